Background: an optimization exercise with open tools, aiming at a short achievable clock period and few clock cycles. Do not read the settings as production practice. RTL that was checked went through simulation tests only; none was proved equivalent to the original. Order is by start time. A run may have started before the one above it ended, and the first run may already hold edits. Not every run is shown, and edits may drop behaviour that the tests do not exercise. Function not checked in run 2: the RTL went through the layout flow alone. Power and IR drop assume default switching activity.

File: design/flow/constraint.sdc
create_clock -name core_clock -period 25.0 [get_ports {Clk}]
set_input_delay 5.0000 -clock core_clock [delete_from_list [all_inputs] [get_ports {Clk}]]
set_output_delay 5.0000 -clock core_clock [all_outputs]
set_load 0.01 [all_outputs]
File: design/flow/run.sh
#!/bin/bash
# synth_recipe.tcl (not shown) runs the flow's synth.tcl, then flattens the netlist and writes it again
# the make line also repeats each setting of config.mk as NAME=value (left out here)
make -C /OpenROAD-flow-scripts/flow DESIGN_CONFIG=/design/flow/config.mk WORK_HOME=/design/flow/orfs CLKGATE_MAP_FILE= SYNTH_SCRIPT=/design/flow/synth_recipe.tcl finish
File: design/flow/config.mk
export PLATFORM = sky130hd
export DESIGN_NAME = ARM_Processor
export DESIGN_NICKNAME = ARM_Processor
export VERILOG_FILES = /design/flow/design.v
export SDC_FILE = /design/flow/constraint.sdc
export NUM_CORES = 4
export LEC_CHECK = 0
export CAP_MARGIN = 20
export CORE_MARGIN = 2
export CORE_UTILIZATION = 40
export SLEW_MARGIN = 20
File: design/flow/design.v
module Adder_N
          #(parameter N = 3)
          (input logic [N-1:0] A, B,
          input logic Ci,
          output logic [N-1:0] S,
          output logic Co, V, Z, Neg);
  assign {Co, S}= A + B + Ci;
  assign Neg = S[N-1] ? 1'b1 : 1'b0;
  assign Z = (S == 0) ? 1'b1 : 1'b0;
  assign V = (~A[N-1] & ~B[N-1] & S[N-1]) | (A[N-1] & B[N-1] & ~S[N-1] );
endmodule
module MUX_2_To_1
						#(parameter N = 8)
						(input logic S,
						input logic [N-1:0] D0, D1,
						output logic [N-1:0] Y);
	always_comb
		begin
			case(S)
				1'b0: Y = D0;
				1'b1: Y = D1;
				default : Y = 0;
			endcase
		end
endmodule
module Plus4(input logic [31:0] PC,
					output logic [31:0] PCP);
	always_comb
		PCP = PC + 4;
endmodule
module PC_Register(input logic clk,reset,
						 input logic [31:0] PCP,
						 output logic [31:0] PC);
	always_ff @(posedge clk)
		begin
			if(reset)
				PC <= 0;
			else
				PC <= PCP;
		end
endmodule
module Extend(input logic [1:0] ImmSrc,
				  input logic [23:0] Instr,
				  output logic [31:0] ExtImm);
	always_comb
		case(ImmSrc)
			2'b00 : ExtImm = {24'b0, Instr[7:0]};
			2'b01 : ExtImm = {20'b0, Instr[11:0]};
			2'b10 : ExtImm = {{6{Instr[23]}}, Instr[23:0], 2'b00};
			default : ExtImm = 32'b0;
		endcase
endmodule
module Register_Bank(input logic Clk, WE3,
							input logic [3:0] A1, A2, A3,
							input logic [31:0] WD3, R15,
							output logic [31:0] RD1, RD2);
	logic [31:0] rf[14:0];
	always_ff @(negedge Clk)
		if(WE3) rf[A3] <= WD3;
	assign RD1 = (A1 == 4'b1111) ? R15 : rf[A1];
	assign RD2 = (A2 == 4'b1111) ? R15 : rf[A2];
endmodule
module ALU(input logic [1:0] ALUControl,
			  input logic [31:0] SrcA, SrcB,
			  output logic [31:0] ALUResult,
			  output logic [3:0] ALUFlags);
	logic [31:0] AddS, SubS;
	logic AddC, AddV, AddZ, AddN, SubC, SubV, SubZ, SubN;
	Adder_N #(32) Add(SrcA, SrcB, 1'b0, AddS, AddC, AddV, AddZ, AddN);
	Adder_N #(32) Sub(SrcA, ~SrcB, 1'b1, SubS, SubC, SubV, SubZ, SubN);
	always_comb
		begin
			case(ALUControl)
				2'b00 : begin
							ALUResult = AddS;
							ALUFlags = {AddN, AddZ, AddC, AddV};
						  end
				2'b01 : begin
							ALUResult = SubS;
							ALUFlags = {SubN, SubZ, SubC, SubV};
						  end
				2'b10 : begin
							ALUResult = SrcA & SrcB;
							ALUFlags = {ALUResult[31], (ALUResult == 32'b0), 2'b00};
						  end
				2'b11 : begin
							ALUResult = SrcA | SrcB;
							ALUFlags = {ALUResult[31], (ALUResult == 32'b0), 2'b00};
						  end
				default : begin
								ALUResult = 32'b0;
								ALUFlags = 4'b0;
							 end
			endcase
		end
endmodule
module ALU_Decoder(input logic ALUOp,
						 input logic [4:0] Funct,
						 output logic NoWrite,
						 output logic [1:0] FlagW, ALUControl);
	logic [3:0] Cmd;
	assign Cmd = Funct[4:1];
	logic S;
	assign S = Funct[0];
	always_comb
		begin
			if(~ALUOp)
				begin
					ALUControl = 2'b00;
					FlagW = 2'b00;
					NoWrite = 1'b0;
				end
			else
				begin
					case(Cmd)
						4'b0100 : begin
										NoWrite = 1'b0;
										ALUControl = 2'b00;
										if(~S) FlagW = 2'b00;
										else FlagW = 2'b11;
									 end
						4'b0010 : begin
										NoWrite = 1'b0;
										ALUControl = 2'b01;
										if(~S) FlagW = 2'b00;
										else FlagW = 2'b11;
									 end
						4'b0000 : begin
										NoWrite = 1'b0;
										ALUControl = 2'b10;
										if(~S) FlagW = 2'b00;
										else FlagW = 2'b10;
									 end
						4'b1100 : begin
										NoWrite = 1'b0;
										ALUControl = 2'b11;
										if(~S) FlagW = 2'b00;
										else FlagW = 2'b10;
									 end
						4'b1010 : begin
										NoWrite = 1'b1;
										ALUControl = 2'b01;
										if(S) FlagW = 2'b11;
										else FlagW = 2'bXX;
									 end
						default : begin
										NoWrite = 1'bx;
										ALUControl = 2'bXX;
										FlagW = 2'bXX;
									 end
					endcase
				end
		end
endmodule		
module Decoder(input logic [1:0] Op,
				   input logic [5:0] Funct,
					input logic [3:0] Rd,
					output logic PCS, RegW, MemW, MemToReg, ALUSrc, NoWrite,
					output logic [1:0] ImmSrc, RegSrc, ALUControl, FlagW);
	logic ALUOp;
	assign MemToReg = ~Op[1] & Op[0] & Funct[0];
	assign MemW = ~Op[1] & Op[0] & ~Funct[0];
	assign ALUSrc = ~(~Op[0] & ~Op[1] & ~Funct[5]);
	assign RegW = ~((~Op[1] & Op[0] & ~Funct[0]) | (Op[1] & ~Op[0]));
	assign ALUOp = ~Op[0] & ~Op[1];
	assign PCS = (((Rd == 15) & RegW) | (Op[1] & ~Op[0]));
	always_comb
		begin
			case(Op)
				2'b00 : if(~Funct[5])
								begin
									ImmSrc = 2'bXX;
									RegSrc = 2'b00;
								end
						  else
								begin
									ImmSrc = 2'b00;
									RegSrc = 2'bX0;
								end
				2'b01 : begin 
							  ImmSrc = 2'b01;
							  if(~Funct[0]) RegSrc = 2'b10;
							  else RegSrc = 2'bX0;
						  end
				2'b10 : begin
								ImmSrc = 2'b10;
								RegSrc = 2'bX1;
						  end
				default:
						begin
							ImmSrc = 2'bXX;
							RegSrc = 2'bXX;
						end
			endcase
		end
	ALU_Decoder ALUDeco(ALUOp, Funct[4:0], NoWrite, FlagW, ALUControl);
endmodule
module Conditional_Logic(input logic [3:0] Cond, ALUFlags,
								 input logic [1:0] FlagW,
								 input logic Clk, Reset, PCS, RegW, MemW, NoWrite,
								 output logic PCSrc, RegWrite, MemWrite);
	logic [3:0] Flags;
	logic [1:0] FlagWrite;
	logic CondEx;
	assign PCSrc = PCS & CondEx;
	assign RegWrite = (RegW) & (CondEx) & (~NoWrite);
	assign MemWrite = MemW & CondEx;
	assign FlagWrite = FlagW & {2{CondEx}};
	logic N, Z, C, V;
	assign {N, Z, C, V} = Flags;
	always_comb
		begin
			case(Cond)
				4'b0000 : CondEx = Z;
				4'b0001 : CondEx = ~Z;
				4'b0010 : CondEx = C;
				4'b0011 : CondEx = ~C;
				4'b0100 : CondEx = N;
				4'b0101 : CondEx = ~N;
				4'b0110 : CondEx = V;
				4'b0111 : CondEx = ~V;
				4'b1000 : CondEx = ~Z & C;
				4'b1001 : CondEx = Z | ~C;
				4'b1010 : CondEx = ~(N ^ V);
				4'b1011 : CondEx = (N ^ V);
				4'b1100 : CondEx = ~Z & (~(N ^ V));
				4'b1101 : CondEx = Z | (N ^ V);
				4'b1110 : CondEx = 1'b1;
				default : CondEx = 1'bX;
			endcase
		end
	always_ff @(negedge Clk)
		begin
			if(!Reset)
				begin
					if(FlagWrite[0]) Flags[1:0] <= ALUFlags[1:0];
					if(FlagWrite[1]) Flags[3:2] <= ALUFlags[3:2];
				end
			else Flags <= 4'b0;	
		end
endmodule
module Control_Unit(input logic [3:0] Cond, ALUFlags, Rd,
						  input logic [5:0] Funct,
						  input logic [1:0] Op,
						  input logic Clk, Reset,
						  output logic [1:0] ImmSrc, RegSrc, ALUControl,
						  output logic PCSrc, RegWrite, MemWrite, MemToReg, ALUSrc);
	logic PCS, RegW, MemW, NoWrite;
	logic [1:0] FlagW;
	Decoder Main_Decoder(Op, Funct, Rd, PCS, RegW, MemW, MemToReg, ALUSrc, NoWrite, ImmSrc, RegSrc, ALUControl, FlagW);
	Conditional_Logic Cond_Logic(Cond, ALUFlags, FlagW, Clk, Reset, PCS, RegW, MemW, NoWrite, PCSrc, RegWrite, MemWrite);
endmodule
module Datapath(input logic Clk, Reset, RegWrite, ALUSrc, MemToReg, PCSrc,
					 input logic [1:0] RegSrc, ImmSrc, ALUControl,
					 input logic [31:0] Instr, ReadData,
					 output logic [3:0] ALUFlags,
					 output logic [31:0] PC, ALUResult, WriteData);
	logic [31:0] PCP, PCP4, PCP8, Result, ExtImm, SrcB, SrcA;
	logic [3:0] RA1, RA2, RD1, RD2;
	Plus4 PCPlus4(PC, PCP4);
	Plus4 PCPlus8(PCP4, PCP8);
	MUX_2_To_1 #(32) PCMux(PCSrc, PCP4, Result, PCP);
	PC_Register PCReg(Clk, Reset, PCP, PC);
	MUX_2_To_1 #(4) RA1Mux(RegSrc[0], Instr[19:16], 4'b1111, RA1);
	MUX_2_To_1 #(4) RA2Mux(RegSrc[1], Instr[3:0], Instr[15:12], RA2);
	Extend Ext(ImmSrc, Instr[23:0], ExtImm);
	MUX_2_To_1 #(32) SrcBMux(ALUSrc, WriteData, ExtImm, SrcB);
	ALU alu(ALUControl, SrcA, SrcB, ALUResult, ALUFlags);
	MUX_2_To_1 #(32) ResultMux(MemToReg, ALUResult, ReadData, Result);
	Register_Bank RegBank(Clk, RegWrite, RA1, RA2, Instr[15:12], Result, PCP8, SrcA, WriteData);
endmodule
module ARM_Processor(input logic Clk, Reset,
							input logic [31:0] Instr, ReadData,
							output logic [31:0] PC, WriteData, ALUResult,
							output logic MemWrite);
	logic RegWrite, ALUSrc, MemToReg, PCSrc;
	logic [1:0] RegSrc, ImmSrc, ALUControl;
	logic [3:0] ALUFlags;
	Datapath Path(Clk, Reset, RegWrite, ALUSrc, MemToReg, PCSrc, RegSrc, ImmSrc, ALUControl, Instr, ReadData, ALUFlags, PC, ALUResult, WriteData);
	Control_Unit Control(Instr[31:28], ALUFlags, Instr[15:12], Instr[25:20], Instr[27:26], Clk, Reset, ImmSrc, RegSrc, ALUControl, PCSrc, RegWrite, MemWrite, MemToReg, ALUSrc);
endmodule
==> summary.md, run 1 <==
* 0 — final hold violations
* 0% — proportion of synthesized flip-flops having asynchronous set or reset
* built — CTS tree
* 101 — number of unique standard cell types used by synthesis
* 0 — aggregate global routing overflow
* 12.19 ns — arrival time of data at the critical path endpoint
* 31,371 — via count of the first global-routing pass
* 0.00342 W — total power of the final layout
* 32,191 — number of vias after detailed routing
* 0 — final slew viol count
* sky130_fd_sc_hd__edfxtp_1 — dominant cell by count in the synthesized netlist
* sky130_fd_sc_hd__edfxtp_1 — Yosys top cell by area
* 516 — Yosys reg bits
* Path.RegBank.rf[5][28]$_DFFE_NP_ — worst setup path end
* 0 — number of hold buffers added after CTS
* 10.3 um^2 — Synth Area per Inst
* 0 — remaining routing DRC violations
* 4,177 — Nets
* 0.577 ns — minimum hold slack
* sky130_fd_sc_hd__edfxtp_1 — top flip-flop cell by instance count after synthesis
* 0.03 ns — clock slew at the register clock pins of the worst setup and hold paths
* 0.0773 ns — worst clock skew
* 0 — Max Cap Violations
* timing/DRC/antenna clean — result of the run
* 5 — antenna violations before repair
* Control.Cond_Logic.Flags[2]$_SDFFE_NP0P_ — endpoint of the worst-slack reg-to-reg timing path
* 35.2% — GRT Overall Usage
* 45.4% — share of synthesized area occupied by flip-flops and latches
* input pin — Critical Path Start Type
* input pin to flip-flop — kind of critical path
* 0 — Post-CTS Setup Repair Bufs
* 0 ns — aggregate negative setup slack
* 3 — Max clock buf depth
* false — setup repair after global routing missed its margin
* 154 mm — Routed WL
* 0.70 ns — source-to-sink clock delay at the later pin of the worst-skew pair
* 2 — number of stages on the worst hold path
* 1.18 ns — transition time of the tightest slew-check pin
* 163 — I/O pin total
* 21 — Critical Path Fanout Max
* 4,533 — cell count after placement
* 293 um — die width
* 10 — Ys Warns
* sky130_fd_sc_hd__edfxtp_1, sky130_fd_sc_hd__mux4_2, sky130_fd_sc_hd__nand2_1 — Area contributors post-synth
* flip-flop — category of the worst setup path capture point
* 293 um — Die Y
* 480 — number of enable flip-flop cells after synthesis
* 12.81 ns — Required @ worst endpoint
* 4.65 ns — flop2flop setup slack
* sky130_fd_sc_hd__clkbuf_16 — CTS Root Cell
* 162 — number of buffers added on ports
* 3,400 — Synth Net Count
* 0 — antenna-violating nets left
* 5,126 — non-filler cells, final
* 21.1% — Worst slew margin
* flip-flop to flip-flop — Worst Hold Class
* 85,600 um^2 — area of the die
* 0 — final setup fails
* 109 mm — hpwl dp
* 6.28 — detail-routed via count per cell
* 81.7 nW/um^2 — Pwr Density
* 16.4% — fraction of final layout cells sized beyond drive strength 1
* 1.12 — placer's final routability congestion estimate
* 82,200 um^2 — total core area
* 105 — number of placement rows
* 43.3% — top cell type's share of synthesized area
* 217 mm — wire length of the first global-routing pass
* 3,229 — gate count of the mapped netlist
* Path.PCReg.PC[2]$_SDFF_PP0_ — startpoint of the lowest-slack register-to-register path
* 63 — largest net degree at the start of global routing
* Instr[27] — critical path startpoint
* 33,300 um^2 — cell area after synthesis
* 0.0723 mV — peak supply drop
* 24 — r2r worst-path depth
* 4,299 — Detailed Route Iter0 Violations
* 2 — H-tree levels
* 7 — detailed-routing iteration count for the pre-antenna-repair pass
* sky130_fd_sc_hd__edfxtp_1, sky130_fd_sc_hd__nand2_1, sky130_fd_sc_hd__nor2_1, sky130_fd_sc_hd__o21ai_0, sky130_fd_sc_hd__a21oi_1 — most numerous cell types in the synthesized netlist
* 40.5% — effective utilization at floorplan
* 16.9 nW — Static Leak
* 0 — post-CTS sizing
* 58 — TritonCTS buffer count
* 30.1 um — DR WL/cell
* 25.8% — growth of design area from synthesis to finish
* 516 — total number of clock tree sinks
==> per-layer routing <==
layer  track usage (%)  vias up  wire length [um]
li1                  -    13858                 -
met5                 0        -                26
met3              8.53      467             16700
met1              43.3    15678             56800
met4              24.6        4             11300
met2              54.4     2184             69600
==> sequential cells by signal, summed over array words and instances, names as in the netlist <==
name,count
Path.RegBank.rf,480
Path.PCReg.PC,32
Control.Cond_Logic.Flags,4
==> through the flow <==
step	area (um^2)	setup WS, ns	util, %
after floorplan	33300	1.81	-
after global placement	38000	0.223	46.3
after detailed placement	38000	0.0854	46.3
after CTS	41900	0.792	50.9
after global routing	41900	0.280	50.9
final	41900	0.615	50.9
==> worst min path at each step <==
stage,endpoint,slack [ns],startpoint
4_1_cts,Control.Cond_Logic.Flags[1]$_SDFFE_NP0P_,0.59,Control.Cond_Logic.Flags[1]$_SDFFE_NP0P_
3_5_place_dp,Control.Cond_Logic.Flags[1]$_SDFFE_NP0P_,0.57,Control.Cond_Logic.Flags[1]$_SDFFE_NP0P_
3_3_place_gp,Control.Cond_Logic.Flags[3]$_SDFFE_NP0P_,0.56,Control.Cond_Logic.Flags[3]$_SDFFE_NP0P_
2_1_floorplan,Path.PCReg.PC[1]$_SDFFE_PP0P_,0.50,Path.PCReg.PC[1]$_SDFFE_PP0P_
5_1_grt,Control.Cond_Logic.Flags[3]$_SDFFE_NP0P_,0.64,Control.Cond_Logic.Flags[3]$_SDFFE_NP0P_
6_report,Control.Cond_Logic.Flags[3]$_SDFFE_NP0P_,0.58,Control.Cond_Logic.Flags[3]$_SDFFE_NP0P_
==> kinds of logic (layout without fill, tap and decap cells) <==
kind of cell	count (synthesis)	after routing	synth area share, %
and+or+nand+nor	990	990	14.1
xor gates and xnor gates	90	90	2.41
buffers and inverters	349	1173	4.08
adders and majority gates	105	105	3.99
other	0	3	0
DFF	516	516	45.4
muxes	272	272	12.3
AOI/OAI and AO/OA	907	907	17.7
==> cell usage in the layout (no fill, tap or decap), types with 27 or more instances in the layout <==
cell type	n
sky130_fd_sc_hd__ha_1	103
sky130_fd_sc_hd__mux4_2	101
sky130_fd_sc_hd__xor2_1	27
sky130_fd_sc_hd__clkdlybuf4s50_1	158
sky130_fd_sc_hd__o22ai_1	36
sky130_fd_sc_hd__o21a_1	35
sky130_fd_sc_hd__a211oi_1	75
sky130_fd_sc_hd__dfxtp_1	36
sky130_fd_sc_hd__nand4_1	28
sky130_fd_sc_hd__a21oi_1	189
sky130_fd_sc_hd__mux2_2	82
sky130_fd_sc_hd__nor2b_1	48
sky130_fd_sc_hd__nand3_1	57
sky130_fd_sc_hd__xnor2_1	61
sky130_fd_sc_hd__clkbuf_16	60
sky130_fd_sc_hd__or3_1	29
sky130_fd_sc_hd__nor2_1	207
sky130_fd_sc_hd__inv_1	614
sky130_fd_sc_hd__nor3_1	52
sky130_fd_sc_hd__buf_4	287
sky130_fd_sc_hd__a31oi_1	91
sky130_fd_sc_hd__nand2_1	387
sky130_fd_sc_hd__o21ai_0	220
sky130_fd_sc_hd__mux2i_1	84
sky130_fd_sc_hd__edfxtp_1	480
sky130_fd_sc_hd__nor4_1	35
==> final cells by class <==
type,instances,area (um^2)
Antenna cell,3,7.51
Timing Repair Buffer,464,4060
Clock inverter,531,2350
Multi-Input combinational cell,2364,17100
Sequential cell,516,15100
Inverter,118,443
Fill cell,7561,40300
Tap cell,1070,1340
Clock buffer,60,1500
==> critical path: stages <==
cell and delay (ns):
sky130_fd_sc_hd__clkdlybuf4s50_1 0.45, sky130_fd_sc_hd__inv_1 0.10, sky130_fd_sc_hd__ha_1 0.45, sky130_fd_sc_hd__buf_4 0.30, sky130_fd_sc_hd__mux2i_4 0.63, sky130_fd_sc_hd__buf_4 0.34, sky130_fd_sc_hd__nor2_1 0.08, sky130_fd_sc_hd__nand3_1 0.09
sky130_fd_sc_hd__buf_4 0.22, sky130_fd_sc_hd__buf_4 0.28, sky130_fd_sc_hd__o21ai_0 0.23, sky130_fd_sc_hd__a222oi_1 0.51, sky130_fd_sc_hd__buf_4 0.23, sky130_fd_sc_hd__ha_1 0.33, sky130_fd_sc_hd__nor4_1 0.56, sky130_fd_sc_hd__o21ai_0 0.26
sky130_fd_sc_hd__nand3_1 0.30, sky130_fd_sc_hd__o21bai_1 0.16, sky130_fd_sc_hd__a21oi_1 0.15, sky130_fd_sc_hd__a21oi_1 0.09, sky130_fd_sc_hd__xnor2_1 0.22, sky130_fd_sc_hd__a221o_1 0.22, sky130_fd_sc_hd__nor2_1 0.07, sky130_fd_sc_hd__nor2_1 0.88
==> report_power, final <==
part	leakage [nW]	internal, W	switching, W
sequential	4.62	0.00106	0.0000209
combinational	8.72	0.000404	0.000735
clock	3.59	0.000627	0.000581
Testbench counts, summed over its fixed seeds: cycles 92,970.
==> run 2, diff against run 1 <==
==> design/flow/design.v (replaced) <==
module ARM_Processor(input logic Clk, Reset,
                     input logic [31:0] Instr, ReadData,
                     output logic [31:0] PC, WriteData, ALUResult,
                     output logic MemWrite);
	function automatic logic cond_pass(input logic [3:0] c, input logic [3:0] f);
		logic n, z, cc, v;
		{n, z, cc, v} = f;
		case (c)
			4'b0000: cond_pass = z;
			4'b0001: cond_pass = ~z;
			4'b0010: cond_pass = cc;
			4'b0011: cond_pass = ~cc;
			4'b0100: cond_pass = n;
			4'b0101: cond_pass = ~n;
			4'b0110: cond_pass = v;
			4'b0111: cond_pass = ~v;
			4'b1000: cond_pass = ~z & cc;
			4'b1001: cond_pass = z | ~cc;
			4'b1010: cond_pass = ~(n ^ v);
			4'b1011: cond_pass = n ^ v;
			4'b1100: cond_pass = ~z & ~(n ^ v);
			4'b1101: cond_pass = z | (n ^ v);
			default: cond_pass = 1'b1;
		endcase
	endfunction
	localparam int NB = 4;    
	logic [31:0] PC_F;
	logic [31:0] IR, PC_D;
	logic        V_D, PT_D;
	logic        V_E;
	logic [3:0]  cond_E, rd_E;
	logic        dp_E, ld_E, st_E, wr_E, s_E, arith_E, sub_E, and_E, orr_E;
	logic [31:0] a_E, b_E, sd_E;
	logic [31:0] alu_M;
	logic [3:0]  rd_M;
	logic        wr_M, ld_M;
	logic [31:0] alu_W, ld_W;
	logic [3:0]  rd_W;
	logic        wr_W, ld_W_sel;
	logic [3:0]  flags;
	logic [31:0] rf [0:14];
	logic        bv [0:NB-1];
	logic [29:0] btag [0:NB-1];
	logic [29:0] btgt [0:NB-1];
	logic [1:0]  bptr;
	logic        bhit;
	logic [29:0] bhit_tgt;
	always_comb begin
		bhit = 1'b0;
		bhit_tgt = 30'b0;
		for (int i = 0; i < NB; i++)
			if (bv[i] && btag[i] == PC_F[31:2]) begin
				bhit = 1'b1;
				bhit_tgt = bhit_tgt | btgt[i];
			end
	end
	logic [3:0]  cond_D, rn_D, rd_D, rm_D, cmd_D;
	logic [1:0]  op_D;
	logic        i_D, s_D, l_D;
	assign cond_D = IR[31:28];
	assign op_D   = IR[27:26];
	assign i_D    = IR[25];
	assign cmd_D  = IR[24:21];
	assign s_D    = IR[20];
	assign l_D    = IR[20];
	assign rn_D   = IR[19:16];
	assign rd_D   = IR[15:12];
	assign rm_D   = IR[3:0];
	logic dp_D, mem_D, ld_D, st_D, b_D;
	assign dp_D  = (op_D == 2'b00);
	assign mem_D = (op_D == 2'b01);
	assign ld_D  = mem_D & l_D;
	assign st_D  = mem_D & ~l_D;
	assign b_D   = (op_D == 2'b10);
	logic use_a_D, use_b_D, use_s_D;
	assign use_a_D = V_D & (dp_D | mem_D);
	assign use_b_D = V_D & dp_D & ~i_D;
	assign use_s_D = V_D & st_D;
	logic [31:0] alu_E;
	logic [3:0]  flags_E;    
	logic        cx_E;       
	logic stall;
	assign stall = V_E & ld_E & cx_E &
	               ((use_a_D & rn_D == rd_E) | (use_b_D & rm_D == rd_E) | (use_s_D & rd_D == rd_E));
	logic [31:0] pc8_D;
	assign pc8_D = PC_D + 32'd8;
	function automatic logic [31:0] fwd(input logic [3:0] r);
		if (V_E & wr_E & cx_E & rd_E == r)
			fwd = alu_E;
		else if (wr_M & rd_M == r)
			fwd = ld_M ? ReadData : alu_M;
		else if (wr_W & rd_W == r)
			fwd = ld_W_sel ? ld_W : alu_W;
		else
			fwd = rf[r];
	endfunction
	logic [31:0] ra_D, rb_D, rs_D;
	assign ra_D = (rn_D == 4'd15) ? pc8_D : fwd(rn_D);
	assign rb_D = i_D ? {24'b0, IR[7:0]} : ((rm_D == 4'd15) ? pc8_D : fwd(rm_D));
	assign rs_D = (rd_D == 4'd15) ? pc8_D : fwd(rd_D);
	logic [31:0] tgt_D, pc4_D;
	assign tgt_D = pc8_D + {{6{IR[23]}}, IR[23:0], 2'b00};
	assign pc4_D = PC_D + 32'd4;
	logic taken_D, mispred;
	assign taken_D = V_D & b_D & cond_pass(cond_D, flags_E);
	assign mispred = V_D & ~stall &
	                 (taken_D ? ~(PT_D & (PC_F == tgt_D)) : PT_D);
	logic [32:0] sum_E;
	logic [31:0] bop_E;
	assign bop_E = sub_E ? ~b_E : b_E;
	assign sum_E = {1'b0, a_E} + {1'b0, bop_E} + {32'b0, sub_E};
	always_comb begin
		if (and_E)      alu_E = a_E & b_E;
		else if (orr_E) alu_E = a_E | b_E;
		else            alu_E = sum_E[31:0];
	end
	assign cx_E = cond_pass(cond_E, flags);
	logic vflag_E;
	assign vflag_E = (a_E[31] & bop_E[31] & ~sum_E[31]) | (~a_E[31] & ~bop_E[31] & sum_E[31]);
	always_comb begin
		flags_E = flags;
		if (V_E & dp_E & s_E & cx_E) begin
			flags_E[3] = alu_E[31];
			flags_E[2] = (alu_E == 32'b0);
			if (arith_E) begin
				flags_E[1] = sum_E[32];
				flags_E[0] = vflag_E;
			end
		end
	end
	always_ff @(posedge Clk) begin
		if (Reset) begin
			PC_F <= 32'b0;
			V_D  <= 1'b0;
		end else if (mispred) begin
			PC_F <= taken_D ? tgt_D : pc4_D;
			V_D  <= 1'b0;
		end else if (!stall) begin
			PC_F <= bhit ? {bhit_tgt, 2'b00} : PC_F + 32'd4;
			V_D  <= 1'b1;
		end
		if (!stall) begin
			IR   <= Instr;
			PC_D <= PC_F;
			PT_D <= bhit;
		end
		if (Reset) begin
			for (int i = 0; i < NB; i++) bv[i] <= 1'b0;
			bptr <= 2'd0;
		end else if (mispred & taken_D) begin
			bv[bptr]   <= 1'b1;
			btag[bptr] <= PC_D[31:2];
			btgt[bptr] <= tgt_D[31:2];
			bptr <= bptr + 2'd1;
		end
		V_E     <= ~Reset & V_D & ~stall & (dp_D | mem_D);
		cond_E  <= cond_D;
		rd_E    <= rd_D;
		dp_E    <= dp_D;
		ld_E    <= ld_D;
		st_E    <= st_D;
		wr_E    <= (dp_D & cmd_D != 4'b1010) | ld_D;
		s_E     <= s_D;
		arith_E <= dp_D & (cmd_D == 4'b0100 | cmd_D == 4'b0010 | cmd_D == 4'b1010);
		sub_E   <= dp_D & (cmd_D == 4'b0010 | cmd_D == 4'b1010);
		and_E   <= dp_D & (cmd_D == 4'b0000);
		orr_E   <= dp_D & (cmd_D == 4'b1100);
		a_E     <= ra_D;
		b_E     <= mem_D ? {20'b0, IR[11:0]} : rb_D;
		sd_E    <= rs_D;
		if (Reset) flags <= 4'b0;
		else       flags <= flags_E;
		alu_M <= alu_E;
		rd_M  <= rd_E;
		wr_M  <= ~Reset & V_E & wr_E & cx_E;
		ld_M  <= ld_E;
		if (V_E & (ld_E | st_E)) ALUResult <= alu_E;
		if (V_E & st_E) WriteData <= sd_E;
		MemWrite <= ~Reset & V_E & st_E & cx_E;
		alu_W    <= alu_M;
		ld_W     <= ReadData;
		rd_W     <= rd_M;
		wr_W     <= ~Reset & wr_M;
		ld_W_sel <= ld_M;
		if (wr_W) rf[rd_W] <= ld_W_sel ? ld_W : alu_W;
	end
	assign PC = PC_F;
endmodule
==> run 2 against run 1 <==
Net effect: largest cell class is now sequential cells; sequential power up 110%; synthesized cell count rose by 40%; worst hold slack worse by 0.26 ns; die area grew 77%; sequential cell count increased by 611; still clean on timing, DRC and antenna; critical endpoint is now btgt[3][10]$_DFFE_PP_; utilization is 5.5 points lower; synthesized area is 78% higher; cell area increased by 60%; register-to-register slack gained 12 ns; combinational power is about 30% lower; largest power group is now sequential cells.
==> summary.md, run 2 <==
* timing/DRC/antenna clean — result of the run
* 13.1 um^2 — Synth Area per Inst
* 0 — number of stages on the worst hold path
* 39,719 — via count of the first global-routing pass
* 43.2% — top cell type's share of synthesized area
* 1.10 ns — transition time of the tightest slew-check pin
* 118 — TritonCTS buffer count
* 5 — antenna violations before repair
* 1,127 — Yosys reg bits
* 4,517 — gate count of the mapped netlist
* simple AND/OR/NAND/NOR gates — kind of cell adding the most delay to the critical path
* 141 — number of placement rows
* 8.16 ns — min cycle time layout
* 13.2% — growth of design area from synthesis to finish
* 31.8 um — DR WL/cell
* 210 mm — Routed WL
* 72.7 nW/um^2 — Pwr Density
* ha_1, and2_1, nor2b_1, nand4_1, xor2_1, inv_1, ha_1, nand2_1, o21bai_1, o21ai_1, and4b_1, nor4_1, o2111ai_1, nor4_1, nand4_1, nor4_1, and4_1, nor2_1, nand2_2, nor2_1, and2_2, buf_4 — Cell Chain, Critical Path
* 389 um — Die Y
* 6 — detailed-routing iteration count for the pre-antenna-repair pass
* 59,300 um^2 — cell area after synthesis
* 5,635 — Detailed Route Iter0 Violations
* 0 — Post-CTS Setup Repair Bufs
* 0 — antenna-violating nets left
* 6.30 — detail-routed via count per cell
* 0 ns — aggregate negative setup slack
* 0 — number of hold buffers added after CTS
* rf — most flop-heavy register
* flip-flop to flip-flop — kind of critical path
* 151,000 um^2 — area of the die
* 4,703 — Nets
* 40.2% — effective utilization at floorplan
* 296 mm — wire length of the first global-routing pass
* 26.5% — Worst slew margin
* 25.32 ns — Required @ worst endpoint
* 0.70 ns — longest individual stage delay on the worst path
* sky130_fd_sc_hd__nor4_1 — library cell appearing most often on the critical path
* sky130_fd_sc_hd__edfxtp_1 — top flip-flop cell by instance count after synthesis
* 123 MHz — upper clock frequency limit
* 389 um — die width
* flip-flop — category of the worst setup path capture point
* 0.0948 ns — worst clock skew
* 1.00 — placer's final routability congestion estimate
* 853 — number of enable flip-flop cells after synthesis
* flip-flop — Critical Path Start Type
* flip-flop to flip-flop — Worst Hold Class
* built — CTS tree
* false — setup repair after global routing missed its margin
* 0.07 ns — clock slew at the register clock pins of the worst setup and hold paths
* 32.6% — Final period util
* 27.2% — GRT Overall Usage
* 162 — number of buffers added on ports
* 0% — proportion of synthesized flip-flops having asynchronous set or reset
* 41,631 — number of vias after detailed routing
* 1 — Ys Warns
* sky130_fd_sc_hd__clkbuf_16 — CTS Root Cell
* sky130_fd_sc_hd__edfxtp_1, sky130_fd_sc_hd__mux4_2, sky130_fd_sc_hd__nand2_1 — commonest cells after routing, fill and taps aside
* 0 — Max Cap Violations
* sky130_fd_sc_hd__edfxtp_1, sky130_fd_sc_hd__mux4_2, sky130_fd_sc_hd__dfxtp_1 — Area contributors post-synth
* 0 — post-CTS sizing
* 16.99 ns — minimum setup slack after placement
* 18.2% — fraction of final layout cells sized beyond drive strength 1
* 144 mm — hpwl dp
* 107 — number of unique standard cell types used by synthesis
* 16.84 ns — crit path setup slack, layout
* sky130_fd_sc_hd__edfxtp_1, sky130_fd_sc_hd__mux4_2, sky130_fd_sc_hd__nand2_1, sky130_fd_sc_hd__dfxtp_1, sky130_fd_sc_hd__clkbuf_1 — most numerous cell types in the synthesized netlist
* 0.0656 mV — peak supply drop
* sky130_fd_sc_hd__edfxtp_1 — cell with the largest stage delay on the worst path
* 0 — remaining routing DRC violations
* 0.80 ns — source-to-sink clock delay at the later pin of the worst-skew pair
* sky130_fd_sc_hd__edfxtp_1 — dominant cell by count in the synthesized netlist
* 97 — largest net degree at the start of global routing
* 23.9 nW — Static Leak
* 4,655 — Synth Net Count
* 0 — final slew viol count
* 0 — aggregate global routing overflow
* 480 — max FFs per register
* 22 — r2r worst-path depth
* 3 — Max clock buf depth
* 147,000 um^2 — total core area
* 3 — H-tree levels
* rf x480, btag x120, btgt x120 — largest registers
* sky130_fd_sc_hd__edfxtp_1 — most frequent standard cell in the layout excluding fill and tap cells
* 2 — number of buffers and inverters on the critical path
* 163 — I/O pin total
* 22 — number of logic stages on the critical path including buffering
* 52.5% — share of synthesized area occupied by flip-flops and latches
* 1,127 — total number of clock tree sinks
* 60 — Critical Path Fanout Max
* 8.48 ns — arrival time of data at the critical path endpoint
* sky130_fd_sc_hd__edfxtp_1 — Yosys top cell by area
* 0 — final hold violations
* 0 — final setup fails
-- run 2: cell types whose count changed in the layout (fill, tap and decap cells not counted), moves of 77 or more --
cell / previous run / this run
sky130_fd_sc_hd__buf_4: 287 / 114
sky130_fd_sc_hd__mux2i_1: 84 / 232
sky130_fd_sc_hd__xor2_1: 27 / 202
sky130_fd_sc_hd__mux4_2: 101 / 382
sky130_fd_sc_hd__edfxtp_1: 480 / 853
sky130_fd_sc_hd__dfxtp_1: 36 / 259
sky130_fd_sc_hd__nand2_1: 387 / 310
sky130_fd_sc_hd__inv_1: 614 / 55
-- run 2: layout make-up --
type                            count  area [um^2]
Antenna cell                        3         7.51
Inverter                           55          206
Multi-Input combinational cell   2983        26800
Sequential cell                  1127        31100
Timing Repair Buffer              280         2540
Clock buffer                      152         3180
Tap cell                         1930         2410
Fill cell                       13133        80400
Clock inverter                     74          846
-- run 2: cell families (layout without fill, tap and decap cells) --
kind of cell,Yosys count,after routing,share of synthesized area [%]
other,0,3,0
AO/OA/AOI/OAI,933,933,10.5
buffers and inverters,407,561,2.71
AND/OR/NAND/NOR,961,961,7.93
adder cells (fa/ha/maj),72,72,1.55
flip-flops,1127,1127,52.5
XOR/XNOR,341,341,5.21
multiplexers,676,676,19.6
-- run 2: path summary, 6_finish.rpt --
kind                                         from               endpoint  slack [ns]
worst max-delay path            PC_D[3]$_DFFE_PN_  btgt[3][10]$_DFFE_PP_       16.84
worst min-delay path             alu_M[8]$_DFF_P_       alu_W[8]$_DFF_P_        0.32
worst max register to register  PC_D[3]$_DFFE_PN_  btgt[3][10]$_DFFE_PP_       16.84
worst min register to register   alu_M[8]$_DFF_P_       alu_W[8]$_DFF_P_        0.32
-- run 2: stage by stage --
step | total power [W] | util (%) | area [um^2] | hold WS [ns] | instances
2_1_floorplan | 0.00274 | - | 59300 | 0.329 | 4517
4_1_cts | 0.00488 | 45.5 | 67100 | 0.305 | 6600
6_report | 0.00488 | 45.5 | 67100 | 0.318 | 6604
5_1_grt | 0.00502 | 45.5 | 67100 | 0.316 | 6601
3_5_place_dp | 0.00307 | 42.7 | 63000 | 0.336 | 6374
3_3_place_gp | 0.00307 | 42.7 | 63000 | 0.333 | 6374
-- run 2: routing by layer --
metal / share of wire [%] / routed length [um] / vias up / track usage (%)
met1: 41 / 87200 / 21194 / 38.5
met2: 44 / 92900 / 2366 / 40.8
met4: 4.2 / 8880 / 0 / 10.6
met5: 0 / 0 / - / 0
met3: 10 / 21100 / 359 / 6.06
li1: - / - / 17712 / -
-- run 2: where the power goes --
part           switching [W]  internal (W)
logic               0.000532      0.000266
registers          0.0000743       0.00218
clock network       0.000793       0.00103
total                0.00140       0.00348
==> run 3, diff against run 2 <==
==> design/flow/design.v (replaced) <==
module ARM_Processor(input logic Clk, Reset,
                     input logic [31:0] Instr, ReadData,
                     output logic [31:0] PC, WriteData, ALUResult,
                     output logic MemWrite);
	function automatic logic cond_pass(input logic [3:0] c, input logic [3:0] f);
		logic n, z, cc, v;
		{n, z, cc, v} = f;
		case (c)
			4'b0000: cond_pass = z;
			4'b0001: cond_pass = ~z;
			4'b0010: cond_pass = cc;
			4'b0011: cond_pass = ~cc;
			4'b0100: cond_pass = n;
			4'b0101: cond_pass = ~n;
			4'b0110: cond_pass = v;
			4'b0111: cond_pass = ~v;
			4'b1000: cond_pass = ~z & cc;
			4'b1001: cond_pass = z | ~cc;
			4'b1010: cond_pass = ~(n ^ v);
			4'b1011: cond_pass = n ^ v;
			4'b1100: cond_pass = ~z & ~(n ^ v);
			4'b1101: cond_pass = z | (n ^ v);
			default: cond_pass = 1'b1;
		endcase
	endfunction
	localparam int NB = 2;    
	logic [31:0] PC_F, NPC_F;         
	logic        FV_F;                
	logic [3:0]  FC_F;                
	logic [31:0] FPC_F, FPC4_F;       
	logic [31:0] IR, PC4_D, PC8_D, PC12_D;
	logic        V_D, FV_D;
	logic [3:0]  FC_D;
	logic [31:0] FPC_D, FPC4_D;
	logic        V_E;                 
	logic [3:0]  rd_E;
	logic        ld_E, wr_E, s_E, arith_E, sub_E, and_E, orr_E;
	logic [31:0] a_E, b_E;
	logic [31:0] alu_M, ldd_M;
	logic [3:0]  rd_M;
	logic        wr_M, ld_M;
	logic [3:0]  flags;
	logic [31:0] rf [0:14];
	logic        bv [0:NB-1];
	logic [29:0] btag [0:NB-1];       
	logic [3:0]  bcond [0:NB-1];
	logic [31:0] btgt [0:NB-1];
	logic [31:0] btgt4 [0:NB-1];
	logic        bptr;              
	logic        bhit;
	logic [3:0]  bhit_cond;
	logic [31:0] bhit_tgt, bhit_tgt4;
	always_comb begin
		bhit = 1'b0;
		bhit_cond = 4'b0;
		bhit_tgt = 32'b0;
		bhit_tgt4 = 32'b0;
		for (int i = 0; i < NB; i++)
			if (bv[i] && btag[i] == NPC_F[31:2]) begin
				bhit = 1'b1;
				bhit_cond = bhit_cond | bcond[i];
				bhit_tgt = bhit_tgt | btgt[i];
				bhit_tgt4 = bhit_tgt4 | btgt4[i];
			end
	end
	logic [3:0]  cond_D, rn_D, rd_D, rm_D, cmd_D;
	logic [1:0]  op_D;
	logic        i_D, s_D, l_D;
	assign cond_D = IR[31:28];
	assign op_D   = IR[27:26];
	assign i_D    = IR[25];
	assign cmd_D  = IR[24:21];
	assign s_D    = IR[20];
	assign l_D    = IR[20];
	assign rn_D   = IR[19:16];
	assign rd_D   = IR[15:12];
	assign rm_D   = IR[3:0];
	logic dp_D, mem_D, ld_D, st_D, b_D;
	assign dp_D  = (op_D == 2'b00);
	assign mem_D = (op_D == 2'b01);
	assign ld_D  = mem_D & l_D;
	assign st_D  = mem_D & ~l_D;
	assign b_D   = (op_D == 2'b10);
	logic [31:0] alu_E;
	logic [3:0]  flags_E;    
	logic stall;
	assign stall = V_D & mem_D & V_E & ld_E & wr_E & (rn_D == rd_E);
	function automatic logic [31:0] fwd(input logic [3:0] r);
		if (V_E & wr_E & rd_E == r)
			fwd = ld_E ? ReadData : alu_E;
		else if (wr_M & rd_M == r)
			fwd = ld_M ? ldd_M : alu_M;
		else
			fwd = rf[r];
	endfunction
	function automatic logic [31:0] fwd_a(input logic [3:0] r);
		if (V_E & wr_E & rd_E == r)
			fwd_a = alu_E;
		else if (wr_M & rd_M == r)
			fwd_a = ld_M ? ldd_M : alu_M;
		else
			fwd_a = rf[r];
	endfunction
	logic [31:0] ra_D, rb_D, rs_D, base_D, addr_D;
	assign ra_D   = (rn_D == 4'd15) ? PC8_D : fwd(rn_D);
	assign rb_D   = i_D ? {24'b0, IR[7:0]} : ((rm_D == 4'd15) ? PC8_D : fwd(rm_D));
	assign rs_D   = (rd_D == 4'd15) ? PC8_D : fwd(rd_D);
	assign base_D = (rn_D == 4'd15) ? PC8_D : fwd_a(rn_D);
	assign addr_D = base_D + {20'b0, IR[11:0]};
	logic cx_D;
	assign cx_D = cond_pass(cond_D, flags_E);
	logic [31:0] off_D, tgt_D, tgt4_D;
	assign off_D  = {{6{IR[23]}}, IR[23:0], 2'b00};
	assign tgt_D  = PC8_D + off_D;
	assign tgt4_D = PC12_D + off_D;
	logic kill, taken, redirect, go_D;
	assign kill     = V_D & FV_D & ~cond_pass(FC_D, flags_E);
	assign taken    = V_D & b_D & cx_D;
	assign redirect = kill | taken;
	assign go_D     = V_D & ~stall & ~kill;
	logic [31:0] rtgt, rtgt4;
	assign rtgt  = kill ? FPC_D : tgt_D;
	assign rtgt4 = kill ? FPC4_D : tgt4_D;
	logic [29:0] bpc_D;
	assign bpc_D = PC4_D[31:2] - 30'd1;
	logic [32:0] sum_E;
	logic [31:0] bop_E;
	assign bop_E = sub_E ? ~b_E : b_E;
	assign sum_E = {1'b0, a_E} + {1'b0, bop_E} + {32'b0, sub_E};
	always_comb begin
		if (and_E)      alu_E = a_E & b_E;
		else if (orr_E) alu_E = a_E | b_E;
		else            alu_E = sum_E[31:0];
	end
	logic vflag_E, zflag_E;
	assign vflag_E = (a_E[31] & bop_E[31] & ~sum_E[31]) | (~a_E[31] & ~bop_E[31] & sum_E[31]);
	always_comb begin
		if (and_E)      zflag_E = ~|(a_E & b_E);
		else if (orr_E) zflag_E = ~|(a_E | b_E);
		else            zflag_E = &((a_E ^ bop_E) ~^ {a_E[30:0] | bop_E[30:0], sub_E});
	end
	always_comb begin
		flags_E = flags;
		if (V_E & s_E) begin
			flags_E[3] = alu_E[31];
			flags_E[2] = zflag_E;
			if (arith_E) begin
				flags_E[1] = sum_E[32];
				flags_E[0] = vflag_E;
			end
		end
	end
	always_ff @(posedge Clk) begin
		if (Reset) begin
			PC_F  <= 32'd0;
			NPC_F <= 32'd4;
			FV_F  <= 1'b0;
		end else if (redirect) begin
			PC_F  <= rtgt;
			NPC_F <= rtgt4;
			FV_F  <= 1'b0;
		end else if (!stall) begin
			if (bhit) begin
				PC_F  <= bhit_tgt;
				NPC_F <= bhit_tgt4;
			end else begin
				PC_F  <= NPC_F;
				NPC_F <= NPC_F + 32'd4;
			end
			FV_F   <= bhit;
			FC_F   <= bhit_cond;
			FPC_F  <= NPC_F + 32'd4;
			FPC4_F <= NPC_F + 32'd8;
		end
		if (Reset | redirect)
			V_D <= 1'b0;
		else if (!stall)
			V_D <= 1'b1;
		if (!stall) begin
			IR     <= Instr;
			PC4_D  <= NPC_F;
			PC8_D  <= NPC_F + 32'd4;
			PC12_D <= NPC_F + 32'd8;
			FV_D   <= FV_F;
			FC_D   <= FC_F;
			FPC_D  <= FPC_F;
			FPC4_D <= FPC4_F;
		end
		if (Reset) begin
			for (int i = 0; i < NB; i++) bv[i] <= 1'b0;
			bptr <= 1'b0;
		end else if (taken & ~kill) begin
			bv[bptr]    <= 1'b1;
			btag[bptr]  <= bpc_D;
			bcond[bptr] <= cond_D;
			btgt[bptr]  <= tgt_D;
			btgt4[bptr] <= tgt4_D;
			bptr <= bptr + 1'b1;
		end
		V_E     <= ~Reset & go_D & cx_D & (dp_D | ld_D);
		rd_E    <= rd_D;
		ld_E    <= ld_D;
		wr_E    <= (dp_D & cmd_D != 4'b1010) | ld_D;
		s_E     <= dp_D & s_D;
		arith_E <= cmd_D == 4'b0100 | cmd_D == 4'b0010 | cmd_D == 4'b1010;
		sub_E   <= cmd_D == 4'b0010 | cmd_D == 4'b1010;
		and_E   <= cmd_D == 4'b0000;
		orr_E   <= cmd_D == 4'b1100;
		a_E     <= ra_D;
		b_E     <= rb_D;
		ALUResult <= addr_D;
		WriteData <= rs_D;
		MemWrite <= ~Reset & go_D & st_D & cx_D;
		if (Reset) flags <= 4'b0;
		else       flags <= flags_E;
		alu_M <= alu_E;
		ldd_M <= ReadData;
		rd_M  <= rd_E;
		wr_M  <= ~Reset & V_E & wr_E;
		ld_M  <= ld_E;
		if (wr_M) rf[rd_M] <= ld_M ? ldd_M : alu_M;
	end
	assign PC = PC_F;
endmodule
==> design/flow/flow/run.sh (new file) <==
#!/bin/bash
# The standard ORFS layout (standard.sh, with its unchanged synthesis), with
# timing repair aiming well below the 25 ns clock so that the achieved period
# shrinks, cell sizing not held to each cell's footprint, and ports buffered
# with buf_4. The SDC, clock period and I/O delays are the standard flow's, unchanged.
set -euo pipefail
bash standard.sh \
  SETUP_SLACK_MARGIN=19 \
  MATCH_CELL_FOOTPRINT=0 \
  "BUFFER_PORTS_ARGS=-buffer_cell sky130_fd_sc_hd__buf_4" \
  finish > flow_make.log 2>&1
==> design/flow/standard.sh (new file) <==
#!/bin/bash
# synth_recipe.tcl (not shown) runs the flow's synth.tcl, then flattens the netlist and writes it again
# the make line also repeats each setting of config.mk as NAME=value (left out here)
make -C /OpenROAD-flow-scripts/flow DESIGN_CONFIG=/design/flow/config.mk WORK_HOME=/design/flow/orfs CLKGATE_MAP_FILE= SYNTH_SCRIPT=/design/flow/synth_recipe.tcl "${@:-finish}"
--- a/design/flow/config.mk
+++ b/design/flow/config.mk
@@ -5,7 +5,8 @@
 export SDC_FILE = /design/flow/constraint.sdc
 export NUM_CORES = 4
 export LEC_CHECK = 0
+export ABC_CLOCK_PERIOD_IN_PS = 5000
 export CAP_MARGIN = 20
 export CORE_MARGIN = 2
-export CORE_UTILIZATION = 40
+export CORE_UTILIZATION = 65
 export SLEW_MARGIN = 20
removed: design/flow/run.sh
==> run 3 against run 2 <==
Net effect: count of clock-buffer cells in the layout increased by 12; clock power about the same; synthesized area increased by 5.8%; critical path depth decreased by 21; register-to-register slack improved by 2.3 ns; global-route usage increased by 13 points; non-clock buffer count increased by 4; still clean; setup slack improved by 1.9 ns; utilization increased by 28 points; highest routed layer is now met5; sequential cell count increased by 97; final cell count decreased by 4.5%.
==> summary.md, run 3 <==
* timing/DRC/antenna clean — result of the run
* 73.7% — post-layout util
* 55.1% — met2 Resource Use GR
* buf_6 — Cell Chain, Critical Path
* met1 — grt peak-use layer
* 113 — number of placement rows
* 161 MHz — upper clock frequency limit
* 6.22 ns — min cycle time layout
* flip-flop to primary output — kind of critical path
* 0 — final setup fails
* 2.84% — Post-Synth Adder-Cell Area
* flip-flops — kind of cell adding the most delay to the critical path
* 7.06 — detail-routed via count per cell
* 44.4% — top cell type's share of synthesized area
* 24.9% — Final period util
* 31.5 um — DR WL/cell
* 0.36 ns — longest individual stage delay on the worst path
* sky130_fd_sc_hd__clkbuf_16 — CTS Root Cell
* sky130_fd_sc_hd__edfxtp_1, sky130_fd_sc_hd__nand2_1, sky130_fd_sc_hd__mux4_2, sky130_fd_sc_hd__dfxtp_1, sky130_fd_sc_hd__o21ai_0 — most numerous cell types in the synthesized netlist
* 25.4 nW — Static Leak
* 95,300 um^2 — total core area
* 928 — number of enable flip-flop cells after synthesis
* flip-flop to flip-flop — Worst Hold Class
* 480 — max FFs per register
* 199 mm — Routed WL
* 90 — number of unique standard cell types used by synthesis
* 315 um — die width
* 0 — number of hold buffers added after CTS
* primary output — category of the worst setup path capture point
* 21.8% — fraction of final layout cells sized beyond drive strength 1
* 12.0% — growth of design area from synthesis to finish
* 163 — I/O pin total
* sky130_fd_sc_hd__edfxtp_1 — most frequent standard cell in the layout excluding fill and tap cells
* 315 um — Die Y
* 9.97% — synthesized-area fraction occupied by ao, oa, aoi and oai cells
* 3 — Max clock buf depth
* true — setup repair after global routing missed its margin
* 0.122 mV — peak supply drop
* flip-flop — Critical Path Start Type
* 111 — largest net degree at the start of global routing
* 1,224 — Yosys reg bits
* 0 — Max Cap Violations
* 130 mm — hpwl dp
* 0.07 ns — clock slew at the register clock pins of the worst setup and hold paths
* 0.74 ns — source-to-sink clock delay at the later pin of the worst-skew pair
* 0% — proportion of synthesized flip-flops having asynchronous set or reset
* sky130_fd_sc_hd__edfxtp_1 — Yosys top cell by area
* sky130_fd_sc_hd__edfxtp_1 — top flip-flop cell by instance count after synthesis
* 5,053 — Synth Net Count
* 0 — remaining routing DRC violations
* 4.55% — share of the synthesized netlist area taken by xor and xnor gates
* 4,847 — gate count of the mapped netlist
* 0 — antenna-violating nets left
* 3 — antenna violations before repair
* 74.1 nW/um^2 — Pwr Density
* 162 — number of buffers added on ports
* 44,560 — number of vias after detailed routing
* 53.9% — share of synthesized area occupied by flip-flops and latches
* 6,309 — non-filler cells, final
* 1,224 — total number of clock tree sinks
* 41,791 — via count of the first global-routing pass
* 121 — TritonCTS buffer count
* rf — most flop-heavy register
* 7.82% — basic-gate share of the synthesized area counting and, or, nand and nor cells
* 6,038 — cell count after placement
* 1 — Critical Path Fanout Max
* multiplexers — dominant combinational cell family by area after synthesis
* 6,957 — Detailed Route Iter0 Violations
* sky130_fd_sc_hd__edfxtp_1 — dominant cell by count in the synthesized netlist
* 28.1% — Worst slew margin
* 20.00 ns — Required @ worst endpoint
* 5,140 — Nets
* 3 — H-tree levels
* 1 — number of buffers and inverters on the critical path
* rf x480, btgt x64 — largest registers
* sky130_fd_sc_hd__edfxtp_1, sky130_fd_sc_hd__nand2_1, sky130_fd_sc_hd__mux4_2 — commonest cells after routing, fill and taps aside
* 39.9% — GRT Overall Usage
* 0 — final hold violations
* 286 mm — wire length of the first global-routing pass
* 1.03 — placer's final routability congestion estimate
* 0.0277 ns — worst clock skew
* 17.9% — share of synthesized area spent on multiplexers
* 1.22 ns — arrival time of data at the critical path endpoint
* 58.9% — M1 GR Usage
* sky130_fd_sc_hd__edfxtp_1, sky130_fd_sc_hd__mux4_2, sky130_fd_sc_hd__dfxtp_1 — Area contributors post-synth
* 12.9 um^2 — Synth Area per Inst
* 0 ns — aggregate negative setup slack
* 99,000 um^2 — area of the die
* 13.9% — met3 layer usage reported by global route
* 1.08 ns — transition time of the tightest slew-check pin
* sky130_fd_sc_hd__dfxtp_4 — cell with the largest stage delay on the worst path
* 65.8% — effective utilization at floorplan
* built — CTS tree
* 1 — Ys Warns
* 0 — aggregate global routing overflow
* 6 — detailed-routing iteration count for the pre-antenna-repair pass
* 62,700 um^2 — cell area after synthesis
* 0 — final slew viol count
-- run 3: kinds of logic after synthesis --
group | count (synthesis)
AO/OA/AOI/OAI | 981
flip-flops | 1224
adder cells (fa/ha/maj) | 140
AND/OR/NAND/NOR | 1075
XOR/XNOR | 324
buffers and inverters | 468
multiplexers | 635
-- run 3: per-layer routing --
metal,wire length (um),part of all wire (%)
met1,76400,38
met2,83000,42
met3,30600,15
met4,8440,4.3
met5,13,0.0065
-- run 3: through the flow --
stage	power (W)	worst slack (ns)	hold WS (ns)	cell area (um^2)
after floorplan	0.00301	16.20	0.329	62800
after global placement	0.00333	17.45	0.400	65100
after detailed placement	0.00334	17.37	0.405	65100
after CTS	0.00517	18.75	0.414	69800
after global routing	0.00535	18.76	0.424	70200
final	0.00520	18.78	0.415	70200
-- run 3: final timing paths --
| kind | start | endpoint | slack, ns | cells past startpoint |
|---|---|---|---|---|
| setup / recovery | WriteData[3]$_DFF_P_ | WriteData[3] | 18.78 | 1 |
| hold / removal | FPC_F[1]$_DFFE_PP_ | FPC_D[1]$_DFFE_PN_ | 0.41 | 0 |
| setup reg to reg | sub_E$_DFF_P_ | PC_F[10]$_SDFFE_PP0P_ | 19.15 | 20 |
| hold reg to reg | FPC_F[1]$_DFFE_PP_ | FPC_D[1]$_DFFE_PN_ | 0.41 | 0 |
-- run 3: timing repair --
| action | in CTS | in global routing |
|---|---|---|
| cloned | 0 | 3 |
| setup endpoints to repair | 415 | 346 |
| pin swaps | 1 | 3 |
| resized for setup | 224 | 41 |
| buffers inserted | 7 | 28 |
-- run 3: where the power goes --
| part | switching [W] | internal (W) | total (W) | leakage (nW) |
|---|---|---|---|---|
| Clock | 0.000800 | 0.00104 | 0.00184 | 1.98 |
| Sequential | 0.0000998 | 0.00238 | 0.00248 | 11.4 |
| Combinational | 0.000563 | 0.000322 | 0.000885 | 12.0 |
| Total | 0.00146 | 0.00374 | 0.00520 | 25.4 |
-- run 3: area by class of cell --
cell class,instances,area (um^2)
diodes,2,5.00
clock buffers,164,3450
clock inverters,67,568
fillers,6252,25100
inverters,148,563
multi-input cells,3155,27300
flip-flops and latches,1224,34000
well taps,1265,1580
repair buffers,284,2740
Testbench counts for the RTL of run 3, summed over its fixed seeds: cycles 90,601.
==> run 4, diff against run 3 <==
--- a/design/flow/design.v
+++ b/design/flow/design.v
@@ -113,14 +113,26 @@
 	assign off_D  = {{6{IR[23]}}, IR[23:0], 2'b00};
 	assign tgt_D  = PC8_D + off_D;
 	assign tgt4_D = PC12_D + off_D;
-	logic kill, taken, redirect, go_D;
+	logic kill, taken, ekill, redirect, go_D;
 	assign kill     = V_D & FV_D & ~cond_pass(FC_D, flags_E);
 	assign taken    = V_D & b_D & cx_D;
-	assign redirect = kill | taken;
+	logic zres_D, z_after_D;
+	always_comb begin
+		case (cmd_D)
+			4'b0000: zres_D = ~|(ra_D & rb_D);
+			4'b1100: zres_D = ~|(ra_D | rb_D);
+			4'b0100: zres_D = &((ra_D ^ rb_D) ~^ {ra_D[30:0] | rb_D[30:0], 1'b0});
+			default: zres_D = (ra_D == rb_D);
+		endcase
+	end
+	assign z_after_D = (dp_D & s_D & cx_D) ? zres_D : flags_E[2];
+	assign ekill    = V_D & ~kill & ~stall & FV_F & (FC_F[3:1] == 3'b000) &
+	                  (FC_F[0] ? z_after_D : ~z_after_D);
+	assign redirect = kill | taken | ekill;
 	assign go_D     = V_D & ~stall & ~kill;
 	logic [31:0] rtgt, rtgt4;
-	assign rtgt  = kill ? FPC_D : tgt_D;
-	assign rtgt4 = kill ? FPC4_D : tgt4_D;
+	assign rtgt  = kill ? FPC_D : taken ? tgt_D : FPC_F;
+	assign rtgt4 = kill ? FPC4_D : taken ? tgt4_D : FPC4_F;
 	logic [29:0] bpc_D;
 	assign bpc_D = PC4_D[31:2] - 30'd1;
 	logic [32:0] sum_E;
==> design/flow/flow/run.sh (replaced) <==
#!/bin/bash
# The standard ORFS layout (standard.sh, with its unchanged synthesis), with
# timing repair aiming well below the 25 ns clock so that the achieved period
# shrinks, cell sizing not held to each cell's footprint, and ports buffered
# with buf_8. The SDC, clock period and I/O delays are the standard flow's, unchanged.
set -euo pipefail
bash standard.sh \
  SETUP_SLACK_MARGIN=19 \
  MATCH_CELL_FOOTPRINT=0 \
  "BUFFER_PORTS_ARGS=-buffer_cell sky130_fd_sc_hd__buf_8" \
  finish > flow_make.log 2>&1
--- a/design/flow/config.mk
+++ b/design/flow/config.mk
@@ -9,4 +9,6 @@
 export CAP_MARGIN = 20
 export CORE_MARGIN = 2
 export CORE_UTILIZATION = 65
+export CTS_CLUSTER_DIAMETER = 300
+export CTS_CLUSTER_SIZE = 20
 export SLEW_MARGIN = 20
==> run 4 against run 3 <==
Net effect: sequential cell count stayed put; die area is 3.5% higher; combinational power is 12% higher; routed wire length is 9.1% higher; largest power group unchanged; worst hold slack worse by 0.010 ns; still clean on timing, DRC and antenna; via count is 6.5% higher; largest cell class unchanged; clock skew is 0.0070 ns higher.
==> summary.md, run 4 <==
* 24.2% — Worst slew margin
* input pin — Critical Path Start Type
* sky130_fd_sc_hd__edfxtp_1 — Yosys top cell by area
* 8.05 ns — min cycle time layout
* 29,800 um^2 — Multi-input gate area
* 64.6 nW/um^2 — Pwr Density
* sky130_fd_sc_hd__edfxtp_1, sky130_fd_sc_hd__nand2_1, sky130_fd_sc_hd__mux4_2, sky130_fd_sc_hd__dfxtp_1, sky130_fd_sc_hd__nor2_1 — most numerous cell types in the synthesized netlist
* 1.13 ns — transition time of the tightest slew-check pin
* 6 — antenna violations before repair
* 0 — number of stages on the worst hold path
* sky130_fd_sc_hd__edfxtp_1 — most frequent standard cell in the layout excluding fill and tap cells
* built — CTS tree
* 29.7% — net switching fraction of the power
* 0.00139 W — Psw
* 5,532 — Nets
* 0.0706 mV — peak supply drop
* 0 — aggregate global routing overflow
* 26.4% — proportion of power drawn by the clock network
* sky130_fd_sc_hd__edfxtp_1 — dominant cell by count in the synthesized netlist
* input pin to flip-flop — kind of critical path
* 7 — Critical Path Fanout Max
* flip-flop to flip-flop — Worst Hold Class
* 124 MHz — upper clock frequency limit
* 42.9% — top cell type's share of synthesized area
* 0 — final hold violations
* 102,000 um^2 — area of the die
* 64,900 um^2 — cell area after synthesis
* 32.2% — Final period util
* 7 — detailed-routing iteration count for the pre-antenna-repair pass
* 52.4% — sequential cell fraction of total power
* flip-flop — category of the worst setup path capture point
* 162 — number of buffers added on ports
* 0.405 ns — minimum hold slack
* 98,700 um^2 — total core area
* 0 — remaining routing DRC violations
* 44,580 — via count of the first global-routing pass
* 0.71 ns — source-to-sink clock delay at the later pin of the worst-skew pair
* 0 — Max Cap Violations
* 8,253 — Detailed Route Iter0 Violations
* 3 — H-tree levels
* 0.0347 ns — worst clock skew
* 80 — number of unique standard cell types used by synthesis
* 0 — final slew viol count
* 27.0 nW — Static Leak
* 307 mm — wire length of the first global-routing pass
* sky130_fd_sc_hd__clkbuf_16 — CTS Root Cell
* 0 — number of hold buffers added after CTS
* 47,466 — number of vias after detailed routing
* rf — most flop-heavy register
* 41.6% — GRT Overall Usage
* 0 — final setup fails
* 928 — number of enable flip-flop cells after synthesis
* 0 ns — aggregate negative setup slack
* sky130_fd_sc_hd__edfxtp_1 — top flip-flop cell by instance count after synthesis
* 0 — antenna-violating nets left
* 115 — number of placement rows
* 21.2% — portion of total power attributed to combinational logic
* 163 — I/O pin total
* 12.5 um^2 — Synth Area per Inst
* 30 — r2r worst-path depth
* 7.19 — detail-routed via count per cell
* timing/DRC/antenna clean — result of the run
* 32.8 um — DR WL/cell
* true — setup repair after global routing missed its margin
* rf x480, btgt x64 — largest registers
* 52.1% — share of synthesized area occupied by flip-flops and latches
* 6,390 — Fillers
* 85 — largest net degree at the start of global routing
* 1,224 — Yosys reg bits
* 480 — max FFs per register
* 320 um — die width
* 11.9% — growth of design area from synthesis to finish
* 21.2% — fraction of final layout cells sized beyond drive strength 1
* 34,000 um^2 — sequential standard cell area
* 1,224 — total number of clock tree sinks
* 320 um — Die Y
* 142 mm — hpwl dp
* 5,461 — Synth Net Count
* 5,191 — gate count of the mapped netlist
* sky130_fd_sc_hd__edfxtp_1, sky130_fd_sc_hd__nand2_1, sky130_fd_sc_hd__mux4_2 — commonest cells after routing, fill and taps aside
* sky130_fd_sc_hd__edfxtp_1, sky130_fd_sc_hd__mux4_2, sky130_fd_sc_hd__dfxtp_1 — Area contributors post-synth
* 3 — Max clock buf depth
* 65.8% — effective utilization at floorplan
* 217 mm — Routed WL
* 25.40 ns — Required @ worst endpoint
* 71 — TritonCTS buffer count
* 1 — Ys Warns
* 0% — proportion of synthesized flip-flops having asynchronous set or reset
* 0.00330 W — internal power
* 0.991 — placer's final routability congestion estimate
* 8.45 ns — arrival time of data at the critical path endpoint
* 0.09 ns — clock slew at the register clock pins of the worst setup and hold paths
==> run 4: changes by cell type after synthesis, sizes merged, moves of 18 or more <==
cell    change
inv        +74
o211ai     +69
ha         +64
nor2       +51
nand3      +50
xnor2      +43
a21o       +31
a22oi      +29
clkbuf     +28
o21ai      -25
nand4      +24
o22ai      -21
mux2       +18
==> run 4: logic make-up after synthesis <==
kind of cell	Yosys count	synth area share (%)
adders and majority gates	204	3.98
DFF	1224	52.1
xor gates and xnor gates	364	4.91
AOI/OAI and AO/OA	985	9.74
buffers and inverters	556	3.31
and+or+nand+nor	1202	8.35
muxes	656	17.7
==> run 4: worst max-delay path, stage by stage <==
cell	delay, ns
sky130_fd_sc_hd__buf_8	0.11
sky130_fd_sc_hd__a21oi_4	0.13
sky130_fd_sc_hd__nor2_2	0.05
sky130_fd_sc_hd__a21oi_2	0.13
sky130_fd_sc_hd__nor2_1	0.06
sky130_fd_sc_hd__a21oi_1	0.14
sky130_fd_sc_hd__o21a_1	0.22
sky130_fd_sc_hd__ha_4	0.24
sky130_fd_sc_hd__nor4_4	0.33
sky130_fd_sc_hd__nand4_1	0.16
sky130_fd_sc_hd__nor2_2	0.17
sky130_fd_sc_hd__nand4_1	0.12
sky130_fd_sc_hd__o21ai_1	0.12
sky130_fd_sc_hd__a31o_2	0.15
sky130_fd_sc_hd__a31oi_4	0.06
sky130_fd_sc_hd__mux2i_4	0.21
sky130_fd_sc_hd__xnor2_2	0.11
sky130_fd_sc_hd__a21o_4	0.22
sky130_fd_sc_hd__buf_12	0.12
sky130_fd_sc_hd__nor3_4	0.18
sky130_fd_sc_hd__buf_12	0.20
sky130_fd_sc_hd__clkbuf_16	0.20
==> run 4: routing by layer <==
metal	vias to the layer above	GRT usage, %	part of all wire, %
met5	-	0	0.0037
met4	2	16.4	4.6
met3	480	15.2	16
met2	3738	57.8	42
met1	23458	60.0	38
li1	19788	-	-
==> run 4: area by class of cell <==
class                           count  area share, %
Inverter                          223           1.15
Tap cell                         1287           2.22
Timing Repair Buffer              327           5.86
Sequential cell                  1224           46.8
Clock buffer                      115           2.73
Clock inverter                      6          0.138
Multi-Input combinational cell   3415           41.1
Antenna cell                        1        0.00345
==> run 4: through the flow <==
stage | total power [W] | utilization (%) | instance area [um^2] | setup WS [ns] | instances
finish | 0.00469 | 73.6 | 72600 | 16.95 | 6598
global route | 0.00481 | 73.6 | 72600 | 16.86 | 6597
CTS | 0.00462 | 72.7 | 71800 | 17.02 | 6562
detailed placement | 0.00340 | 69.6 | 68700 | 14.82 | 6402
global placement | 0.00339 | 69.6 | 68700 | 14.85 | 6402
floorplan | 0.00302 | - | 65100 | 15.58 | 5191
==> run 4: worst paths after layout <==
kind	endpoint	slack, ns	startpoint
min	rd_M[0]$_DFF_P_	0.40	rd_E[0]$_DFF_P_
min reg2reg	rd_M[0]$_DFF_P_	0.40	rd_E[0]$_DFF_P_
max	FPC4_F[8]$_DFFE_PP_	16.95	ReadData[5]
max reg2reg	FPC4_F[8]$_DFFE_PP_	17.25	sub_E$_DFF_P_
==> run 4: power groups by stage <==
stage	sequential, W	clock (W)	combinational (W)
after floorplan	0.00245	0	0.000561
after CTS	0.00246	0.00124	0.000931
final	0.00246	0.00124	0.000993
after detailed placement	0.00250	0	0.000901
after global routing	0.00247	0.00130	0.00105
after global placement	0.00250	0	0.000887
==> run 4: what timing repair did <==
action | in CTS | in global routing
gates resized for setup | 210 | 96
pin swaps | 23 | 36
cloned | 15 | 11
hold endpoints to repair | 0 | 0
setup endpoints to repair | 446 | 441
setup buffers | 24 | 24
Testbench counts for the RTL of run 4, summed over its fixed seeds: cycles 89,343.
==> run 5, diff against run 4 <==
--- a/design/flow/design.v
+++ b/design/flow/design.v
@@ -116,17 +116,29 @@
 	logic kill, taken, ekill, redirect, go_D;
 	assign kill     = V_D & FV_D & ~cond_pass(FC_D, flags_E);
 	assign taken    = V_D & b_D & cx_D;
+	function automatic logic [31:0] fwd_m(input logic [3:0] r);
+		if (wr_M & rd_M == r)
+			fwd_m = ld_M ? ldd_M : alu_M;
+		else
+			fwd_m = rf[r];
+	endfunction
+	logic [31:0] za_D, zb_D;
+	assign za_D = (rn_D == 4'd15) ? PC8_D : fwd_m(rn_D);
+	assign zb_D = i_D ? {24'b0, IR[7:0]} : ((rm_D == 4'd15) ? PC8_D : fwd_m(rm_D));
+	logic zld_D;
+	assign zld_D = V_E & wr_E & ((rn_D == rd_E) | (~i_D & rm_D == rd_E));
 	logic zres_D, z_after_D;
 	always_comb begin
 		case (cmd_D)
-			4'b0000: zres_D = ~|(ra_D & rb_D);
-			4'b1100: zres_D = ~|(ra_D | rb_D);
-			4'b0100: zres_D = &((ra_D ^ rb_D) ~^ {ra_D[30:0] | rb_D[30:0], 1'b0});
-			default: zres_D = (ra_D == rb_D);
+			4'b0000: zres_D = ~|(za_D & zb_D);
+			4'b1100: zres_D = ~|(za_D | zb_D);
+			4'b0100: zres_D = &((za_D ^ zb_D) ~^ {za_D[30:0] | zb_D[30:0], 1'b0});
+			default: zres_D = (za_D == zb_D);
 		endcase
 	end
 	assign z_after_D = (dp_D & s_D & cx_D) ? zres_D : flags_E[2];
 	assign ekill    = V_D & ~kill & ~stall & FV_F & (FC_F[3:1] == 3'b000) &
+	                  ~(dp_D & s_D & zld_D) &
 	                  (FC_F[0] ? z_after_D : ~z_after_D);
 	assign redirect = kill | taken | ekill;
 	assign go_D     = V_D & ~stall & ~kill;
@@ -180,6 +192,8 @@
 				NPC_F <= NPC_F + 32'd4;
 			end
 			FV_F   <= bhit;
+		end
+		if (!stall) begin
 			FC_F   <= bhit_cond;
 			FPC_F  <= NPC_F + 32'd4;
 			FPC4_F <= NPC_F + 32'd8;
==> run 5 against run 4 <==
Net effect: largest power group unchanged; utilization down 1.1 points; global-route usage rose by 1.0 points; routed wire length rose by 1.7%; highest routed layer unchanged; critical path depth is 21 lower.
==> summary.md, run 5 <==
* met2 — grt peak-use layer
* 63.0 nW/um^2 — Pwr Density
* 17.00 ns — minimum setup slack after placement
* 48,068 — number of vias after detailed routing
* 30.4% — net switching fraction of the power
* 26.5% — proportion of power drawn by the clock network
* multiplexers — dominant combinational cell family by area after synthesis
* buf_8 — Cell Chain, Critical Path
* flip-flop — Critical Path Start Type
* true — setup repair after global routing missed its margin
* 29.0% — Worst slew margin
* 161 MHz — upper clock frequency limit
* 162 — number of buffers added on ports
* 98,400 um^2 — total core area
* 0.0807 mV — peak supply drop
* 24.9% — Final period util
* 1 — Ys Warns
* 0 ns — aggregate negative setup slack
* 1 — Critical Path Fanout Max
* 1,162 — Yosys reg bits
* 319 um — die width
* 0 — Max Cap Violations
* 101 — number of unique standard cell types used by synthesis
* 26.2 nW — Static Leak
* 11 — antenna violations before repair
* sky130_fd_sc_hd__edfxtp_1 — top flip-flop cell by instance count after synthesis
* 0% — proportion of synthesized flip-flops having asynchronous set or reset
* 42.7% — GRT Overall Usage
* 0.00313 W — internal power
* 6,421 — cell count after placement
* 21.8% — portion of total power attributed to combinational logic
* 4.00% — Post-Synth Adder-Cell Area
* primary output — category of the worst setup path capture point
* 18.2% — share of synthesized area spent on multiplexers
* 40.3% — top cell type's share of synthesized area
* 0.09 ns — clock slew at the register clock pins of the worst setup and hold paths
* 0 — final hold violations
* 6.22 ns — min cycle time layout
* sky130_fd_sc_hd__edfxtp_1, sky130_fd_sc_hd__nand2_1, sky130_fd_sc_hd__mux4_2 — commonest cells after routing, fill and taps aside
* rf — most flop-heavy register
* 49.5% — share of synthesized area occupied by flip-flops and latches
* 11.6% — synthesized-area fraction occupied by ao, oa, aoi and oai cells
* 0 — number of hold buffers added after CTS
* flip-flops — kind of cell adding the most delay to the critical path
* 4.96% — share of the synthesized netlist area taken by xor and xnor gates
* sky130_fd_sc_hd__edfxtp_1, sky130_fd_sc_hd__mux4_2, sky130_fd_sc_hd__dfxtp_1 — Area contributors post-synth
* sky130_fd_sc_hd__edfxtp_1 — most frequent standard cell in the layout excluding fill and tap cells
* 1.00 — placer's final routability congestion estimate
* sky130_fd_sc_hd__dfxtp_4 — cell with the largest stage delay on the worst path
* sky130_fd_sc_hd__edfxtp_1 — dominant cell by count in the synthesized netlist
* 5,501 — Synth Net Count
* 20.00 ns — Required @ worst endpoint
* 32,200 um^2 — sequential standard cell area
* 19.17 ns — flop2flop setup slack
* 56.8% — M1 GR Usage
* flip-flop to flip-flop — Worst Hold Class
* 10.6% — growth of design area from synthesis to finish
* 1.06 ns — transition time of the tightest slew-check pin
* 65.5% — effective utilization at floorplan
* 0 — final setup fails
* 0 — final slew viol count
* 0 — antenna-violating nets left
* 0.42 ns — longest individual stage delay on the worst path
* 3 — H-tree levels
* 12.3 um^2 — Synth Area per Inst
* 6,486 — Fillers
* 20.6% — fraction of final layout cells sized beyond drive strength 1
* 68 — TritonCTS buffer count
* 3 — Max clock buf depth
* 163 — I/O pin total
* 220 mm — Routed WL
* 18.78 ns — crit path setup slack, layout
* 0.70 ns — source-to-sink clock delay at the later pin of the worst-skew pair
* 102,000 um^2 — area of the die
* 5,517 — Nets
* 7,545 — Detailed Route Iter0 Violations
* 1 — number of buffers and inverters on the critical path
* 7.29 — detail-routed via count per cell
* 6 — detailed-routing iteration count for the pre-antenna-repair pass
* sky130_fd_sc_hd__edfxtp_1 — Yosys top cell by area
* built — CTS tree
* 0.00137 W — Psw
* sky130_fd_sc_hd__edfxtp_1, sky130_fd_sc_hd__nand2_1, sky130_fd_sc_hd__mux4_2, sky130_fd_sc_hd__o21ai_0, sky130_fd_sc_hd__dfxtp_1 — most numerous cell types in the synthesized netlist
* timing/DRC/antenna clean — result of the run
* 146 mm — hpwl dp
* 46,079 — via count of the first global-routing pass
* 51.7% — sequential cell fraction of total power
* 6,590 — non-filler cells, final
* 866 — number of enable flip-flop cells after synthesis
* 1,162 — total number of clock tree sinks
* sky130_fd_sc_hd__clkbuf_16 — CTS Root Cell
* 33.4 um — DR WL/cell
* 1.22 ns — arrival time of data at the critical path endpoint
* rf x480, btgt x64 — largest registers
* 8.12% — basic-gate share of the synthesized area counting and, or, nand and nor cells
* 5,231 — gate count of the mapped netlist
* 135 — largest net degree at the start of global routing
* 319 um — Die Y
* 66.7% — met2 Resource Use GR
* 64,500 um^2 — cell area after synthesis
* 8.48% — met3 layer usage reported by global route
* 30,700 um^2 — Multi-input gate area
* 0.0271 ns — worst clock skew
* 115 — number of placement rows
* 0 — remaining routing DRC violations
* 480 — max FFs per register
* 0 — aggregate global routing overflow
* 316 mm — wire length of the first global-routing pass
* flip-flop to primary output — kind of critical path
==> run 5: cell count changes after synthesis, moves of 21 or more <==
| cell | before | now |
|---|---|---|
| sky130_fd_sc_hd__o22ai_1 | 37 | 12 |
| sky130_fd_sc_hd__a31o_2 | 4 | 41 |
| sky130_fd_sc_hd__clkbuf_1 | 251 | 277 |
| sky130_fd_sc_hd__nand2_1 | 506 | 477 |
| sky130_fd_sc_hd__a21boi_0 | 8 | 50 |
| sky130_fd_sc_hd__a311o_1 | 37 | 11 |
| sky130_fd_sc_hd__mux2i_1 | 197 | 244 |
| sky130_fd_sc_hd__edfxtp_1 | 928 | 866 |
| sky130_fd_sc_hd__nor2_1 | 282 | 210 |
| sky130_fd_sc_hd__a21oi_1 | 232 | 168 |
| sky130_fd_sc_hd__o21ai_0 | 270 | 321 |
| sky130_fd_sc_hd__o221ai_1 | 4 | 50 |
| sky130_fd_sc_hd__a21o_1 | 70 | 49 |
==> run 5: cell families after synthesis <==
group,count (synthesis)
flops,1162
simple gates,1118
compound gates,1111
mux,687
buf+inv,584
xor+xnor,365
fa+ha+maj,204
==> run 5: per-stage QoR <==
stage	util [%]	total power, W	hold slack [ns]	area (um^2)
2_1_floorplan	-	0.00287	0.389	64600
3_3_place_gp	69.3	0.00326	0.409	68200
3_5_place_dp	69.3	0.00328	0.413	68200
4_1_cts	72.0	0.00444	0.421	70900
5_1_grt	72.5	0.00460	0.437	71300
6_report	72.5	0.00449	0.419	71300
==> run 5: worst reg2reg max path, stage by stage (launching register included) <==
cell	delay (ns)
sky130_fd_sc_hd__dfxtp_2	0.35
sky130_fd_sc_hd__buf_12	0.25
sky130_fd_sc_hd__xor2_1	0.27
sky130_fd_sc_hd__inv_1	0.07
sky130_fd_sc_hd__ha_1	0.38
sky130_fd_sc_hd__a21o_1	0.21
sky130_fd_sc_hd__a31oi_1	0.32
sky130_fd_sc_hd__a2bb2oi_2	0.32
sky130_fd_sc_hd__a31oi_4	0.15
sky130_fd_sc_hd__nor3b_2	0.29
sky130_fd_sc_hd__a21oi_1	0.15
sky130_fd_sc_hd__nor3_4	0.37
sky130_fd_sc_hd__nor4_1	0.10
sky130_fd_sc_hd__or4_4	0.57
sky130_fd_sc_hd__o211ai_4	0.20
sky130_fd_sc_hd__buf_8	0.29
sky130_fd_sc_hd__buf_8	0.48
sky130_fd_sc_hd__a21oi_1	0.23
sky130_fd_sc_hd__o22ai_1	0.55
sky130_fd_sc_hd__a31oi_1	0.16
==> run 5: repair_timing <==
action,in CTS,in global routing
pin swaps,4,4
endpoints found under the hold margin,0,0
resized for setup,190,58
endpoints found under the setup margin,379,348
gates cloned,3,2
buffers inserted,20,17
==> run 5: cell type report <==
| class | count | area share (%) |
|---|---|---|
| Multi-Input combinational cell | 3486 | 43.0 |
| Antenna cell | 4 | 0.0140 |
| Clock buffer | 114 | 2.63 |
| Inverter | 216 | 1.16 |
| Tap cell | 1287 | 2.26 |
| Clock inverter | 8 | 0.186 |
| Sequential cell | 1162 | 45.1 |
| Timing Repair Buffer | 313 | 5.60 |
==> run 5: power groups by stage <==
stage	Sequential (W)	Clock, W	Combinational (W)
2_1_floorplan	0.00231	0	0.000559
3_3_place_gp	0.00236	0	0.000901
3_5_place_dp	0.00236	0	0.000912
4_1_cts	0.00232	0.00119	0.000934
5_1_grt	0.00233	0.00125	0.00103
6_report	0.00232	0.00119	0.000979
==> run 5: final timing paths <==
check / startpoint / cells after the start / endpoint
worst max-delay path: WriteData[4]$_DFF_P_ / 1 / WriteData[4]
worst min register to register: rd_E[1]$_DFF_P_ / 0 / rd_M[1]$_DFF_P_
worst max register to register: sub_E$_DFF_P_ / 19 / NPC_F[2]$_SDFFE_PP1P_
worst min-delay path: rd_E[1]$_DFF_P_ / 0 / rd_M[1]$_DFF_P_
==> run 5: layer usage <==
metal	vias to the layer above	share of wire, %
li1	20028	-
met1	23531	35
met2	3754	46
met3	749	13
met5	-	0.019
met4	6	6.6
Testbench counts for the RTL of run 5, summed over its fixed seeds: cycles 89,343.
==> run 6, diff against run 5 <==
--- a/design/flow/design.v
+++ b/design/flow/design.v
@@ -1,3 +1,67 @@
+module FetchNext(input  logic [31:0] Instr,
+                 input  logic [31:0] pc8, pc12,      
+                 input  logic [31:0] npc, npc4,      
+                 input  logic        bhit,           
+                 input  logic [31:0] btgt, btgt4,    
+                 input  logic        rst, redirect, stall,
+                 input  logic [31:0] rtgt, rtgt4,    
+                 input  logic [31:0] pc_cur,         
+                 output logic [31:0] pc_next, npc_next,
+                 output logic        pf);
+	function automatic logic [7:0] add8(input logic [7:0] a, input logic [7:0] b);
+		logic [7:0] p, g, gg, pp, g2, p2;
+		p = a ^ b;
+		g = a & b;
+		gg = g;
+		pp = p;
+		for (int d = 1; d < 8; d = d * 2) begin
+			for (int i = 0; i < 8; i++) begin
+				if (i >= d) begin
+					g2[i] = gg[i] | (pp[i] & gg[i-d]);
+					p2[i] = pp[i] & pp[i-d];
+				end else begin
+					g2[i] = gg[i];
+					p2[i] = pp[i];
+				end
+			end
+			gg = g2;
+			pp = p2;
+		end
+		add8[0] = p[0];
+		for (int i = 1; i < 8; i++) add8[i] = p[i] ^ gg[i-1];
+	endfunction
+	logic isb, sgn;
+	assign isb = Instr[27:26] == 2'b10;
+	assign sgn = Instr[23];
+	assign pf  = isb & (sgn | Instr[31:28] == 4'b1110);
+	logic [7:0] l8, l12;
+	assign l8   = add8(pc8[9:2], Instr[7:0]);
+	assign l12  = add8(pc12[9:2], Instr[7:0]);
+	logic [31:0] ptgt, ptgt4;
+	assign ptgt  = {pc8[31:10], l8, 2'b00};
+	assign ptgt4 = {pc12[31:10], l12, 2'b00};
+	always_comb begin
+		if (rst) begin
+			pc_next  = 32'd0;
+			npc_next = 32'd4;
+		end else if (redirect) begin
+			pc_next  = rtgt;
+			npc_next = rtgt4;
+		end else if (stall) begin
+			pc_next  = pc_cur;
+			npc_next = npc;
+		end else if (pf) begin
+			pc_next  = ptgt;
+			npc_next = ptgt4;
+		end else if (bhit) begin
+			pc_next  = btgt;
+			npc_next = btgt4;
+		end else begin
+			pc_next  = npc;
+			npc_next = npc4;
+		end
+	end
+endmodule
 module ARM_Processor(input logic Clk, Reset,
                      input logic [31:0] Instr, ReadData,
                      output logic [31:0] PC, WriteData, ALUResult,
@@ -29,7 +93,7 @@
 	logic [3:0]  FC_F;                
 	logic [31:0] FPC_F, FPC4_F;       
 	logic [31:0] IR, PC4_D, PC8_D, PC12_D;
-	logic        V_D, FV_D;
+	logic        V_D, FV_D, PT_D;
 	logic [3:0]  FC_D;
 	logic [31:0] FPC_D, FPC4_D;
 	logic        V_E;                 
@@ -63,6 +127,16 @@
 				bhit_tgt4 = bhit_tgt4 | btgt4[i];
 			end
 	end
+	logic [31:0] pc_next, npc_next;
+	logic        pf;
+	logic [31:0] rtgt, rtgt4;
+	logic        redirect;
+	FetchNext fetch_next(.Instr(Instr), .pc8(NPC_F + 32'd4), .pc12(NPC_F + 32'd8),
+	                     .npc(NPC_F), .npc4(NPC_F + 32'd4),
+	                     .bhit(bhit), .btgt(bhit_tgt), .btgt4(bhit_tgt4),
+	                     .rst(Reset), .redirect(redirect), .stall(stall),
+	                     .rtgt(rtgt), .rtgt4(rtgt4), .pc_cur(PC_F),
+	                     .pc_next(pc_next), .npc_next(npc_next), .pf(pf));
 	logic [3:0]  cond_D, rn_D, rd_D, rm_D, cmd_D;
 	logic [1:0]  op_D;
 	logic        i_D, s_D, l_D;
@@ -113,9 +187,17 @@
 	assign off_D  = {{6{IR[23]}}, IR[23:0], 2'b00};
 	assign tgt_D  = PC8_D + off_D;
 	assign tgt4_D = PC12_D + off_D;
-	logic kill, taken, ekill, redirect, go_D;
+	logic kill, taken, ekill, go_D;
 	assign kill     = V_D & FV_D & ~cond_pass(FC_D, flags_E);
 	assign taken    = V_D & b_D & cx_D;
+	logic [8:0] pl8_D, pl12_D;
+	assign pl8_D  = {1'b0, PC8_D[9:2]} + {1'b0, IR[7:0]};
+	assign pl12_D = {1'b0, PC12_D[9:2]} + {1'b0, IR[7:0]};
+	logic PTOK_D;
+	assign PTOK_D = (IR[23] ? (&IR[22:8]) : ~(|IR[22:8])) &
+	                (pl8_D[8] == IR[23]) & (pl12_D[8] == IR[23]);
+	logic bmiss;
+	assign bmiss    = V_D & ((b_D & cx_D) ? ~(PT_D & PTOK_D) : PT_D);
 	function automatic logic [31:0] fwd_m(input logic [3:0] r);
 		if (wr_M & rd_M == r)
 			fwd_m = ld_M ? ldd_M : alu_M;
@@ -140,11 +222,10 @@
 	assign ekill    = V_D & ~kill & ~stall & FV_F & (FC_F[3:1] == 3'b000) &
 	                  ~(dp_D & s_D & zld_D) &
 	                  (FC_F[0] ? z_after_D : ~z_after_D);
-	assign redirect = kill | taken | ekill;
+	assign redirect = kill | bmiss | ekill;
 	assign go_D     = V_D & ~stall & ~kill;
-	logic [31:0] rtgt, rtgt4;
-	assign rtgt  = kill ? FPC_D : taken ? tgt_D : FPC_F;
-	assign rtgt4 = kill ? FPC4_D : taken ? tgt4_D : FPC4_F;
+	assign rtgt  = kill ? FPC_D : bmiss ? (cx_D ? tgt_D : PC4_D) : FPC_F;
+	assign rtgt4 = kill ? FPC4_D : bmiss ? (cx_D ? tgt4_D : PC8_D) : FPC4_F;
 	logic [29:0] bpc_D;
 	assign bpc_D = PC4_D[31:2] - 30'd1;
 	logic [32:0] sum_E;
@@ -175,24 +256,12 @@
 		end
 	end
 	always_ff @(posedge Clk) begin
-		if (Reset) begin
-			PC_F  <= 32'd0;
-			NPC_F <= 32'd4;
-			FV_F  <= 1'b0;
-		end else if (redirect) begin
-			PC_F  <= rtgt;
-			NPC_F <= rtgt4;
-			FV_F  <= 1'b0;
-		end else if (!stall) begin
-			if (bhit) begin
-				PC_F  <= bhit_tgt;
-				NPC_F <= bhit_tgt4;
-			end else begin
-				PC_F  <= NPC_F;
-				NPC_F <= NPC_F + 32'd4;
-			end
-			FV_F   <= bhit;
-		end
+		PC_F  <= pc_next;
+		NPC_F <= npc_next;
+		if (Reset | redirect)
+			FV_F <= 1'b0;
+		else if (!stall)
+			FV_F <= bhit & ~pf;
 		if (!stall) begin
 			FC_F   <= bhit_cond;
 			FPC_F  <= NPC_F + 32'd4;
@@ -204,6 +273,7 @@
 			V_D <= 1'b1;
 		if (!stall) begin
 			IR     <= Instr;
+			PT_D   <= pf;
 			PC4_D  <= NPC_F;
 			PC8_D  <= NPC_F + 32'd4;
 			PC12_D <= NPC_F + 32'd8;
--- a/design/flow/config.mk
+++ b/design/flow/config.mk
@@ -5,10 +5,11 @@
 export SDC_FILE = /design/flow/constraint.sdc
 export NUM_CORES = 4
 export LEC_CHECK = 0
-export ABC_CLOCK_PERIOD_IN_PS = 5000
+export ABC_CLOCK_PERIOD_IN_PS = 100
 export CAP_MARGIN = 20
 export CORE_MARGIN = 2
 export CORE_UTILIZATION = 65
 export CTS_CLUSTER_DIAMETER = 300
 export CTS_CLUSTER_SIZE = 20
 export SLEW_MARGIN = 20
+export SYNTH_HIERARCHICAL = 1
==> run 6 against run 5 <==
Net effect: largest cell class is now multi-input combinational cells; critical path type unchanged; non-clock buffer count grew 146; die area up 3.9%; still clean; first-iteration DRC count up 13%; combinational power is 44% higher; sequential cell count up 1; critical endpoint is now PC[9]; synthesized cell count increased by 6.1%; final cell count grew 8.2%; maximum frequency is 0.43% higher.
==> summary.md, run 6 <==
* timing/DRC/antenna clean — result of the run
* sky130_fd_sc_hd__edfxtp_1, sky130_fd_sc_hd__mux4_2, sky130_fd_sc_hd__dfxtp_1 — Area contributors post-synth
* 16 — antenna violations before repair
* 1.33 ns — transition time of the tightest slew-check pin
* 155 mm — hpwl dp
* 5,549 — gate count of the mapped netlist
* 0.09 ns — clock slew at the register clock pins of the worst setup and hold paths
* 1,163 — Yosys reg bits
* 34.7 um — DR WL/cell
* 28.3 nW — Static Leak
* 20.00 ns — Required @ worst endpoint
* sky130_fd_sc_hd__edfxtp_1, sky130_fd_sc_hd__nand2_1, sky130_fd_sc_hd__mux4_2 — commonest cells after routing, fill and taps aside
* 47.7% — share of synthesized area occupied by flip-flops and latches
* 3 — H-tree levels
* 0 — remaining routing DRC violations
* 8 — Ys Warns
* flip-flop to primary output — kind of critical path
* 68 — TritonCTS buffer count
* sky130_fd_sc_hd__edfxtp_1 — dominant cell by count in the synthesized netlist
* met2 — grt peak-use layer
* built — CTS tree
* 1.20 ns — arrival time of data at the critical path endpoint
* 1.03 — placer's final routability congestion estimate
* 0 — final setup fails
* rf x480, btgt x64 — largest registers
* 345 mm — wire length of the first global-routing pass
* 24.4% — fraction of final layout cells sized beyond drive strength 1
* 13.9% — growth of design area from synthesis to finish
* sky130_fd_sc_hd__edfxtp_1 — top flip-flop cell by instance count after synthesis
* buf_8 — Cell Chain, Critical Path
* 0.71 ns — source-to-sink clock delay at the later pin of the worst-skew pair
* 32,200 um^2 — sequential standard cell area
* 1 — number of buffers and inverters on the critical path
* 0 — final slew viol count
* 12.1 um^2 — Synth Area per Inst
* 102,000 um^2 — total core area
* 0 — number of hold buffers added after CTS
* 0 — aggregate global routing overflow
* 0.38 ns — longest individual stage delay on the worst path
* 5,835 — Synth Net Count
* flip-flop — Critical Path Start Type
* 15.84 ns — minimum setup slack after placement
* 14.7% — met3 layer usage reported by global route
* 0% — proportion of synthesized flip-flops having asynchronous set or reset
* primary output — category of the worst setup path capture point
* 162 — number of buffers added on ports
* 2 — Critical Path Fanout Max
* sky130_fd_sc_hd__edfxtp_1, sky130_fd_sc_hd__nand2_1, sky130_fd_sc_hd__mux4_2, sky130_fd_sc_hd__o21ai_0, sky130_fd_sc_hd__mux2i_1 — most numerous cell types in the synthesized netlist
* 6.20 ns — min cycle time layout
* rf — most flop-heavy register
* 5,991 — Nets
* 3 — Max clock buf depth
* 9 — detailed-routing iteration count for the pre-antenna-repair pass
* sky130_fd_sc_hd__edfxtp_1 — most frequent standard cell in the layout excluding fill and tap cells
* 325 um — die width
* 33,600 um^2 — Multi-input gate area
* 8,536 — Detailed Route Iter0 Violations
* 10.2% — Worst slew margin
* 0 — antenna-violating nets left
* 53,003 — number of vias after detailed routing
* sky130_fd_sc_hd__edfxtp_1 — Yosys top cell by area
* 0.0709 mV — peak supply drop
* sky130_fd_sc_hd__dfxtp_4 — cell with the largest stage delay on the worst path
* 77 — largest net degree at the start of global routing
* 65.8 nW/um^2 — Pwr Density
* flip-flops — kind of cell adding the most delay to the critical path
* 247 mm — Routed WL
* 163 — I/O pin total
* 94 — number of unique standard cell types used by synthesis
* 106,000 um^2 — area of the die
* 18.80 ns — crit path setup slack, layout
* 161 MHz — upper clock frequency limit
* 1,163 — total number of clock tree sinks
* 65.7% — effective utilization at floorplan
* 325 um — Die Y
* 0 — final hold violations
* 59.0% — M1 GR Usage
* 7.43 — detail-routed via count per cell
* 45.0% — GRT Overall Usage
* 38.8% — top cell type's share of synthesized area
* 66.3% — met2 Resource Use GR
* 49,459 — via count of the first global-routing pass
* 24.8% — Final period util
* 0 — Max Cap Violations
* 67,100 um^2 — cell area after synthesis
* 6,548 — Fillers
* flip-flop to flip-flop — Worst Hold Class
* 117 — number of placement rows
* 0 ns — aggregate negative setup slack
* 480 — max FFs per register
* 867 — number of enable flip-flop cells after synthesis
* 0.0432 ns — worst clock skew
* sky130_fd_sc_hd__clkbuf_16 — CTS Root Cell
* true — setup repair after global routing missed its margin
[run 6: through the flow]
stage / instance area [um^2] / total power (W) / hold WS, ns / util (%) / cells
2_1_floorplan: 67400 / 0.00316 / 0.329 / - / 5549
3_3_place_gp: 70800 / 0.00367 / 0.420 / 69.4 / 6811
3_5_place_dp: 70800 / 0.00368 / 0.424 / 69.4 / 6811
4_1_cts: 75500 / 0.00491 / 0.436 / 74.0 / 7073
5_1_grt: 76400 / 0.00513 / 0.447 / 74.8 / 7125
6_report: 76400 / 0.00502 / 0.449 / 74.8 / 7131
[run 6: layer usage]
layer	share of wire, %	wire length (um)	vias to the layer above
met5	0.10	246	-
met4	7.5	18600	26
met3	15	37600	1104
met2	43	106000	4729
met1	34	84700	25797
li1	-	-	21347
[run 6: cell type report]
cell class	count	share of cell area [%]
Multi-Input combinational cell	3745	44.0
Sequential cell	1163	42.1
Timing Repair Buffer	459	7.69
Clock buffer	116	2.49
Tap cell	1368	2.24
Inverter	268	1.33
Clock inverter	6	0.103
Antenna cell	6	0.0197
[run 6: what timing repair did]
item,CTS,global route
cloned,34,9
buffers inserted,106,43
setup endpoints to repair,381,316
resized for setup,304,83
pin swaps,18,16
endpoints found under the hold margin,0,0
[run 6: logic make-up (layout without fill, tap and decap cells)]
group | count (synthesis) | in the layout | share of synthesized area, %
AO/OA/AOI/OAI | 1142 | 1145 | 11.5
XOR/XNOR | 369 | 369 | 4.82
adder cells (fa/ha/maj) | 220 | 220 | 4.17
buffers and inverters | 647 | 849 | 3.94
flip-flops | 1163 | 1163 | 47.7
multiplexers | 821 | 821 | 19.7
other | 0 | 6 | 0
AND/OR/NAND/NOR | 1187 | 1190 | 8.23
[run 6: modules after synthesis (local to each module, per instance)]
module	area (um^2)	copies in the design	flops+latches
ARM_Processor	63300	1	1163
FetchNext	3750	1	0
[run 6: final timing paths]
kind	startpoint	endpoint	slack [ns]	cells after the start
worst max register to register	flip-flop	NPC_F[5]$_DFF_P_	18.96	21
worst min register to register	rd_E[2]$_DFF_P_	rd_M[2]$_DFF_P_	0.45	0
worst min-delay path	rd_E[2]$_DFF_P_	rd_M[2]$_DFF_P_	0.45	0
worst max-delay path	PC_F[9]$_DFF_P_	PC[9]	18.80	1
[run 6: where the power goes]
group	total [W]	switching, W	internal (W)
logic	0.00141	0.000876	0.000534
registers	0.00241	0.000120	0.00229
clock network	0.00120	0.000675	0.000529
Testbench counts for the RTL of run 6, summed over its fixed seeds: cycles 87,469.
==> run 7, diff against run 6 <==
--- a/design/flow/design.v
+++ b/design/flow/design.v
@@ -90,10 +90,11 @@
 	localparam int NB = 2;    
 	logic [31:0] PC_F, NPC_F;         
 	logic        FV_F;                
+	logic        FT_F;                
 	logic [3:0]  FC_F;                
 	logic [31:0] FPC_F, FPC4_F;       
 	logic [31:0] IR, PC4_D, PC8_D, PC12_D;
-	logic        V_D, FV_D, PT_D;
+	logic        V_D, FV_D, FT_D, PT_D;
 	logic [3:0]  FC_D;
 	logic [31:0] FPC_D, FPC4_D;
 	logic        V_E;                 
@@ -111,29 +112,57 @@
 	logic [31:0] btgt [0:NB-1];
 	logic [31:0] btgt4 [0:NB-1];
 	logic        bptr;              
-	logic        bhit;
+	logic        brv [0:NB-1];
+	logic [3:0]  brn [0:NB-1];
+	logic [7:0]  bimm [0:NB-1];
+	logic        rec_E;
+	logic [3:0]  rn_E;
+	logic [7:0]  imm8_E;
+	logic        bhit, bpt;
 	logic [3:0]  bhit_cond;
 	logic [31:0] bhit_tgt, bhit_tgt4;
+	logic        wr_D;              
+	logic        bpt_i [0:NB-1];
+	always_comb begin
+		for (int i = 0; i < NB; i++) begin
+			logic [31:0] v;
+			logic haz, z;
+			v = (wr_M & rd_M == brn[i]) ? (ld_M ? ldd_M : alu_M) : rf[brn[i]];
+			haz = (V_D & wr_D & rd_D == brn[i]) | (V_E & wr_E & rd_E == brn[i]);
+			z = (v == {24'b0, bimm[i]});
+			if (brv[i] & ~haz & bcond[i][3:1] == 3'b000)
+				bpt_i[i] = bcond[i][0] ? ~z : z;
+			else
+				bpt_i[i] = 1'b1;
+		end
+	end
 	always_comb begin
 		bhit = 1'b0;
+		bpt = 1'b0;
 		bhit_cond = 4'b0;
 		bhit_tgt = 32'b0;
 		bhit_tgt4 = 32'b0;
 		for (int i = 0; i < NB; i++)
 			if (bv[i] && btag[i] == NPC_F[31:2]) begin
 				bhit = 1'b1;
+				bpt = bpt | bpt_i[i];
 				bhit_cond = bhit_cond | bcond[i];
 				bhit_tgt = bhit_tgt | btgt[i];
 				bhit_tgt4 = bhit_tgt4 | btgt4[i];
 			end
 	end
+	logic [31:0] fgo, fgo4, falt, falt4;
+	assign fgo   = bpt ? bhit_tgt  : NPC_F + 32'd4;
+	assign fgo4  = bpt ? bhit_tgt4 : NPC_F + 32'd8;
+	assign falt  = bpt ? NPC_F + 32'd4 : bhit_tgt;
+	assign falt4 = bpt ? NPC_F + 32'd8 : bhit_tgt4;
 	logic [31:0] pc_next, npc_next;
 	logic        pf;
 	logic [31:0] rtgt, rtgt4;
 	logic        redirect;
 	FetchNext fetch_next(.Instr(Instr), .pc8(NPC_F + 32'd4), .pc12(NPC_F + 32'd8),
 	                     .npc(NPC_F), .npc4(NPC_F + 32'd4),
-	                     .bhit(bhit), .btgt(bhit_tgt), .btgt4(bhit_tgt4),
+	                     .bhit(bhit), .btgt(fgo), .btgt4(fgo4),
 	                     .rst(Reset), .redirect(redirect), .stall(stall),
 	                     .rtgt(rtgt), .rtgt4(rtgt4), .pc_cur(PC_F),
 	                     .pc_next(pc_next), .npc_next(npc_next), .pf(pf));
@@ -155,6 +184,7 @@
 	assign ld_D  = mem_D & l_D;
 	assign st_D  = mem_D & ~l_D;
 	assign b_D   = (op_D == 2'b10);
+	assign wr_D  = (dp_D & cmd_D != 4'b1010) | ld_D;
 	logic [31:0] alu_E;
 	logic [3:0]  flags_E;    
 	logic stall;
@@ -188,7 +218,7 @@
 	assign tgt_D  = PC8_D + off_D;
 	assign tgt4_D = PC12_D + off_D;
 	logic kill, taken, ekill, go_D;
-	assign kill     = V_D & FV_D & ~cond_pass(FC_D, flags_E);
+	assign kill     = V_D & FV_D & (cond_pass(FC_D, flags_E) != FT_D);
 	assign taken    = V_D & b_D & cx_D;
 	logic [8:0] pl8_D, pl12_D;
 	assign pl8_D  = {1'b0, PC8_D[9:2]} + {1'b0, IR[7:0]};
@@ -221,7 +251,7 @@
 	assign z_after_D = (dp_D & s_D & cx_D) ? zres_D : flags_E[2];
 	assign ekill    = V_D & ~kill & ~stall & FV_F & (FC_F[3:1] == 3'b000) &
 	                  ~(dp_D & s_D & zld_D) &
-	                  (FC_F[0] ? z_after_D : ~z_after_D);
+	                  ((FC_F[0] ? ~z_after_D : z_after_D) != FT_F);
 	assign redirect = kill | bmiss | ekill;
 	assign go_D     = V_D & ~stall & ~kill;
 	assign rtgt  = kill ? FPC_D : bmiss ? (cx_D ? tgt_D : PC4_D) : FPC_F;
@@ -263,9 +293,10 @@
 		else if (!stall)
 			FV_F <= bhit & ~pf;
 		if (!stall) begin
+			FT_F   <= bpt;
 			FC_F   <= bhit_cond;
-			FPC_F  <= NPC_F + 32'd4;
-			FPC4_F <= NPC_F + 32'd8;
+			FPC_F  <= falt;
+			FPC4_F <= falt4;
 		end
 		if (Reset | redirect)
 			V_D <= 1'b0;
@@ -278,6 +309,7 @@
 			PC8_D  <= NPC_F + 32'd4;
 			PC12_D <= NPC_F + 32'd8;
 			FV_D   <= FV_F;
+			FT_D   <= FT_F;
 			FC_D   <= FC_F;
 			FPC_D  <= FPC_F;
 			FPC4_D <= FPC4_F;
@@ -291,8 +323,15 @@
 			bcond[bptr] <= cond_D;
 			btgt[bptr]  <= tgt_D;
 			btgt4[bptr] <= tgt4_D;
+			brv[bptr]   <= V_E & rec_E;
+			brn[bptr]   <= rn_E;
+			bimm[bptr]  <= imm8_E;
 			bptr <= bptr + 1'b1;
 		end
+		rec_E   <= dp_D & s_D & i_D & (cmd_D == 4'b0010 | cmd_D == 4'b1010) &
+		           cond_D == 4'b1110 & rn_D != 4'd15;
+		rn_E    <= rn_D;
+		imm8_E  <= IR[7:0];
 		V_E     <= ~Reset & go_D & cx_D & (dp_D | ld_D);
 		rd_E    <= rd_D;
 		ld_E    <= ld_D;
==> run 7 against run 6 <==
Net effect: still clean on timing, DRC and antenna; count of clock-buffer cells in the layout shrank 11; sequential cell count grew 103; utilization shrank 1.3 points; register-to-register slack gained 0.03 ns; power grew 4.4%; synthesized area grew 12%; die area grew 12%; cell area grew 10%; critical path type unchanged; highest routed layer unchanged.
==> summary.md, run 7 <==
* 7,519 — cell count after placement
* built — CTS tree
* flip-flop to flip-flop — Worst Hold Class
* flip-flops — kind of cell adding the most delay to the critical path
* sky130_fd_sc_hd__dfxtp_4 — cell with the largest stage delay on the worst path
* flip-flop — Critical Path Start Type
* flip-flop to primary output — kind of critical path
* 2 — Critical Path Fanout Max
* rf[2][9]$_DFFE_PP_ — startpoint of the lowest-slack register-to-register path
* sky130_fd_sc_hd__edfxtp_1 — dominant cell by count in the synthesized netlist
* 0.09 ns — clock slew at the register clock pins of the worst setup and hold paths
* buf_8 — Cell Chain, Critical Path
* 18 — r2r worst-path depth
* 0 ns — aggregate negative setup slack
* 12.2 um^2 — Synth Area per Inst
* 38,600 um^2 — Multi-input gate area
* 14 — antenna violations before repair
* 62.2 nW/um^2 — Pwr Density
* 286 mm — Routed WL
* 73 — TritonCTS buffer count
* PC_F[0]$_DFF_P_ — endpoint of the worst-slack reg-to-reg timing path
* 19.6% — Worst slew margin
* 3 — H-tree levels
* 1.19 ns — transition time of the tightest slew-check pin
* 59,566 — number of vias after detailed routing
* 84,300 um^2 — area of all placed cells without fillers
* sky130_fd_sc_hd__clkbuf_16 — CTS Root Cell
* 1 — number of buffers and inverters on the critical path
* sky130_fd_sc_hd__edfxtp_1, sky130_fd_sc_hd__mux4_2, sky130_fd_sc_hd__nand2_1 — commonest cells after routing, fill and taps aside
* 344 um — Die Y
* 0 — final hold violations
* rf x480, btgt x64 — largest registers
* 119,000 um^2 — area of the die
* 0% — proportion of synthesized flip-flops having asynchronous set or reset
* 1 — number of logic stages on the critical path including buffering
* 162 — number of buffers added on ports
* 35,100 um^2 — sequential standard cell area
* sky130_fd_sc_hd__edfxtp_1, sky130_fd_sc_hd__mux4_2, sky130_fd_sc_hd__dfxtp_1 — Area contributors post-synth
* 344 um — die width
* 46.4% — share of synthesized area occupied by flip-flops and latches
* 26.2% — portion of total power attributed to combinational logic
* sky130_fd_sc_hd__edfxtp_1, sky130_fd_sc_hd__mux4_2, sky130_fd_sc_hd__nand2_1, sky130_fd_sc_hd__o21ai_0, sky130_fd_sc_hd__dfxtp_1 — most numerous cell types in the synthesized netlist
* 148 — largest net degree at the start of global routing
* 0 — Max Cap Violations
* 0 — final setup fails
* 0.42 ns — longest individual stage delay on the worst path
* 65.7% — effective utilization at floorplan
* 6,147 — gate count of the mapped netlist
* 9 — detailed-routing iteration count for the pre-antenna-repair pass
* 0.00525 W — total power of the final layout
* 0.0833 mV — peak supply drop
* 1.05 — placer's final routability congestion estimate
* 7.65 — detail-routed via count per cell
* 115,000 um^2 — total core area
* 957 — number of enable flip-flop cells after synthesis
* 1.23 ns — arrival time of data at the critical path endpoint
* 46.2% — GRT Overall Usage
* 49.3% — sequential cell fraction of total power
* 0.72 ns — source-to-sink clock delay at the later pin of the worst-skew pair
* sky130_fd_sc_hd__edfxtp_1 — top flip-flop cell by instance count after synthesis
* 0 — number of stages on the worst hold path
* 25.8% — fraction of final layout cells sized beyond drive strength 1
* 36.8 um — DR WL/cell
* 0 — aggregate global routing overflow
* 1,266 — Yosys reg bits
* 20.00 ns — Required @ worst endpoint
* 11,187 — Detailed Route Iter0 Violations
* 187 mm — hpwl dp
* 124 — number of placement rows
* 9 — Ys Warns
* 38.2% — top cell type's share of synthesized area
* 31.2 nW — Static Leak
* 0 — remaining routing DRC violations
* 24.5% — proportion of power drawn by the clock network
* 392 mm — wire length of the first global-routing pass
* 79,300 um^2 — total cell area at the placement stage
* 32.7% — net switching fraction of the power
* rf — most flop-heavy register
* 90 — number of unique standard cell types used by synthesis
* true — setup repair after global routing missed its margin
* 75,300 um^2 — cell area after synthesis
* 7,449 — Fillers
* 160 MHz — upper clock frequency limit
* sky130_fd_sc_hd__edfxtp_1 — most frequent standard cell in the layout excluding fill and tap cells
* 6,433 — Synth Net Count
* timing/DRC/antenna clean — result of the run
* PC[30] — worst setup path end
* PC_F[30]$_DFF_P_ — critical path startpoint
* 0 — final slew viol count
* 7,785 — non-filler cells, final
* 55,136 — via count of the first global-routing pass
* 1,266 — total number of clock tree sinks
* 0.0399 ns — worst clock skew
* 6.23 ns — min cycle time layout
* 0 — antenna-violating nets left
* 480 — max FFs per register
* 6,516 — Nets
* 163 — I/O pin total
* 0.00172 W — Psw
* sky130_fd_sc_hd__edfxtp_1 — Yosys top cell by area
* 12.0% — growth of design area from synthesis to finish
* 0.00353 W — internal power
* 24.9% — Final period util
* 3 — Max clock buf depth
* primary output — category of the worst setup path capture point
* 18.99 ns — flop2flop setup slack
[run 7: cell count changes after synthesis, sizes merged, moves of 15 or more]
cell and change:
mux2 +220, nor2 +24, xor2 +44, edfxtp +90, o211ai +18, nand2 -44, o21ai -23, mux4 +64
a21o +23, clkbuf +34, nor3 +15, nor4 +83
[run 7: logic make-up after synthesis]
family	share of synthesized area, %
AND/OR/NAND/NOR	8.06
flip-flops	46.4
AO/OA/AOI/OAI	10.8
multiplexers	22.5
buffers and inverters	3.74
XOR/XNOR	4.77
adder cells (fa/ha/maj)	3.72
[run 7: repair_timing]
item                                    4_1_cts  5_1_grt
gates cloned                                 16       20
resized for setup                           224      110
hold buffers                                  0        0
pin swaps                                    10       26
setup buffers                                63       49
endpoints found under the setup margin      401      450
[run 7: cell type report]
class	count	share of cell area [%]
diodes	5	0.0148
clock buffers	105	2.31
clock inverters	8	0.162
inverters	282	1.27
multi-input cells	4181	45.8
flip-flops and latches	1266	41.7
well taps	1512	2.24
repair buffers	426	6.58
[run 7: worst register-to-register path: cells and delay by family (launching register included)]
family,cells,cell delay [ns]
AND/OR/NAND/NOR,7,2.39
AO/OA/AOI/OAI,7,1.77
multiplexers,2,0.55
flip-flops,1,0.53
buffers and inverters,1,0.43
XOR/XNOR,1,0.19
[run 7: worst min-delay path by stage]
stage                           endpoint               from
CTS                 bimm[0][0]$_DFFE_PP_  imm8_E[0]$_DFF_P_
floorplan                rd_M[0]$_DFF_P_    rd_E[0]$_DFF_P_
global placement     brn[1][3]$_DFFE_PP_    rn_E[3]$_DFF_P_
global route        bimm[0][1]$_DFFE_PP_  imm8_E[1]$_DFF_P_
finish              bimm[0][0]$_DFFE_PP_  imm8_E[0]$_DFF_P_
detailed placement  bimm[0][0]$_DFFE_PP_  imm8_E[0]$_DFF_P_
[run 7: per-layer routing]
layer | global-route usage (%) | wire (um)
met1 | 63.5 | 98400
met2 | 64.4 | 117000
met5 | 0.601 | 130
met3 | 19.3 | 52900
met4 | 20.0 | 17500
[run 7: modules after synthesis, one instance, submodules excluded]
| module | copies in the design | flops+latches |
|---|---|---|
| ARM_Processor | 1 | 1266 |
| FetchNext | 1 | 0 |
[run 7: power by group through the flow]
stage / Combinational (W) / Clock (W) / Sequential, W
after global placement: 0.00121 / 0 / 0.00262
after detailed placement: 0.00123 / 0 / 0.00263
final: 0.00137 / 0.00128 / 0.00259
after CTS: 0.00128 / 0.00127 / 0.00258
after floorplan: 0.000771 / 0 / 0.00256
after global routing: 0.00143 / 0.00133 / 0.00259
[run 7: through the flow]
stage	util, %	setup WS, ns	hold slack [ns]
floorplan	-	16.34	0.329
global placement	69.2	17.48	0.406
detailed placement	69.2	17.43	0.411
CTS	72.3	18.75	0.416
global route	73.5	18.75	0.431
finish	73.5	18.77	0.415
Testbench counts for the RTL of run 7, summed over its fixed seeds: cycles 86,355.
==> run 8, diff against run 7 <==
==> design/flow/flow/run.sh (replaced) <==
#!/bin/bash
# The standard ORFS layout (standard.sh, with its unchanged synthesis), with
# timing repair aiming well below the 25 ns clock so that the achieved period
# shrinks, cell sizing not held to each cell's footprint, ports buffered with
# buf_8, and, before detailed placement, the flip-flops that drive output
# ports moved beside their port buffers (flow/pull_out_flops.tcl). The SDC,
# clock period and I/O delays are the standard flow's, unchanged.
set -euo pipefail
here=$(pwd)
bash standard.sh \
  SETUP_SLACK_MARGIN=19 \
  MATCH_CELL_FOOTPRINT=0 \
  "BUFFER_PORTS_ARGS=-buffer_cell sky130_fd_sc_hd__buf_8" \
  PRE_DETAIL_PLACE_TCL="$here/flow/pull_out_flops.tcl" \
  finish > flow_make.log 2>&1
==> design/flow/flow/pull_out_flops.tcl (new file) <==
# Run before detailed placement: move each flip-flop that drives an output
# port's buffer onto that buffer, so the legaliser places it right beside it
# (the output paths are the slowest: clock-to-Q plus the wire to the pin).
set block [ord::get_db_block]
set moved 0
proc driver_of {net} {
  foreach it [$net getITerms] {
    if {[$it isOutputSignal]} { return $it }
  }
  return ""
}
foreach bt [$block getBTerms] {
  if {[$bt getIoType] ne "OUTPUT"} { continue }
  set net [$bt getNet]
  if {$net eq "NULL"} { continue }
  set drv [driver_of $net]
  if {$drv eq ""} { continue }
  set buf [$drv getInst]
  set in_net ""
  foreach it [$buf getITerms] {
    if {[$it isInputSignal] && [$it getNet] ne "NULL"} { set in_net [$it getNet] }
  }
  if {$in_net eq ""} { continue }
  set d2 [driver_of $in_net]
  if {$d2 eq ""} { continue }
  set ff [$d2 getInst]
  if {![string match "*df*" [[$ff getMaster] getName]]} { continue }
  set loc [$buf getLocation]
  $ff setLocation [lindex $loc 0] [lindex $loc 1]
  $ff setPlacementStatus PLACED
  incr moved
}
puts "pull_out_flops: moved $moved flip-flops next to their output buffers"
==> run 8 against run 7 <==
Net effect: still clean; setup slack improved by 0.037 ns; power increased by 0.50%; global-route usage grew 0.92 points; first-iteration DRC count increased by 2.6%; via count up 0.87%; sequential share of layout area decreased by 0.27 points; cell area is 0.62% higher; maximum frequency grew 0.61%; critical path type unchanged.
==> summary.md, run 8 <==
* sky130_fd_sc_hd__dfxtp_2 — cell with the largest stage delay on the worst path
* 12.2 um^2 — Synth Area per Inst
* 0 — number of stages on the worst hold path
* 124 — number of placement rows
* 62.2 nW/um^2 — Pwr Density
* 9 — Ys Warns
* 0 — final hold violations
* 21 — r2r worst-path depth
* 119,000 um^2 — area of the die
* 161 MHz — upper clock frequency limit
* built — CTS tree
* 2 — Critical Path Fanout Max
* 1 — number of buffers and inverters on the critical path
* 7,277 — Fillers
* 1 — number of logic stages on the critical path including buffering
* 47.1% — GRT Overall Usage
* 0 — remaining routing DRC violations
* 1,266 — Yosys reg bits
* 187 mm — hpwl dp
* 291 mm — Routed WL
* flip-flop to flip-flop — Worst Hold Class
* 65.7% — effective utilization at floorplan
* sky130_fd_sc_hd__edfxtp_1, sky130_fd_sc_hd__mux4_2, sky130_fd_sc_hd__dfxtp_1 — Area contributors post-synth
* 0 — final setup fails
* 7 — detailed-routing iteration count for the pre-antenna-repair pass
* 1.17 ns — transition time of the tightest slew-check pin
* primary output — category of the worst setup path capture point
* 74.0% — post-layout util
* 0.73 ns — source-to-sink clock delay at the later pin of the worst-skew pair
* sky130_fd_sc_hd__edfxtp_1 — most frequent standard cell in the layout excluding fill and tap cells
* 3 — Max clock buf depth
* 60,087 — number of vias after detailed routing
* sky130_fd_sc_hd__edfxtp_1 — top flip-flop cell by instance count after synthesis
* 0 ns — aggregate negative setup slack
* 480 — max FFs per register
* flip-flop to primary output — kind of critical path
* flip-flop — Critical Path Start Type
* 344 um — Die Y
* sky130_fd_sc_hd__clkbuf_16 — CTS Root Cell
* 0.421 ns — minimum hold slack
* 12.6% — growth of design area from synthesis to finish
* 31.5 nW — Static Leak
* 55,838 — via count of the first global-routing pass
* 7.68 — detail-routed via count per cell
* 0 — Max Cap Violations
* 24.8% — Final period util
* 162 — number of buffers added on ports
* 26.4% — fraction of final layout cells sized beyond drive strength 1
* 0.0463 ns — worst clock skew
* 344 um — die width
* rf — most flop-heavy register
* 46.4% — share of synthesized area occupied by flip-flops and latches
* 0 — final slew viol count
* 0.0726 mV — peak supply drop
* 6,554 — Nets
* 115,000 um^2 — total core area
* 6.20 ns — min cycle time layout
* 6,147 — gate count of the mapped netlist
* buf_8 — Cell Chain, Critical Path
* 6,433 — Synth Net Count
* 15 — antenna violations before repair
* 3 — H-tree levels
* 957 — number of enable flip-flop cells after synthesis
* 38.2% — top cell type's share of synthesized area
* timing/DRC/antenna clean — result of the run
* sky130_fd_sc_hd__edfxtp_1 — dominant cell by count in the synthesized netlist
* 1.05 — placer's final routability congestion estimate
* sky130_fd_sc_hd__edfxtp_1, sky130_fd_sc_hd__mux4_2, sky130_fd_sc_hd__nand2_1, sky130_fd_sc_hd__o21ai_0, sky130_fd_sc_hd__dfxtp_1 — most numerous cell types in the synthesized netlist
* 0.09 ns — clock slew at the register clock pins of the worst setup and hold paths
* 1,266 — total number of clock tree sinks
* 0.37 ns — longest individual stage delay on the worst path
* 0% — proportion of synthesized flip-flops having asynchronous set or reset
* 399 mm — wire length of the first global-routing pass
* 37.2 um — DR WL/cell
* flip-flops — kind of cell adding the most delay to the critical path
* true — setup repair after global routing missed its margin
* 90 — number of unique standard cell types used by synthesis
* 11,478 — Detailed Route Iter0 Violations
* 75,300 um^2 — cell area after synthesis
* 0 — antenna-violating nets left
* 21.2% — Worst slew margin
* 163 — I/O pin total
* sky130_fd_sc_hd__edfxtp_1 — Yosys top cell by area
* 20.00 ns — Required @ worst endpoint
* rf x480, btgt x64 — largest registers
* 0 — aggregate global routing overflow
* 1.20 ns — arrival time of data at the critical path endpoint
* sky130_fd_sc_hd__edfxtp_1, sky130_fd_sc_hd__mux4_2, sky130_fd_sc_hd__nand2_1 — commonest cells after routing, fill and taps aside
* 73 — TritonCTS buffer count
* 148 — largest net degree at the start of global routing
[run 8: cell counts after synthesis]
No cell type changed its count.
[run 8: logic make-up after synthesis]
family / share of synthesized area (%)
buf+inv: 3.74
xor+xnor: 4.77
compound gates: 10.8
flops: 46.4
simple gates: 8.06
mux: 22.5
fa+ha+maj: 3.72
[run 8: worst register-to-register path, stage by stage, from the launching register on]
cell and delay [ns]:
sky130_fd_sc_hd__dfxtp_4 0.45, sky130_fd_sc_hd__buf_12 0.17, sky130_fd_sc_hd__xor2_4 0.16, sky130_fd_sc_hd__inv_2 0.06, sky130_fd_sc_hd__ha_4 0.26, sky130_fd_sc_hd__a2111o_1 0.48, sky130_fd_sc_hd__buf_4 0.17, sky130_fd_sc_hd__o2111a_2 0.28
sky130_fd_sc_hd__a41o_1 0.26, sky130_fd_sc_hd__o211ai_4 0.37, sky130_fd_sc_hd__mux2i_4 0.44, sky130_fd_sc_hd__xor2_4 0.16, sky130_fd_sc_hd__buf_4 0.17, sky130_fd_sc_hd__a311oi_2 0.35, sky130_fd_sc_hd__mux2i_1 0.35, sky130_fd_sc_hd__a31oi_1 0.21
sky130_fd_sc_hd__nor2_4 0.16, sky130_fd_sc_hd__buf_12 0.21, sky130_fd_sc_hd__o211ai_1 0.12, sky130_fd_sc_hd__buf_4 0.21, sky130_fd_sc_hd__clkbuf_8 0.35, sky130_fd_sc_hd__a221oi_4 0.62
[run 8: per-layer routing]
metal	vias up	GRT usage [%]	part of all wire [%]
li1	23820	-	-
met1	29077	64.2	34
met5	-	0.641	0.070
met4	16	20.4	6.1
met2	6012	65.6	41
met3	1162	20.7	19
[run 8: final timing paths]
check,start,to,slack [ns]
worst max-delay path,PC_F[29]$_DFF_P_,PC[29],18.80
worst min-delay path,imm8_E[0]$_DFF_P_,bimm[0][0]$_DFFE_PP_,0.42
worst max register to register,sub_E$_DFF_P_,PC_F[30]$_DFF_P_,18.87
worst min register to register,imm8_E[0]$_DFF_P_,bimm[0][0]$_DFFE_PP_,0.42
[run 8: metrics by stage]
stage | power (W) | setup slack [ns] | area, um^2 | instances
2_1_floorplan | 0.00333 | 16.34 | 75800 | 6147
3_3_place_gp | 0.00384 | 17.48 | 79300 | 7519
3_5_place_dp | 0.00386 | 17.43 | 79300 | 7519
4_1_cts | 0.00514 | 18.80 | 83200 | 7724
5_1_grt | 0.00537 | 18.74 | 84800 | 7818
6_report | 0.00527 | 18.80 | 84800 | 7824
[run 8: report_power, final]
part | leakage (nW) | switching, W | internal [W]
Combinational | 18.5 | 0.000870 | 0.000525
Sequential | 12.0 | 0.000126 | 0.00246
Clock | 0.999 | 0.000737 | 0.000553
Total | 31.5 | 0.00173 | 0.00354
[run 8: modules after synthesis, one instance, submodules excluded]
module	cell area (um^2)	flip-flops and latches	copies in the design
ARM_Processor	71500	1266	1
FetchNext	3750	0	1
[run 8: cell type report]
| type | count | area (um^2) | area share [%] |
|---|---|---|---|
| multi-input cells | 4183 | 38700 | 45.6 |
| flip-flops and latches | 1266 | 35100 | 41.4 |
| repair buffers | 462 | 5940 | 7.01 |
| clock buffers | 105 | 1950 | 2.30 |
| well taps | 1512 | 1890 | 2.23 |
| inverters | 282 | 1080 | 1.28 |
| clock inverters | 8 | 136 | 0.161 |
| diodes | 6 | 15.0 | 0.0177 |
[run 8: timing repair]
action                                  CTS  global route
resized for setup                       227           124
endpoints found under the setup margin  394           494
hold buffers                              0             0
pin swaps                                12            51
setup buffers                            67            78
cloned                                   25            16

-- what the ideal ports hide --
The flow's constraints put no driver on any port. The routed layouts listed below were extracted and timed again, unchanged, in two steps.
Step 1: set_driving_cell puts a clkbuf_16 on Clk and a buf_2 on each other input, an assumption about the parent block.
Step 2 times the ports against the registers' clock, not the clock port: input delays grow and output delays shrink by t, the midpoint of the rising clock arrivals with the driver on.
a / b / c = ideal / step 1 / step 2; a / b = the first two.
run	shift t [ns]	setup slack, ns	clock arrival spread, ns	worst register clock-pin slew, ns
run 2	0.842	16.838 / 16.838 / 16.838	0.102 / 0.102	0.07 / 0.07
run 3	0.800	18.780 / 18.702 / 18.230	0.028 / 0.029	0.07 / 0.07
run 4	0.760	16.953 / 16.974 / 16.213	0.034 / 0.035	0.10 / 0.10
run 5	0.770	18.775 / 18.696 / 18.328	0.031 / 0.031	0.11 / 0.11
run 6	0.772	18.802 / 18.720 / 18.193	0.046 / 0.046	0.10 / 0.10
run 7	0.781	18.766 / 18.684 / 18.214	0.040 / 0.040	0.10 / 0.10
run 8	0.792	18.804 / 18.723 / 18.049	0.046 / 0.046	0.10 / 0.10
After both steps setup and hold are still met in every run listed. The setup slack of run 8, which loses most, moves by -0.081 ns with the drivers and by -0.755 ns with both steps.
